What follows belongs to an exercise in optimizing a design on an open flow for small area, a short achievable clock period and few clock cycles per item; a production flow would make more cautious choices.
Function was checked by simulation only, so behaviour that the tests miss may differ from the original.
Order is by start time. A run may have started before the one above it ended, and the first run may already hold edits.
Not every run is shown, and edits may drop behaviour that the tests do not exercise.
Power figures rest on the tool's default switching activity, not on a simulated workload.

===== flow/design.v =====
`timescale 1ns/1ps
module fft8_f32_stream (
    input  wire        clk,
    input  wire        rst_n,
    input  wire        s_valid,
    output wire        s_ready,
    input  wire [31:0] s_real,
    input  wire [31:0] s_imag,
    output reg         m_valid,
    input  wire        m_ready,
    output reg  [31:0] m_real,
    output reg  [31:0] m_imag
);
    localparam [31:0] FP_P0    = 32'h00000000;  
    localparam [31:0] FP_P1    = 32'h3F800000;  
    localparam [31:0] FP_M1    = 32'hBF800000;  
    localparam [31:0] FP_P0707 = 32'h3F3504F3;  
    localparam [31:0] FP_M0707 = 32'hBF3504F3;  
    localparam [31:0] TW_R0 = 32'h3F800000;  
    localparam [31:0] TW_I0 = 32'h00000000;
    localparam [31:0] TW_R1 = 32'h3F3504F3;  
    localparam [31:0] TW_I1 = 32'hBF3504F3;
    localparam [31:0] TW_R2 = 32'h00000000;  
    localparam [31:0] TW_I2 = 32'hBF800000;
    localparam [31:0] TW_R3 = 32'hBF3504F3;  
    localparam [31:0] TW_I3 = 32'hBF3504F3;
    function [31:0] fneg32;
        input [31:0] x;
        begin fneg32 = {~x[31], x[30:0]}; end
    endfunction
    function [31:0] fadd32;
        input [31:0] a, b;
        reg sa,sb,sr;
        reg [7:0] ea,eb,er;
        reg [23:0] ma,mb;
        reg [24:0] s,d;
        reg [23:0] shv;
        integer sh, i;
        reg [24:0] d_reg;
        reg [7:0] er_reg;
        begin
            sa = a[31]; ea = a[30:23]; ma = (ea==8'd0) ? 24'd0 : {1'b1, a[22:0]};
            sb = b[31]; eb = b[30:23]; mb = (eb==8'd0) ? 24'd0 : {1'b1, b[22:0]};
            if (eb > ea) begin
                sr = sb; er = eb;
                sh = eb - ea;
                if (sh >= 24) shv = 24'd0; else shv = ma >> sh;
                ma = mb; mb = shv;
            end else begin
                sr = sa; er = ea;
                sh = ea - eb;
                if (sh >= 24) shv = 24'd0; else shv = mb >> sh;
                mb = shv;
            end
            if (sa == sb) begin
                s = {1'b0, ma} + {1'b0, mb};
                if (s[24]) begin er = er + 8'd1; s = s >> 1; end
                fadd32 = {sr, er, s[22:0]};
            end else begin
                if (ma >= mb) d = {1'b0, ma} - {1'b0, mb};
                else begin d = {1'b0, mb} - {1'b0, ma}; sr = ~sr; end
                if (d == 25'd0) fadd32 = 32'h00000000;
                else begin
                    d_reg = d;
                    er_reg = er;
                    for (i = 0; i < 24; i = i + 1) begin
                        if (d_reg[23] == 1'b0 && er_reg != 8'd0) begin
                            d_reg = d_reg << 1;
                            er_reg = er_reg - 8'd1;
                        end
                    end
                    fadd32 = {sr, er_reg, d_reg[22:0]};
                end
            end
        end
    endfunction
    function [31:0] fsub32;
        input [31:0] a, b;
        begin fsub32 = fadd32(a, fneg32(b)); end
    endfunction
    function [31:0] fmul32;
        input [31:0] a, b;
        reg sa, sb, sr;
        reg [7:0] ea, eb, er;
        reg [23:0] ma, mb;
        reg [47:0] prod;
        begin
            sa = a[31]; ea = a[30:23]; ma = (ea==8'd0) ? 24'd0 : {1'b1, a[22:0]};
            sb = b[31]; eb = b[30:23]; mb = (eb==8'd0) ? 24'd0 : {1'b1, b[22:0]};
            sr = sa ^ sb;
            if (ma == 24'd0 || mb == 24'd0) fmul32 = 32'h00000000;
            else begin
                er = ea + eb - 8'd127;
                prod = ma * mb;  
                if (prod[47]) fmul32 = {sr, er+8'd1, prod[46:24]};
                else          fmul32 = {sr, er,     prod[45:23]};
            end
        end
    endfunction
    function [31:0] ffma32;
        input [31:0] a,b,c;
        begin ffma32 = fadd32(fmul32(a,b), c); end
    endfunction
    function [31:0] cadd_r; input [31:0] ax, bx; begin cadd_r = fadd32(ax, bx); end endfunction
    function [31:0] cadd_i; input [31:0] ay, by; begin cadd_i = fadd32(ay, by); end endfunction
    function [31:0] csub_r; input [31:0] ax, bx; begin csub_r = fsub32(ax, bx); end endfunction
    function [31:0] csub_i; input [31:0] ay, by; begin csub_i = fsub32(ay, by); end endfunction
    reg fill_sel;                     
    reg [2:0] wr_idx;
    reg full_A, full_B;
    reg [31:0] xrA [0:7];
    reg [31:0] xiA [0:7];
    reg [31:0] xrB [0:7];
    reg [31:0] xiB [0:7];
    wire load_A, load_B;
    always @(posedge clk or negedge rst_n) begin
        if (!rst_n) begin
            fill_sel <= 1'b0;
            wr_idx   <= 3'd0;
            full_A   <= 1'b0;
            full_B   <= 1'b0;
        end else begin
            if (s_valid && s_ready) begin
                if (fill_sel == 1'b0) begin
                    xrA[wr_idx] <= s_real;
                    xiA[wr_idx] <= s_imag;
                end else begin
                    xrB[wr_idx] <= s_real;
                    xiB[wr_idx] <= s_imag;
                end
                if (wr_idx == 3'd7) begin
                    if (fill_sel == 1'b0) full_A <= 1'b1; else full_B <= 1'b1;
                    wr_idx  <= 3'd0;
                    fill_sel<= ~fill_sel;
                end else begin
                    wr_idx <= wr_idx + 3'd1;
                end
            end
            if (load_A) full_A <= 1'b0;
            if (load_B) full_B <= 1'b0;
        end
    end
    assign s_ready = (fill_sel == 1'b0) ? !full_A : !full_B;
    localparam [1:0] ST_IDLE = 2'd0, ST_COMP = 2'd1, ST_OUT = 2'd2;
    reg [1:0]  state;
    reg        rd_sel;           
    reg [3:0]  bf_cnt;           
    reg [2:0]  out_idx;
    reg [31:0] wr [0:7];
    reg [31:0] wi [0:7];
    wire load_go = (state == ST_IDLE) && (rd_sel ? full_B : full_A);
    assign load_A = load_go && !rd_sel;
    assign load_B = load_go &&  rd_sel;
    reg [2:0] bp, bq;
    reg [1:0] tw;
    always @(*) begin
        case (bf_cnt)
            4'd0:  begin bp = 3'd0; bq = 3'd1; tw = 2'd0; end
            4'd1:  begin bp = 3'd2; bq = 3'd3; tw = 2'd0; end
            4'd2:  begin bp = 3'd4; bq = 3'd5; tw = 2'd0; end
            4'd3:  begin bp = 3'd6; bq = 3'd7; tw = 2'd0; end
            4'd4:  begin bp = 3'd0; bq = 3'd2; tw = 2'd0; end
            4'd5:  begin bp = 3'd1; bq = 3'd3; tw = 2'd2; end
            4'd6:  begin bp = 3'd4; bq = 3'd6; tw = 2'd0; end
            4'd7:  begin bp = 3'd5; bq = 3'd7; tw = 2'd2; end
            4'd8:  begin bp = 3'd0; bq = 3'd4; tw = 2'd0; end
            4'd9:  begin bp = 3'd1; bq = 3'd5; tw = 2'd1; end
            4'd10: begin bp = 3'd2; bq = 3'd6; tw = 2'd2; end
            default: begin bp = 3'd3; bq = 3'd7; tw = 2'd3; end
        endcase
    end
    reg [31:0] twr, twi;
    always @(*) begin
        case (tw)
            2'd0: begin twr = TW_R0; twi = TW_I0; end
            2'd1: begin twr = TW_R1; twi = TW_I1; end
            2'd2: begin twr = TW_R2; twi = TW_I2; end
            default: begin twr = TW_R3; twi = TW_I3; end
        endcase
    end
    wire [31:0] ar = wr[bp];
    wire [31:0] ai = wi[bp];
    wire [31:0] br = wr[bq];
    wire [31:0] bi = wi[bq];
    wire [31:0] tr = fsub32(fmul32(twr, br), fmul32(twi, bi));
    wire [31:0] ti = fadd32(fmul32(twr, bi), fmul32(twi, br));
    wire [31:0] yr_p = cadd_r(ar, tr);
    wire [31:0] yi_p = cadd_i(ai, ti);
    wire [31:0] yr_q = csub_r(ar, tr);
    wire [31:0] yi_q = csub_i(ai, ti);
    integer n;
    always @(posedge clk or negedge rst_n) begin
        if (!rst_n) begin
            state   <= ST_IDLE;
            rd_sel  <= 1'b0;
            bf_cnt  <= 4'd0;
            out_idx <= 3'd0;
            m_valid <= 1'b0;
            m_real  <= 32'h0;
            m_imag  <= 32'h0;
        end else begin
            case (state)
                ST_IDLE: begin
                    if (load_go) begin
                        for (n = 0; n < 8; n = n + 1) begin
                            wr[{n[0], n[1], n[2]}] <= rd_sel ? xrB[n] : xrA[n];
                            wi[{n[0], n[1], n[2]}] <= rd_sel ? xiB[n] : xiA[n];
                        end
                        rd_sel <= ~rd_sel;
                        bf_cnt <= 4'd0;
                        state  <= ST_COMP;
                    end
                end
                ST_COMP: begin
                    wr[bp] <= yr_p; wi[bp] <= yi_p;
                    wr[bq] <= yr_q; wi[bq] <= yi_q;
                    if (bf_cnt == 4'd11) begin
                        state   <= ST_OUT;
                        out_idx <= 3'd0;
                    end else begin
                        bf_cnt <= bf_cnt + 4'd1;
                    end
                end
                default: begin  
                    if (!m_valid || m_ready) begin
                        if (m_valid && out_idx == 3'd0) begin
                            m_valid <= 1'b0;
                            state   <= ST_IDLE;
                        end else begin
                            m_valid <= 1'b1;
                            m_real  <= wr[out_idx];
                            m_imag  <= wi[out_idx];
                            out_idx <= out_idx + 3'd1;
                        end
                    end
                end
            endcase
        end
    end
endmodule

===== flow/run.sh =====
#!/bin/bash
# synth_recipe.tcl (not shown) runs the flow's synth.tcl, then flattens the netlist and writes it again
# the make line also repeats each setting of config.mk as NAME=value (left out here)
make -C /OpenROAD-flow-scripts/flow DESIGN_CONFIG=/design/flow/config.mk WORK_HOME=/design/flow/orfs CLKGATE_MAP_FILE= SYNTH_SCRIPT=/design/flow/synth_recipe.tcl finish

===== flow/config.mk =====
export PLATFORM = sky130hd
export DESIGN_NAME = fft8_f32_stream
export DESIGN_NICKNAME = fft8_f32_stream
export VERILOG_FILES = /design/flow/design.v
export SDC_FILE = /design/flow/constraint.sdc
export NUM_CORES = 4
export LEC_CHECK = 0
export CAP_MARGIN = 20
export CORE_MARGIN = 2
export CORE_UTILIZATION = 30
export PLACE_DENSITY = 0.4
export SLEW_MARGIN = 20

===== flow/constraint.sdc =====
create_clock -name core_clock -period 90.0 [get_ports {clk}]
set_input_delay 18.0000 -clock core_clock [delete_from_list [all_inputs] [get_ports {clk}]]
set_output_delay 18.0000 -clock core_clock [all_outputs]
set_load 0.01 [all_outputs]

==> flow_summary.ini, run 1 <==
[place]
numPortBuffers = 133
dpl.hpwl_mm = 671
placed_area_sq_um = 213000
place_congestion = 0.931

[critical_path]
cpMostUsedCell = ha_1
path_class = flop to flop
critPathCaptureType = flop
cp_slowest_cell = buf_4
rr_endpoint = wr[1][23]$_DFFE_PP_
max_stage_delay_ns = 0.69
worstPathMaxFanout = 32
r2r-start = bf_cnt[0]$_DFFE_PN0P_
rr_worst_depth = 313
worstPathArrival_ns = 84.31
start_kind = flop
ff2ff_setup_slack_ns = 6.35
required_ns = 90.66

[logic_synthesis]
syn_inst = 22500
netlist.area_leader.share_pct = 23.0
synth.distinct_cells = 228
ys_seq_area_share_pct = 24.0
synth_fp_nets = 24600
synth_edf_count = 1536
synth_most_common_cell = nand2_1
synth-async-reset-ratio_pct = 5.01
synth_area_per_cell_sq_um = 8.91
synth_ff_type = edfxtp_1
synth_area_leader_cell = edfxtp_1
synth_area_leaders = edfxtp_1 23%, ha_1 8.8%, mux2i_1 7.1%, fa_1 6.7%, a21oi_1 4.2%
synth_common_cells = 1921 x nand2_1, 1839 x nor2_1, 1666 x a21oi_1
ys_ff_latch = 1617
yosys_warnings = 7
syn_area_sq_um = 200000

[clocking]
cts_buffer_depth = 4
worstSkewPairLatency_ns = 0.87
root_buffer = clkbuf_16
cts.clk_slew.worst_paths_ns = 0.06
tritoncts = built
cts_buffers = 168
h-tree-depth = 4
cts.sinks = 1617

[finish]
fin_nets = 24600
final_util_pct = 32.8
design_area_sq_um = 219000
area_growth_pct = 9.25
final_layout_size_suffix_gt1_share_pct = 14.7

[floorplan]
initial_utilization_pct = 30.1
rows = 300
pin_count = 134
die_area_sq_um = 675000
die_height_um = 821
coreArea_sq_um = 667000
die_w_um = 821

[grt]
grt_max_degree = 107
antenna_found_initial = 53
grt_pass1_wl_mm = 1260
grt_usage_pct = 24.9
grt_pass1_vias = 173000
grt_overflow = 0

[min_path]
hp-start = m_real[27]$_DFFE_PN0P_
hold_depth = 2
hold_end = m_real[27]$_DFFE_PN0P_
hp-class = flop to flop

[sta]
final.period_utilization_pct = 92.9
clock_skew_ns = 0.0628
period_needed_ns = 83.65
holdWs_ns = 0.482
tightest_slew_ns = 1.30
hold_viol_final = 0
drv_slew = 0
max_slew_margin_pct = 12.4
setup_violations = 0
max_freq_mhz = 12.0

[detailed_routing]
wirelength_mm = 884
drt-initial-drc-count = 19900
dr.pass1.iters = 10
vias = 181000
drt.antenna.violating_nets = 0
remaining_drc_errors = 0
post_drt_wl_per_cell_um = 28.1
avgViaCountPerCell = 5.75

[flow_run]
drv_cap = 0

[run_status]
status = timing/DRC/antenna clean
metrics by stage:
step / setup slack [ns] / instances / setup TNS, ns
after detailed placement: 3.59 / 31200 / 0
final: 6.35 / 31500 / 0
after global placement: 4.64 / 31200 / 0
after floorplan: 16.52 / 22500 / 0
after global routing: -0.00349 / 31500 / -0.00349
after CTS: 3.17 / 31500 / 0
registers in the layout, summed over array words and instances (netlist names), 2 cells and up:
name / count
wi: 256
xiA: 256
bf_cnt: 4
xrA: 256
state: 2
m_imag: 32
wr_idx: 3
wr: 256
xiB: 256
out_idx: 3
m_real: 32
xrB: 256
critical path: cells and delay by family, from the launching register on:
kind / cells / cell delay, ns
compound gates: 107 / 32.77
simple gates: 104 / 23.99
fa+ha+maj: 35 / 11.75
xor+xnor: 25 / 6.21
buf+inv: 36 / 5.96
mux: 6 / 1.85
flops: 1 / 0.62
timing repair:
| action | 4_1_cts | 5_1_grt |
|---|---|---|
| endpoints found under the setup margin | 0 | 496 |
| setup buffers | 0 | 10 |
| hold buffers | 0 | 0 |
| gates resized for setup | 0 | 63 |
| hold endpoints to repair | 0 | 0 |
routing by layer:
layer  share of wire (%)  track usage [%]  up-vias
met5               0.021                0        -
met3                 7.0             3.78     1108
met1                  47             36.2    90000
met4                 2.9             6.22       26
li1                    -                -    83500
met2                  43             38.4     6555
cell families (layout without fill, tap and decap cells):
| logic type | after synthesis | in the layout | share of synthesized area [%] |
|---|---|---|---|
| AND/OR/NAND/NOR | 6455 | 6455 | 16.0 |
| flip-flops | 1617 | 1617 | 24.0 |
| multiplexers | 1999 | 1999 | 10.5 |
| AO/OA/AOI/OAI | 6768 | 6770 | 23.7 |
| buffers and inverters | 2912 | 2986 | 7.16 |
| other | 0 | 20 | 0 |
| adder cells (fa/ha/maj) | 2079 | 2079 | 15.5 |
| XOR/XNOR | 661 | 661 | 3.07 |
how the worst max path moves through the flow:
stage                     startpoint                  end  cells past startpoint
6_report       bf_cnt[0]$_DFFE_PN0P_  wr[1][23]$_DFFE_PP_                    313
5_1_grt        bf_cnt[1]$_DFFE_PN0P_  wi[1][16]$_DFFE_PP_                    342
4_1_cts        bf_cnt[1]$_DFFE_PN0P_  wi[7][23]$_DFFE_PP_                    341
3_5_place_dp   bf_cnt[1]$_DFFE_PN0P_  wi[7][23]$_DFFE_PP_                    341
3_3_place_gp   bf_cnt[1]$_DFFE_PN0P_  wi[7][23]$_DFFE_PP_                    340
2_1_floorplan  bf_cnt[2]$_DFFE_PN0P_  wi[1][16]$_DFFE_PP_                    350
final cells by class:
cell class | instances | area (sq um)
fill | 70100 | 448000
multi-input combinational | 18000 | 140000
sequential | 1617 | 48200
tap | 8909 | 11100
timing repair buffer | 1019 | 8500
inverter | 1675 | 6300
clock buffer | 214 | 4470
clock inverter | 78 | 759
antenna | 20 | 50.0
placed cells by master (no fill, tap or decap), types with 207 or more instances in the layout:
cell type / synthesis / layout
mux2_2: 499 / 499
mux2i_1: 1428 / 1419
nand2_1: 1921 / 1917
o22ai_1: 280 / 277
o21ai_0: 1235 / 1228
a211oi_1: 237 / 236
nor3_1: 389 / 377
nand3_1: 461 / 461
a21oi_1: 1666 / 1620
inv_1: 1641 / 1640
buf_4: 32 / 841
o21ai_1: 207 / 207
nand4_1: 217 / 217
a22oi_1: 261 / 261
ha_1: 1406 / 1399
fa_1: 670 / 670
nor2_1: 1839 / 1822
xnor2_1: 475 / 441
edfxtp_1: 1536 / 1536
Testbench counts, summed over its fixed seeds: cycles 8,512, frames 384.
Power of run 1 is left out: the tool's default activity adds up to more than one toggle a clock period on the data nets, which glitch-free logic cannot reach.
==> run 2, diff against run 1 <==
==> flow/design.v (replaced) <==
`timescale 1ns/1ps
module fft8_f32_stream (
    input  wire        clk,
    input  wire        rst_n,
    input  wire        s_valid,
    output wire        s_ready,
    input  wire [31:0] s_real,
    input  wire [31:0] s_imag,
    output reg         m_valid,
    input  wire        m_ready,
    output reg  [31:0] m_real,
    output reg  [31:0] m_imag
);
    function [31:0] fz;
        input [31:0] x;
        begin fz = {x[31] & (x[30:23] != 8'd0), x[30:0]}; end
    endfunction
    function [31:0] fnz;
        input [31:0] x;
        begin fnz = {~x[31] & (x[30:23] != 8'd0), x[30:0]}; end
    endfunction
    function [31:0] ftriv;
        input [31:0] x, y;
        begin
            if (x[30:23] == 8'd0 && y[30:23] == 8'd0) ftriv = {x[31] & y[31], 31'd0};
            else if (x[30:23] == 8'd0)                ftriv = y;
            else                                      ftriv = x;
        end
    endfunction
    function [31:0] fflip;
        input [31:0] x;
        begin fflip = {~x[31], x[30:0]}; end
    endfunction
    function [63:0] tw2;
        input [63:0] b;
        begin tw2 = {fz(b[31:0]), fnz(b[63:32])}; end
    endfunction
    function [63:0] tw0;
        input [63:0] b;
        begin tw0 = {fz(b[63:32]), fz(b[31:0])}; end
    endfunction
    reg        hv, tv;
    reg [63:0] h, t;             
    reg [2:0]  ph;               
    reg        dm;               
    reg        fvc, fv1, fv2;    
    reg        skv;              
    reg [63:0] sk;
    wire in_ok  = (ph == 3'd0) ? (hv | fv1 | fv2) : (dm | hv);
    wire adv    = ~skv & in_ok;
    wire dmy    = (ph == 3'd0) ? ~hv : dm;
    wire pop    = adv & ~dmy;
    assign s_ready = ~tv;
    wire h_en = pop | ~hv;
    wire t_en = hv & ~pop & ~tv;
    always @(posedge clk) begin
        if (h_en) h <= tv ? t : {s_real, s_imag};
        if (t_en) t <= {s_real, s_imag};
    end
    always @(posedge clk or negedge rst_n) begin
        if (!rst_n) begin
            hv <= 1'b0;
            tv <= 1'b0;
        end else begin
            if (h_en) hv <= tv | s_valid;
            if (t_en) tv <= s_valid;
            else if (pop) tv <= 1'b0;
        end
    end
    always @(posedge clk or negedge rst_n) begin
        if (!rst_n) begin
            ph  <= 3'd0;
            dm  <= 1'b0;
            fvc <= 1'b0;
            fv1 <= 1'b0;
            fv2 <= 1'b0;
        end else if (adv) begin
            ph <= ph + 3'd1;
            if (ph == 3'd0) begin
                fvc <= hv;
                dm  <= ~hv;
            end
            if (ph == 3'd7) begin
                fv1 <= fvc;
                fv2 <= fv1;
            end
        end
    end
    reg [63:0] d1, d2, d3, d4;       
    reg [63:0] e1;
    reg [63:0] ss1, ss2, ss3, ss4;   
    reg [63:0] c5;                   
    reg [63:0] mm;                   
    reg        mzr, mzi;             
    reg [63:0] tt1, tt3;             
    reg [63:0] g1, g2;               
    reg [63:0] u1, u3;
    reg [63:0] f1, f2, f3, f4;       
    wire [63:0] xp, xq, yp, yq;      
    wire [63:0] tw;                  
    always @(posedge clk) begin
        if (adv) begin
            d1 <= ph[2] ? xq : h;
            d2 <= d1;
            d3 <= d2;
            d4 <= d3;
            e1 <= d4;
            g1 <= yp;
            g2 <= g1;
            f1 <= yq;
            f2 <= f1;
            f3 <= f2;
            f4 <= f3;
            if (ph[2] || ph == 3'd2) begin
                ss1 <= xp;
                ss2 <= ss1;
                ss3 <= ss2;
                ss4 <= ss3;
            end
            if (ph == 3'd0) c5 <= yp;
            if (ph == 3'd1) begin
                u1 <= yp;
                u3 <= yq;
            end
            if (ph == 3'd2) tt1 <= tw;
            if (ph == 3'd3) tt3 <= tw;
        end
    end
    wire [63:0] cin = (ph == 3'd1) ? c5 : f2;
    wire [31:0] cm_r, cm_i;
    fft8_cmul cmr (.x(cin[63:32]), .y(cm_r));
    fft8_cmul cmi (.x(cin[31:0]),  .y(cm_i));
    always @(posedge clk) begin
        if (adv) begin
            mm  <= {cm_r, cm_i};
            mzr <= (cin[62:55] == 8'd0);
            mzi <= (cin[30:23] == 8'd0);
        end
    end
    wire        w3  = (ph == 3'd3);
    wire [31:0] pr  = mm[63:32];
    wire [31:0] pi  = mm[31:0];
    wire [31:0] nr  = mzr ? 32'd0 : fflip(pr);     
    wire [31:0] ni  = mzi ? 32'd0 : fflip(pi);     
    wire        triv = (pr[30:23] == 8'd0) | (pi[30:23] == 8'd0);
    wire [31:0] tra = w3 ? ftriv(nr, fflip(ni)) : ftriv(pr, fflip(ni));
    wire [31:0] tia = w3 ? ftriv(ni, nr)        : ftriv(pi, nr);
    wire        x_tw = ~ph[2];
    wire [63:0] xa   = d4;
    wire [63:0] xb   = tw0(h);
    wire [31:0] xra  = x_tw ? (w3 ? fflip(pr) : pi) : xa[63:32];
    wire [31:0] xrb  = x_tw ? (w3 ? pi : pr)        : xb[63:32];
    fft8_as xr (.a(xra),       .b(xrb),      .p(xp[63:32]), .q(xq[63:32]));
    fft8_as xi (.a(xa[31:0]),  .b(xb[31:0]), .p(xp[31:0]),  .q(xq[31:0]));
    assign tw = triv ? {tra, tia} : {xp[63:32], xq[63:32]};
    reg [63:0] ya, yb;
    always @(*) begin
        case (ph)
            3'd0:    begin ya = d3;  yb = tw2(d1);  end    
            3'd1:    begin ya = e1;  yb = tw2(d3);  end    
            3'd2:    begin ya = ss4; yb = tw0(ss2); end    
            3'd3:    begin ya = ss4; yb = tw0(ss2); end    
            3'd4:    begin ya = g2;  yb = tw0(g1);  end    
            3'd5:    begin ya = u1;  yb = tt1;      end    
            3'd6:    begin ya = f4;  yb = tw2(f3);  end    
            default: begin ya = u3;  yb = tt3;      end    
        endcase
    end
    fft8_as yr (.a(ya[63:32]), .b(yb[63:32]), .p(yp[63:32]), .q(yq[63:32]));
    fft8_as yi (.a(ya[31:0]),  .b(yb[31:0]),  .p(yp[31:0]),  .q(yq[31:0]));
    wire [63:0] po_d = ph[2] ? yp : f4;
    wire        po_v = ph[2] ? fv1 : fv2;
    wire        o_free = ~m_valid | m_ready;
    always @(posedge clk) begin
        if (o_free & (adv | skv)) {m_real, m_imag} <= adv ? po_d : sk;
        if (adv & ~o_free) sk <= po_d;
    end
    always @(posedge clk or negedge rst_n) begin
        if (!rst_n) begin
            m_valid <= 1'b0;
            skv     <= 1'b0;
        end else if (adv) begin
            if (o_free) m_valid <= po_v;
            else if (po_v) skv <= 1'b1;
        end else if (skv & o_free) begin
            m_valid <= 1'b1;
            skv     <= 1'b0;
        end else if (m_ready) begin
            m_valid <= 1'b0;
        end
    end
endmodule
module fft8_as (
    input  wire [31:0] a,
    input  wire [31:0] b,
    output wire [31:0] p,
    output wire [31:0] q
);
    wire        sa = a[31];
    wire        sb = b[31];
    wire [7:0]  ea = a[30:23];
    wire [7:0]  eb = b[30:23];
    wire [23:0] ma = (ea == 8'd0) ? 24'd0 : {1'b1, a[22:0]};
    wire [23:0] mb = (eb == 8'd0) ? 24'd0 : {1'b1, b[22:0]};
    wire [8:0]  dab  = {1'b0, ea} - {1'b0, eb};
    wire        swap = dab[8];
    wire [7:0]  sh   = swap ? (eb - ea) : dab[7:0];
    wire [7:0]  er   = swap ? eb : ea;
    wire [23:0] mbig = swap ? mb : ma;
    wire [23:0] msm0 = swap ? ma : mb;
    wire        far  = (sh[7:5] != 3'd0) || (sh[4] & sh[3]);
    wire [23:0] msm  = far ? 24'd0 : (msm0 >> sh[4:0]);
    wire [24:0] s    = {1'b0, mbig} + {1'b0, msm};
    wire [31:0] ra   = {sa, er + {7'd0, s[24]}, s[24] ? s[23:1] : s[22:0]};
    wire [24:0] d1   = {1'b0, mbig} - {1'b0, msm};
    wire        neg  = d1[24];
    wire [23:0] d2   = msm - mbig;
    wire [23:0] d    = neg ? d2 : d1[23:0];
    reg  [4:0]  lz;
    integer k;
    always @(*) begin
        lz = 5'd23;
        for (k = 0; k < 24; k = k + 1)
            if (d[k]) lz = 5'd23 - k[4:0];
    end
    wire [7:0]  shn  = (er < {3'd0, lz}) ? er : {3'd0, lz};
    wire [23:0] dn   = d << shn[4:0];
    wire [31:0] rs   = (d == 24'd0) ? 32'd0 : {sa ^ swap ^ neg, er - shn, dn[22:0]};
    wire same = (sa == sb);
    assign p = same ? ra : rs;
    assign q = same ? rs : ra;
endmodule
module fft8_cmul (
    input  wire [31:0] x,
    output wire [31:0] y
);
    wire [7:0]  e  = x[30:23];
    wire [23:0] m  = {1'b1, x[22:0]};
    wire [26:0] t5   = {3'd0, m} + {1'b0, m, 2'b00};
    wire [31:0] t180 = {t5, 5'd0} + {3'd0, t5, 2'd0};
    wire [31:0] y181 = t180 + {8'd0, m};
    wire [34:0] y7   = {y181, 3'd0} - {3'd0, y181};
    wire [47:0] pr   = {y181, 16'd0} + {13'd0, y7};
    wire        p47  = pr[47];
    wire [7:0]  er   = p47 ? e : e - 8'd1;
    wire [22:0] mr   = p47 ? pr[46:24] : pr[45:23];
    assign y = (e == 8'd0) ? 32'd0 : {x[31], er, mr};
endmodule
==> run 2 against run 1 <==
  * The layout now fails its checks (capacitance limit, slew limit)
  * Die area shrank 45%
  * Synthesized area shrank 46%
  * Clock skew grew 0.061 ns
  * Flip-flop and latch count shrank 4
  * Synthesized cell count shrank 52%
  * Worst hold slack lost 0.14 ns
  * Non-clock buffer count shrank 638
  * Core utilization grew 1.0 points
  * Count of clock-buffer cells in the layout grew 14
  * Cell count shrank 50%
  * Largest cell class unchanged
  * Highest routed layer unchanged
==> flow_summary.ini, run 2 <==
[floorplan]
die_area_sq_um = 368000
rows = 221
die_w_um = 607
coreArea_sq_um = 362000
pin_count = 134
initial_utilization_pct = 30.1
die_height_um = 607

[clocking]
hold_buffers = 0
worstSkewPairLatency_ns = 0.97
cts_buffers = 194
postCtsSetupBuffers = 0
cts_buffer_depth = 4
tritoncts = built
h-tree-depth = 4
cts.clk_slew.worst_paths_ns = 0.06
cts.sinks = 1613
root_buffer = clkbuf_16
cts_resized = 0

[logic_synthesis]
yosys.area_share.xor_xnor_pct = 2.94
synth_top_family_by_area = compound AO/OA/AOI/OAI gates
synth-async-reset-ratio_pct = 0.682
netlist.area_leader.share_pct = 44.2
syn_inst = 10900
synthMuxAreaShare_pct = 8.19
synth.distinct_cells = 137
synth_fp_nets = 11600
synth_edf_count = 1602
syn_area_sq_um = 109000
synth_compound_area_share_pct = 18.5
synth_common_cells = 1602 x edfxtp_1, 1099 x nand2_1, 879 x nor2_1
yosys.area_share.simple_pct = 13.7
ys_seq_area_share_pct = 44.4
synth_area_per_cell_sq_um = 10.0
yosys_warnings = 2
synth_ff_type = edfxtp_1
synth_area_leaders = edfxtp_1 44%, ha_1 6.9%, mux2i_1 5.3%, nand2_1 3.8%, a21oi_1 3.6%
synth_area_leader_cell = edfxtp_1
synth_most_common_cell = edfxtp_1
ys_ff_latch = 1613
synth_adder_area_share_pct = 8.11

[critical_path]
ff2ff_setup_slack_ns = 70.86
worstPathMaxFanout = 19
critPathCaptureType = output port
start_kind = flop
required_ns = 72.00
worstPathArrival_ns = 2.23
path_class = flop to output port

[place]
dpl.hpwl_mm = 406
place_congestion = 0.928
place_inst = 15400
numPortBuffers = 133

[finish]
final_layout_size_suffix_gt1_share_pct = 9.38
final_cells = 15800
final_common_cell = edfxtp_1
fin_nets = 11600
fillers = 36500
area_growth_pct = 12.6
final_cell_mix = 1602 x edfxtp_1, 1098 x nand2_1, 869 x nor2_1

[sta]
hold_viol_final = 0
period_needed_ns = 20.23
max_slew_margin_pct = -0.365
tns_ns = 0
rsz0062_at_grt = false
clock_skew_ns = 0.124
drv_slew = 1
final.period_utilization_pct = 22.5
max_freq_mhz = 49.4
setup_violations = 0
tightest_slew_ns = 1.49

[flow_run]
drv_cap = 1

[detailed_routing]
remaining_drc_errors = 0
wirelength_mm = 513
vias = 91000
dr.pass1.iters = 11
post_drt_wl_per_cell_um = 32.5
drt-initial-drc-count = 11100
drt.antenna.violating_nets = 0
avgViaCountPerCell = 5.76

[grt]
grt_max_degree = 148
grt_pass1_wl_mm = 702
antenna_found_initial = 51
grt_usage_pct = 27.0
grt_pass1_vias = 85100
grt_overflow = 0

[min_path]
hp-class = flop to flop

[run_status]
checkFailReasons = capacitance limit, slew limit
status = finished with violations
[run 2: cell types whose count changed in the layout (fill, tap and decap cells not counted), sizes merged, moves of 606 or more]
| cell | delta |
|---|---|
| a21oi | -961 |
| buf | -641 |
| fa | -606 |
| ha | -802 |
| inv | -1099 |
| mux2i | -893 |
| nand2 | -850 |
| nor2 | -997 |
| o21ai | -911 |
[run 2: area by class of cell]
type	instances	area (sq um)	share of cell area, %
Antenna cell	21	52.6	0.0428
Clock buffer	228	5000	4.08
Clock inverter	121	1270	1.04
Inverter	565	2140	1.75
Multi-Input combinational cell	8072	56500	46.1
Sequential cell	1613	48400	39.5
Tap cell	4794	6000	4.89
Timing Repair Buffer	381	3270	2.66
[run 2: cell families after synthesis]
| kind of cell | Yosys count |
|---|---|
| buf+inv | 1171 |
| mux | 840 |
| xor+xnor | 362 |
| compound gates | 2973 |
| fa+ha+maj | 668 |
| flops | 1613 |
| simple gates | 3229 |
[run 2: worst max-delay path, stage by stage (launching register included)]
cell,delay [ns]
dfrtp_4,0.63
inv_1,0.10
clkdlybuf4s50_1,0.53
[run 2: per-stage QoR]
step	utilization (%)	worst slack, ns	hold slack (ns)	area (sq um)
2_1_floorplan	-	64.27	0.400	109000
3_3_place_gp	32.1	69.41	0.400	116000
3_5_place_dp	32.1	69.41	0.405	116000
4_1_cts	33.9	69.71	0.317	123000
5_1_grt	33.9	69.71	0.345	123000
6_report	33.9	69.77	0.338	123000
[run 2: final timing paths]
path / start / end / cells after the start
worst min-delay path: f1[11]$_DFFE_PP_ / f2[11]$_DFFE_PP_ / 0
max in group asynchronous: rst_n / tv$_DFFE_PN0P_ / 1
worst max register to register: ph[2]$_DFFE_PN0P_ / m_real[14]$_DFFE_PP_ / 52
worst max-delay path: tv$_DFFE_PN0P_ / s_ready / 2
min in group asynchronous: rst_n / ph[1]$_DFFE_PN0P_ / 1
worst min register to register: f1[11]$_DFFE_PP_ / f2[11]$_DFFE_PP_ / 0
[run 2: per-layer routing]
layer  global-route usage (%)  wire [um]
met1                     38.7     234000
met3                     3.14      32400
met5                        0         58
met4                     9.36      20200
met2                     41.9     227000
Testbench counts for the RTL of run 2, summed over its fixed seeds: cycles 3,184, frames 384.
Power of run 2 is left out for the same reason.
==> run 3, diff against run 2 <==
==> flow/design.v (replaced) <==
`timescale 1ns/1ps
module fft8_f32_stream (
    input  wire        clk,
    input  wire        rst_n,
    input  wire        s_valid,
    output wire        s_ready,
    input  wire [31:0] s_real,
    input  wire [31:0] s_imag,
    output reg         m_valid,
    input  wire        m_ready,
    output reg  [31:0] m_real,
    output reg  [31:0] m_imag
);
    function [31:0] fz;
        input [31:0] x;
        begin fz = {x[31] & (x[30:23] != 8'd0), x[30:0]}; end
    endfunction
    function [31:0] fnz;
        input [31:0] x;
        begin fnz = {~x[31] & (x[30:23] != 8'd0), x[30:0]}; end
    endfunction
    function [31:0] ftriv;
        input [31:0] x, y;
        begin
            if (x[30:23] == 8'd0 && y[30:23] == 8'd0) ftriv = {x[31] & y[31], 31'd0};
            else if (x[30:23] == 8'd0)                ftriv = y;
            else                                      ftriv = x;
        end
    endfunction
    function [31:0] fflip;
        input [31:0] x;
        begin fflip = {~x[31], x[30:0]}; end
    endfunction
    function [63:0] tw2;
        input [63:0] b;
        begin tw2 = {fz(b[31:0]), fnz(b[63:32])}; end
    endfunction
    function [63:0] tw0;
        input [63:0] b;
        begin tw0 = {fz(b[63:32]), fz(b[31:0])}; end
    endfunction
    reg        hv, tv;
    reg [63:0] h, t;             
    reg [2:0]  ph;               
    reg [7:0]  po;               
    reg        srdy;             
    reg        mvn;              
    reg        dm;               
    reg        fvc, fv1, fv2;    
    reg        skv;              
    reg [63:0] sk;
    wire in_ok  = po[0] ? (hv | fv1 | fv2) : (dm | hv);
    wire adv    = ~skv & in_ok;
    wire dmy    = po[0] ? ~hv : dm;
    wire pop    = adv & ~dmy;
    assign s_ready = srdy;
    wire h_en = pop | ~hv;
    wire t_en = hv & ~pop & ~tv;
    always @(posedge clk) begin
        if (h_en) h <= tv ? t : {s_real, s_imag};
        if (t_en) t <= {s_real, s_imag};
    end
    always @(posedge clk or negedge rst_n) begin
        if (!rst_n) begin
            hv   <= 1'b0;
            tv   <= 1'b0;
            srdy <= 1'b1;
        end else begin
            if (h_en) hv <= tv | s_valid;
            if (t_en) begin
                tv   <= s_valid;
                srdy <= ~s_valid;
            end else if (pop) begin
                tv   <= 1'b0;
                srdy <= 1'b1;
            end
        end
    end
    always @(posedge clk or negedge rst_n) begin
        if (!rst_n) begin
            ph  <= 3'd0;
            po  <= 8'd1;
            dm  <= 1'b0;
            fvc <= 1'b0;
            fv1 <= 1'b0;
            fv2 <= 1'b0;
        end else if (adv) begin
            ph <= ph + 3'd1;
            po <= {po[6:0], po[7]};
            if (po[0]) begin
                fvc <= hv;
                dm  <= ~hv;
            end
            if (po[7]) begin
                fv1 <= fvc;
                fv2 <= fv1;
            end
        end
    end
    reg [63:0] d1, d2, d3, d4;       
    reg [63:0] e1;
    reg [63:0] ss1, ss2, ss3, ss4;   
    reg [63:0] mm;                   
    reg        mzr, mzi;             
    reg [63:0] tt1, tt3;             
    reg [63:0] g1, g2;               
    reg [63:0] u1, u3;
    reg [63:0] f1, f2, f3, f4;       
    wire [63:0] xp, xq, yp, yq;      
    wire [63:0] tw;                  
    always @(posedge clk) begin
        if (adv) begin
            d1 <= ph[2] ? xq : h;
            d2 <= d1;
            d3 <= d2;
            d4 <= d3;
            e1 <= d4;
            g1 <= yp;
            g2 <= g1;
            f1 <= yq;
            f2 <= f1;
            f3 <= f2;
            f4 <= f3;
            if (ph[2] || po[2]) begin
                ss1 <= xp;
                ss2 <= ss1;
                ss3 <= ss2;
                ss4 <= ss3;
            end
            if (po[1]) begin
                u1 <= yp;
                u3 <= yq;
            end
            if (po[2]) tt1 <= tw;
            if (po[3]) tt3 <= tw;
        end
    end
    wire [63:0] cin = po[1] ? g1 : f2;
    wire [31:0] cm_r, cm_i;
    fft8_cmul cmr (.x(cin[63:32]), .y(cm_r));
    fft8_cmul cmi (.x(cin[31:0]),  .y(cm_i));
    always @(posedge clk) begin
        if (adv) begin
            mm  <= {cm_r, cm_i};
            mzr <= (cin[62:55] == 8'd0);
            mzi <= (cin[30:23] == 8'd0);
        end
    end
    wire        w3  = po[3];
    wire [31:0] pr  = mm[63:32];
    wire [31:0] pi  = mm[31:0];
    wire [31:0] nr  = mzr ? 32'd0 : fflip(pr);     
    wire [31:0] ni  = mzi ? 32'd0 : fflip(pi);     
    wire        triv = (pr[30:23] == 8'd0) | (pi[30:23] == 8'd0);
    wire [31:0] tra = w3 ? ftriv(nr, fflip(ni)) : ftriv(pr, fflip(ni));
    wire [31:0] tia = w3 ? ftriv(ni, nr)        : ftriv(pi, nr);
    wire        x_tw = ~ph[2];
    wire [63:0] xa   = d4;
    wire [63:0] xb   = tw0(h);
    wire [31:0] xra  = x_tw ? (w3 ? fflip(pr) : pi) : xa[63:32];
    wire [31:0] xrb  = x_tw ? (w3 ? pi : pr)        : xb[63:32];
    fft8_as xr (.a(xra),       .b(xrb),      .p(xp[63:32]), .q(xq[63:32]));
    fft8_as xi (.a(xa[31:0]),  .b(xb[31:0]), .p(xp[31:0]),  .q(xq[31:0]));
    assign tw = triv ? {tra, tia} : {xp[63:32], xq[63:32]};
    wire [63:0] ya = ({64{po[0]}} & d3) | ({64{po[1]}} & e1) |
                     ({64{po[2] | po[3]}} & ss4) | ({64{po[4]}} & g2) |
                     ({64{po[5]}} & u1) | ({64{po[6]}} & f4) | ({64{po[7]}} & u3);
    wire [63:0] yb = ({64{po[0]}} & tw2(d1)) | ({64{po[1]}} & tw2(d3)) |
                     ({64{po[2] | po[3]}} & tw0(ss2)) | ({64{po[4]}} & tw0(g1)) |
                     ({64{po[5]}} & tt1) | ({64{po[6]}} & tw2(f3)) | ({64{po[7]}} & tt3);
    fft8_as yr (.a(ya[63:32]), .b(yb[63:32]), .p(yp[63:32]), .q(yq[63:32]));
    fft8_as yi (.a(ya[31:0]),  .b(yb[31:0]),  .p(yp[31:0]),  .q(yq[31:0]));
    wire [63:0] po_d = ph[2] ? yp : f4;
    wire        po_v = ph[2] ? fv1 : fv2;
    wire        o_free = mvn | m_ready;
    always @(posedge clk) begin
        if (o_free & (adv | skv)) {m_real, m_imag} <= adv ? po_d : sk;
        if (adv & ~o_free) sk <= po_d;
    end
    always @(posedge clk or negedge rst_n) begin
        if (!rst_n) begin
            m_valid <= 1'b0;
            mvn     <= 1'b1;
            skv     <= 1'b0;
        end else if (adv) begin
            if (o_free) begin
                m_valid <= po_v;
                mvn     <= ~po_v;
            end else if (po_v) skv <= 1'b1;
        end else if (skv & o_free) begin
            m_valid <= 1'b1;
            mvn     <= 1'b0;
            skv     <= 1'b0;
        end else if (m_ready) begin
            m_valid <= 1'b0;
            mvn     <= 1'b1;
        end
    end
endmodule
module fft8_as (
    input  wire [31:0] a,
    input  wire [31:0] b,
    output wire [31:0] p,
    output wire [31:0] q
);
    wire        sa = a[31];
    wire        sb = b[31];
    wire [7:0]  ea = a[30:23];
    wire [7:0]  eb = b[30:23];
    wire        za = (ea == 8'd0);
    wire        zb = (eb == 8'd0);
    wire [22:0] fa = za ? 23'd0 : a[22:0];
    wire [22:0] fb = zb ? 23'd0 : b[22:0];
    wire        swap = {ea, fa} < {eb, fb};
    wire [7:0]  er   = swap ? eb : ea;
    wire [7:0]  es   = swap ? ea : eb;
    wire [7:0]  sh   = er - es;
    wire [23:0] mbig = swap ? {~zb, fb} : {~za, fa};
    wire [23:0] msm0 = swap ? {~za, fa} : {~zb, fb};
    wire        far  = (sh[7:5] != 3'd0) || (sh[4] & sh[3]);
    wire [23:0] msm  = far ? 24'd0 : (msm0 >> sh[4:0]);
    wire [24:0] s    = {1'b0, mbig} + {1'b0, msm};
    wire [31:0] ra   = {sa, er + {7'd0, s[24]}, s[24] ? s[23:1] : s[22:0]};
    wire [23:0] d    = mbig - msm;
    reg  [4:0]  lz;
    integer k;
    always @(*) begin
        lz = 5'd23;
        for (k = 0; k < 24; k = k + 1)
            if (d[k]) lz = 5'd23 - k[4:0];
    end
    wire [7:0]  shn  = (er < {3'd0, lz}) ? er : {3'd0, lz};
    wire [23:0] dn   = d << shn[4:0];
    wire [31:0] rs   = (d == 24'd0) ? 32'd0 : {sa ^ swap, er - shn, dn[22:0]};
    wire same = (sa == sb);
    assign p = same ? ra : rs;
    assign q = same ? rs : ra;
endmodule
module fft8_cmul (
    input  wire [31:0] x,
    output wire [31:0] y
);
    function [47:0] radd;    
        input [47:0] a, b;
        input ci;
        reg c;
        integer i;
        begin
            c = ci;
            for (i = 0; i < 48; i = i + 1) begin
                radd[i] = a[i] ^ b[i] ^ c;
                c = (a[i] & b[i]) | (c & (a[i] ^ b[i]));
            end
        end
    endfunction
    wire [7:0]  e  = x[30:23];
    wire [47:0] m  = {24'd0, 1'b1, x[22:0]};
    wire [47:0] t5   = radd(m, m << 2, 1'b0);                  
    wire [47:0] t180 = radd(t5 << 5, t5 << 2, 1'b0);           
    wire [47:0] y181 = radd(t180, m, 1'b0);                    
    wire [34:0] y7   = {y181[31:0], 3'd0} - {3'd0, y181[31:0]};
    wire [47:0] pr   = {y181[31:0], 16'd0} + {13'd0, y7};
    wire        p47 = pr[47];
    wire [7:0]  er  = p47 ? e : e - 8'd1;
    wire [22:0] mr  = p47 ? pr[46:24] : pr[45:23];
    assign y = (e == 8'd0) ? 32'd0 : {x[31], er, mr};
endmodule
--- a/flow/config.mk
+++ b/flow/config.mk
@@ -5,8 +5,8 @@
 export SDC_FILE = /design/flow/constraint.sdc
 export NUM_CORES = 4
 export LEC_CHECK = 0
-export CAP_MARGIN = 20
+export CAP_MARGIN = 35
 export CORE_MARGIN = 2
 export CORE_UTILIZATION = 30
 export PLACE_DENSITY = 0.4
-export SLEW_MARGIN = 20
+export SLEW_MARGIN = 35
==> run 3 against run 2 <==
  * The run now finishes clean
  * Synthesized area fell by 6.2%
  * Maximum frequency up 1.6%
  * Flip-flop and latch count down 54
  * Wire length down 8.3%
  * Die area shrank 6.2%
  * Worst setup slack improved by 0.32 ns
  * Clock skew down 0.069 ns
==> flow_summary.ini, run 3 <==
[critical_path]
critPathCaptureType = output port
cp_cell_sequence = clkdlybuf4s50_1
start_kind = flop
worstPathArrival_ns = 1.91
cp_slowest_cell = dfstp_2
required_ns = 72.00
critical_path.n_buffers_inverters = 1
crit_family = flip-flops
path_class = flop to output port
max_stage_delay_ns = 0.53
worstPathMaxFanout = 2

[logic_synthesis]
syn_area_sq_um = 102000
synth_adder_area_share_pct = 8.60
synth_top_family_by_area = compound AO/OA/AOI/OAI gates
synth_area_leader_cell = edfxtp_1
synth_fp_nets = 10500
synth_most_common_cell = edfxtp_1
ys_seq_area_share_pct = 45.7
yosys.area_share.xor_xnor_pct = 2.50
yosys_warnings = 3
synth_common_cells = 1538 x edfxtp_1, 932 x nand2_1, 729 x nor2_1
synth-async-reset-ratio_pct = 1.35
yosys.area_share.simple_pct = 13.3
synth_area_per_cell_sq_um = 10.4
synth_area_leaders = edfxtp_1 45%, ha_1 5.9%, mux2i_1 5.5%, nand2_1 3.4%, a21oi_1 3.0%
syn_inst = 9811
synth.distinct_cells = 122
netlist.area_leader.share_pct = 45.2
synth_ff_type = edfxtp_1
ys_ff_latch = 1559
synth_compound_area_share_pct = 16.7
synth_edf_count = 1538
synthMuxAreaShare_pct = 9.04

[detailed_routing]
post_drt_wl_per_cell_um = 32.5
wirelength_mm = 471
vias = 83000
remaining_drc_errors = 0
drt.antenna.violating_nets = 0
dr.pass1.iters = 9
drt-initial-drc-count = 11000
avgViaCountPerCell = 5.73

[finish]
multiInputGateArea_sq_um = 51800
fillers = 34300
final_cell_mix = 1538 x edfxtp_1, 926 x nand2_1, 723 x nor2_1
fin_nets = 10500
register_area_sq_um = 46700
final_common_cell = edfxtp_1
final_layout_size_suffix_gt1_share_pct = 10.1
area_growth_pct = 12.6

[place]
dp_slack_ns = 69.71
place_congestion = 0.958
dpl.hpwl_mm = 375
numPortBuffers = 133

[min_path]
hp-class = flop to flop

[grt]
grt_pass1_wl_mm = 644
grt_pass1_vias = 77800
grt_usage_pct = 26.3
antenna_found_initial = 42
use_met1_pct = 38.6
grt.busiest_layer = met2
gr-usage-met2_pct = 39.5
grt_overflow = 0
gr-usage-met3_pct = 3.78
grt_max_degree = 131

[sta]
hold_viol_final = 0
max_slew_margin_pct = 26.4
drv_slew = 0
max_freq_mhz = 50.2
layout_setup_ws_ns = 70.09
period_needed_ns = 19.91
clock_skew_ns = 0.0543
final.period_utilization_pct = 22.1
tightest_slew_ns = 1.10
setup_violations = 0
rsz0062_at_grt = false
tns_ns = 0

[clocking]
tritoncts = built
h-tree-depth = 4
root_buffer = clkbuf_16
cts.clk_slew.worst_paths_ns = 0.06
cts_resized = 0
cts_buffers = 185
postCtsSetupBuffers = 0
cts.sinks = 1559
cts_buffer_depth = 4
hold_buffers = 0
worstSkewPairLatency_ns = 0.90

[flow_run]
drv_cap = 0

[run_status]
status = timing/DRC/antenna clean

[floorplan]
die_w_um = 587
coreArea_sq_um = 339000
die_height_um = 587
pin_count = 134
initial_utilization_pct = 30.1
die_area_sq_um = 345000
rows = 214
-- run 3: cell types whose count changed in the layout (fill, tap and decap cells not counted), sizes merged, moves of 80 or more --
cell and delta:
a21oi -166, o211ai -80, ha -123, nand2 -169, nor2 -160, o21ai -110, a22oi +199
-- run 3: cells by family (layout without fill, tap and decap cells) --
group,count (synthesis),count (layout)
XOR/XNOR,292,292
multiplexers,860,860
other,0,14
adder cells (fa/ha/maj),619,619
flip-flops,1559,1559
buffers and inverters,1074,1185
AO/OA/AOI/OAI,2504,2504
AND/OR/NAND/NOR,2903,2903
-- run 3: layout make-up --
type,count,share of cell area [%]
Sequential cell,1559,40.6
Clock buffer,227,4.21
Timing Repair Buffer,343,2.64
Tap cell,4536,4.93
Clock inverter,106,0.831
Multi-Input combinational cell,7178,45.1
Inverter,509,1.67
Antenna cell,14,0.0305
-- run 3: metrics by stage --
step                hold slack, ns  std cells  area [sq um]  utilization (%)
finish                       0.401      14500        115000             33.9
global route                 0.407      14500        115000             33.9
CTS                          0.408      14500        115000             33.9
detailed placement           0.405      14100        109000             32.2
global placement             0.400      14100        109000             32.1
floorplan                    0.400       9811        102000                -
-- run 3: worst paths after layout --
kind / startpoint / to / slack [ns] / cells past startpoint
worst min-delay path: ss3[4]$_DFFE_PP_ / ss4[4]$_DFFE_PP_ / 0.40 / 0
max in group asynchronous: rst_n / po[1]$_DFFE_PN0P_ / 72.20 / 2
worst min register to register: ss3[4]$_DFFE_PP_ / ss4[4]$_DFFE_PP_ / 0.40 / 0
min in group asynchronous: rst_n / ph[0]$_DFFE_PN0P_ / 17.25 / 2
worst max-delay path: srdy$_DFFE_PN1P_ / s_ready / 70.09 / 1
worst max register to register: po[1]$_DFFE_PN0P_ / mm[29]$_SDFFCE_PP0P_ / 70.38 / 56
-- run 3: layer usage --
metal	part of all wire (%)	wire length (um)	vias to the layer above
li1	-	-	36900
met1	46	217000	42000
met2	43	202000	3491
met3	7.1	33500	505
met4	3.8	17900	20
met5	0.029	138	-
Testbench counts for the RTL of run 3, summed over its fixed seeds: cycles 3,184, frames 384.
Power of run 3 is left out for the same reason.
==> run 4, diff against run 3 <==
--- a/flow/config.mk
+++ b/flow/config.mk
@@ -7,6 +7,6 @@
 export LEC_CHECK = 0
 export CAP_MARGIN = 35
 export CORE_MARGIN = 2
-export CORE_UTILIZATION = 30
-export PLACE_DENSITY = 0.4
+export CORE_UTILIZATION = 45
+export PLACE_DENSITY = 0.55
 export SLEW_MARGIN = 35
==> run 4 against run 3 <==
  * Critical path type unchanged
  * Cell count down 11%
  * Clock skew down 0.014 ns
  * Critical endpoint unchanged
  * Synthesized cell count unchanged
  * Non-clock buffer count down 43
  * Synthesized area unchanged
  * Core utilization up 16 points
  * Worst setup slack better by 0.053 ns
  * Count of clock-buffer cells in the layout down 33
  * Flip-flop and latch count unchanged
  * Critical path depth unchanged
  * Via count up 1.0%
==> flow_summary.ini, run 4 <==
[run_status]
status = timing/DRC/antenna clean

[critical_path]
cp_slowest_cell = dfstp_2
ff2ff_setup_slack_ns = 70.40
critical_path.n_buffers_inverters = 1
crit_family = flip-flops
path_class = flop to output port
required_ns = 72.00
worstPathArrival_ns = 1.86
cp_cell_sequence = clkdlybuf4s50_1
rr_endpoint = mm[21]$_SDFFCE_PP0P_
rr_worst_depth = 57
r2r-start = po[1]$_DFFE_PN0P_
worstPathMaxFanout = 2
max_stage_delay_ns = 0.53
start_kind = flop
critPathCaptureType = output port
crit_cells = 1

[floorplan]
die_height_um = 480
coreArea_sq_um = 225000
rows = 174
die_w_um = 480
pin_count = 134
die_area_sq_um = 231000
initial_utilization_pct = 45.3

[grt]
grt_usage_pct = 35.3
grt_overflow = 0
grt_pass1_vias = 76300
grt_pass1_wl_mm = 582
grt_max_degree = 144
antenna_found_initial = 33

[logic_synthesis]
netlist.area_leader.share_pct = 45.2
synth_fp_nets = 10500
yosys_warnings = 3
synth_common_cells = 1538 x edfxtp_1, 932 x nand2_1, 729 x nor2_1
syn_inst = 9811
ys_seq_area_share_pct = 45.7
synth_edf_count = 1538
synth_area_per_cell_sq_um = 10.4
synth_area_leaders = edfxtp_1 45%, ha_1 5.9%, mux2i_1 5.5%, nand2_1 3.4%, a21oi_1 3.0%
synth_area_leader_cell = edfxtp_1
syn_area_sq_um = 102000
synth.distinct_cells = 122
synth-async-reset-ratio_pct = 1.35
synth_most_common_cell = edfxtp_1
ys_ff_latch = 1559
synth_ff_type = edfxtp_1

[detailed_routing]
remaining_drc_errors = 0
post_drt_wl_per_cell_um = 32.6
drt-initial-drc-count = 12400
vias = 83800
dr.pass1.iters = 10
drt.antenna.violating_nets = 0
wirelength_mm = 418
avgViaCountPerCell = 6.53

[sta]
rsz0062_at_grt = false
hold_viol_final = 0
setup_violations = 0
tightest_slew_ns = 1.11
drv_slew = 0
tns_ns = 0
clock_skew_ns = 0.0407
max_slew_margin_pct = 25.4
holdWs_ns = 0.401
period_needed_ns = 19.86
max_freq_mhz = 50.4
final.period_utilization_pct = 22.1

[finish]
final_common_cell = edfxtp_1
fin_nets = 10400
final_cell_mix = 1538 x edfxtp_1, 927 x nand2_1, 723 x nor2_1
fillers = 20600
final_layout_size_suffix_gt1_share_pct = 9.32
design_area_sq_um = 112000
area_growth_pct = 9.92

[clocking]
worstSkewPairLatency_ns = 0.83
cts.clk_slew.worst_paths_ns = 0.06
tritoncts = built
cts_buffer_depth = 3
h-tree-depth = 4
root_buffer = clkbuf_16
cts_resized = 0
hold_buffers = 0
cts_buffers = 164
cts.sinks = 1559
postCtsSetupBuffers = 0

[min_path]
hp-class = flop to flop
hold_end = ss2[61]$_DFFE_PP_
hp-start = ss1[61]$_DFFE_PP_
hold_depth = 0

[flow_run]
drv_cap = 0

[place]
place_congestion = 1.01
dpl.hpwl_mm = 328
numPortBuffers = 133
placed_area_sq_um = 107000
run 4: changes by cell type in the layout (fill, tap and decap cells not counted), sizes merged:
| cell | change |
|---|---|
| clkdlybuf4s18 | +1 |
| clkinvlp | +3 |
| diode | -5 |
| buf | -44 |
| clkinv | -11 |
| inv | -4 |
| clkbuf | -33 |
run 4: layout make-up:
type / instances / area [sq um] / share of cell area (%)
multi-input combinational: 7178 / 51800 / 46.1
sequential: 1559 / 46700 / 41.6
clock buffer: 194 / 4280 / 3.81
tap: 2992 / 3740 / 3.33
timing repair buffer: 300 / 2820 / 2.51
inverter: 509 / 1920 / 1.71
clock inverter: 94 / 963 / 0.858
antenna: 9 / 22.5 / 0.0201
run 4: logic make-up after synthesis:
| group | synth area share (%) |
|---|---|
| and+or+nand+nor | 13.3 |
| AOI/OAI and AO/OA | 16.7 |
| DFF | 45.7 |
| buffers and inverters | 4.08 |
| muxes | 9.04 |
| adders and majority gates | 8.60 |
| xor gates and xnor gates | 2.50 |
run 4: how the worst max path moves through the flow:
stage / startpoint / slack, ns / end
2_1_floorplan: po[0]$_DFFE_PN1P_ / 64.75 / d1[0]$_DFFE_PP_
3_3_place_gp: m_ready / 69.20 / m_imag[18]$_DFFE_PP_
3_5_place_dp: m_ready / 70.06 / m_imag[13]$_DFFE_PP_
4_1_cts: srdy$_DFFE_PN1P_ / 70.10 / s_ready
5_1_grt: po[1]$_DFFE_PN0P_ / 69.37 / mm[21]$_SDFFCE_PP0P_
6_report: srdy$_DFFE_PN1P_ / 70.14 / s_ready
run 4: layer usage:
layer / vias up / GRT usage, % / routed length [um]
li1: 36800 / - / -
met1: 41700 / 52.2 / 179000
met2: 4751 / 50.7 / 175000
met3: 598 / 6.90 / 45300
met4: 20 / 13.3 / 18200
met5: - / 0 / 127
run 4: metrics by stage:
stage	setup WS (ns)	instances	utilization, %
2_1_floorplan	64.75	9811	-
3_3_place_gp	69.20	12500	47.3
3_5_place_dp	70.06	12500	47.4
4_1_cts	70.10	12800	49.7
5_1_grt	69.37	12800	49.8
6_report	70.14	12800	49.8
run 4: worst register-to-register path: cells and delay by family, from the launching register on:
kind | cells | cell delay, ns
multiplexers | 1 | 0.57
AO/OA/AOI/OAI | 3 | 0.75
XOR/XNOR | 3 | 0.43
AND/OR/NAND/NOR | 7 | 1.91
adder cells (fa/ha/maj) | 31 | 12.35
flip-flops | 1 | 0.73
buffers and inverters | 12 | 2.67
Power of run 4 is left out for the same reason.
==> run 5, diff against run 4 <==
--- a/flow/design.v
+++ b/flow/design.v
@@ -39,8 +39,8 @@
         input [63:0] b;
         begin tw0 = {fz(b[63:32]), fz(b[31:0])}; end
     endfunction
-    reg        hv, tv;
-    reg [63:0] h, t;             
+    reg        hv;
+    reg [63:0] h;                
     reg [2:0]  ph;               
     reg [7:0]  po;               
     reg        srdy;             
@@ -53,60 +53,53 @@
     wire adv    = ~skv & in_ok;
     wire dmy    = po[0] ? ~hv : dm;
     wire pop    = adv & ~dmy;
+    wire [63:0] po_d;                
+    wire        po_v;
+    wire        o_free = mvn | m_ready;
+    wire       hv_n  = srdy ? s_valid : hv;
+    wire [7:0] po_n  = adv ? {po[6:0], po[7]} : po;
+    wire       dm_n  = (adv & po[0]) ? ~hv : dm;
+    wire       fvc_n = (adv & po[0]) ? hv : fvc;
+    wire       fv1_n = (adv & po[7]) ? fvc : fv1;
+    wire       fv2_n = (adv & po[7]) ? fv1 : fv2;
+    wire       skv_n = adv ? (~o_free & po_v) : (skv & ~o_free);
+    wire       adv_n = ~skv_n & (po_n[0] ? (hv_n | fv1_n | fv2_n) : (dm_n | hv_n));
+    wire       pop_n = adv_n & ~(po_n[0] ? ~hv_n : dm_n);
     assign s_ready = srdy;
-    wire h_en = pop | ~hv;
-    wire t_en = hv & ~pop & ~tv;
-    always @(posedge clk) begin
-        if (h_en) h <= tv ? t : {s_real, s_imag};
-        if (t_en) t <= {s_real, s_imag};
+    always @(posedge clk) begin
+        if (srdy) h <= {s_real, s_imag};
     end
     always @(posedge clk or negedge rst_n) begin
         if (!rst_n) begin
             hv   <= 1'b0;
-            tv   <= 1'b0;
             srdy <= 1'b1;
+            ph   <= 3'd0;
+            po   <= 8'd1;
+            dm   <= 1'b0;
+            fvc  <= 1'b0;
+            fv1  <= 1'b0;
+            fv2  <= 1'b0;
         end else begin
-            if (h_en) hv <= tv | s_valid;
-            if (t_en) begin
-                tv   <= s_valid;
-                srdy <= ~s_valid;
-            end else if (pop) begin
-                tv   <= 1'b0;
-                srdy <= 1'b1;
-            end
-        end
-    end
-    always @(posedge clk or negedge rst_n) begin
-        if (!rst_n) begin
-            ph  <= 3'd0;
-            po  <= 8'd1;
-            dm  <= 1'b0;
-            fvc <= 1'b0;
-            fv1 <= 1'b0;
-            fv2 <= 1'b0;
-        end else if (adv) begin
-            ph <= ph + 3'd1;
-            po <= {po[6:0], po[7]};
-            if (po[0]) begin
-                fvc <= hv;
-                dm  <= ~hv;
-            end
-            if (po[7]) begin
-                fv1 <= fvc;
-                fv2 <= fv1;
-            end
+            hv   <= hv_n;
+            srdy <= ~hv_n | pop_n;
+            if (adv) ph <= ph + 3'd1;
+            po   <= po_n;
+            dm   <= dm_n;
+            fvc  <= fvc_n;
+            fv1  <= fv1_n;
+            fv2  <= fv2_n;
         end
     end
     reg [63:0] d1, d2, d3, d4;       
-    reg [63:0] e1;
     reg [63:0] ss1, ss2, ss3, ss4;   
-    reg [63:0] mm;                   
+    reg [63:0] rr;                   
     reg        mzr, mzi;             
-    reg [63:0] tt1, tt3;             
-    reg [63:0] g1, g2;               
-    reg [63:0] u1, u3;
+    reg [63:0] tt1;                  
+    reg [63:0] u1;
+    reg [63:0] u3;
     reg [63:0] f1, f2, f3, f4;       
     wire [63:0] xp, xq, yp, yq;      
+    wire [31:0] cm_r, cm_i;          
     wire [63:0] tw;                  
     always @(posedge clk) begin
         if (adv) begin
@@ -114,41 +107,40 @@
             d2 <= d1;
             d3 <= d2;
             d4 <= d3;
-            e1 <= d4;
-            g1 <= yp;
-            g2 <= g1;
             f1 <= yq;
             f2 <= f1;
             f3 <= f2;
             f4 <= f3;
             if (ph[2] || po[2]) begin
-                ss1 <= xp;
-                ss2 <= ss1;
+                ss1 <= po[2] ? yp : xp;
                 ss3 <= ss2;
                 ss4 <= ss3;
             end
+            if (ph[2] || po[2] || po[3]) ss2 <= po[3] ? yp : ss1;
+            if (po[0]) tt1 <= yp;
+            if (po[1]) tt1 <= f1;
             if (po[1]) begin
                 u1 <= yp;
                 u3 <= yq;
             end
             if (po[2]) tt1 <= tw;
-            if (po[3]) tt3 <= tw;
-        end
-    end
-    wire [63:0] cin = po[1] ? g1 : f2;
-    wire [31:0] cm_r, cm_i;
+            if (po[0]) rr <= d4;
+            if (po[1] || po[2]) rr <= {cm_r, cm_i};
+            if (po[3]) rr <= tw;
+        end
+    end
+    wire [63:0] cin = tt1;
     fft8_cmul cmr (.x(cin[63:32]), .y(cm_r));
     fft8_cmul cmi (.x(cin[31:0]),  .y(cm_i));
     always @(posedge clk) begin
         if (adv) begin
-            mm  <= {cm_r, cm_i};
             mzr <= (cin[62:55] == 8'd0);
             mzi <= (cin[30:23] == 8'd0);
         end
     end
     wire        w3  = po[3];
-    wire [31:0] pr  = mm[63:32];
-    wire [31:0] pi  = mm[31:0];
+    wire [31:0] pr  = rr[63:32];
+    wire [31:0] pi  = rr[31:0];
     wire [31:0] nr  = mzr ? 32'd0 : fflip(pr);     
     wire [31:0] ni  = mzi ? 32'd0 : fflip(pi);     
     wire        triv = (pr[30:23] == 8'd0) | (pi[30:23] == 8'd0);
@@ -162,17 +154,16 @@
     fft8_as xr (.a(xra),       .b(xrb),      .p(xp[63:32]), .q(xq[63:32]));
     fft8_as xi (.a(xa[31:0]),  .b(xb[31:0]), .p(xp[31:0]),  .q(xq[31:0]));
     assign tw = triv ? {tra, tia} : {xp[63:32], xq[63:32]};
-    wire [63:0] ya = ({64{po[0]}} & d3) | ({64{po[1]}} & e1) |
-                     ({64{po[2] | po[3]}} & ss4) | ({64{po[4]}} & g2) |
+    wire [63:0] ya = ({64{po[0]}} & d3) | ({64{po[1]}} & rr) |
+                     ({64{po[2] | po[3]}} & ss4) | ({64{po[4]}} & ss1) |
                      ({64{po[5]}} & u1) | ({64{po[6]}} & f4) | ({64{po[7]}} & u3);
     wire [63:0] yb = ({64{po[0]}} & tw2(d1)) | ({64{po[1]}} & tw2(d3)) |
-                     ({64{po[2] | po[3]}} & tw0(ss2)) | ({64{po[4]}} & tw0(g1)) |
-                     ({64{po[5]}} & tt1) | ({64{po[6]}} & tw2(f3)) | ({64{po[7]}} & tt3);
+                     ({64{po[2] | po[3] | po[4]}} & tw0(ss2)) |
+                     ({64{po[5]}} & tt1) | ({64{po[6]}} & tw2(f3)) | ({64{po[7]}} & rr);
     fft8_as yr (.a(ya[63:32]), .b(yb[63:32]), .p(yp[63:32]), .q(yq[63:32]));
     fft8_as yi (.a(ya[31:0]),  .b(yb[31:0]),  .p(yp[31:0]),  .q(yq[31:0]));
-    wire [63:0] po_d = ph[2] ? yp : f4;
-    wire        po_v = ph[2] ? fv1 : fv2;
-    wire        o_free = mvn | m_ready;
+    assign po_d = ph[2] ? yp : f4;
+    assign po_v = ph[2] ? fv1 : fv2;
     always @(posedge clk) begin
         if (o_free & (adv | skv)) {m_real, m_imag} <= adv ? po_d : sk;
         if (adv & ~o_free) sk <= po_d;
@@ -182,18 +173,15 @@
             m_valid <= 1'b0;
             mvn     <= 1'b1;
             skv     <= 1'b0;
-        end else if (adv) begin
-            if (o_free) begin
-                m_valid <= po_v;
-                mvn     <= ~po_v;
-            end else if (po_v) skv <= 1'b1;
-        end else if (skv & o_free) begin
-            m_valid <= 1'b1;
-            mvn     <= 1'b0;
-            skv     <= 1'b0;
-        end else if (m_ready) begin
-            m_valid <= 1'b0;
-            mvn     <= 1'b1;
+        end else begin
+            skv <= skv_n;
+            if (o_free & (adv | skv)) begin
+                m_valid <= adv ? po_v : 1'b1;
+                mvn     <= adv ? ~po_v : 1'b0;
+            end else if (m_ready) begin
+                m_valid <= 1'b0;
+                mvn     <= 1'b1;
+            end
         end
     end
 endmodule
--- a/flow/config.mk
+++ b/flow/config.mk
@@ -7,6 +7,6 @@
 export LEC_CHECK = 0
 export CAP_MARGIN = 35
 export CORE_MARGIN = 2
-export CORE_UTILIZATION = 45
-export PLACE_DENSITY = 0.55
+export CORE_UTILIZATION = 30
+export PLACE_DENSITY = 0.4
 export SLEW_MARGIN = 35
==> run 5 against run 4 <==
  * Maximum frequency decreased by 2.1%
  * Sequential share of layout area decreased by 6.0 points
  * First-iteration DRC count decreased by 11%
  * Die area increased by 36%
  * Worst setup slack got worse by 0.42 ns
  * Design area decreased by 7.1%
  * Synthesized area decreased by 9.3%
  * Highest routed layer unchanged
==> flow_summary.ini, run 5 <==
[grt]
use_met1_pct = 40.8
grt_usage_pct = 28.8
gr-usage-met3_pct = 3.42
antenna_found_initial = 24
grt_overflow = 0
grt_max_degree = 130
grt.busiest_layer = met2
gr-usage-met2_pct = 43.9
grt_pass1_wl_mm = 640
grt_pass1_vias = 77100

[sta]
tightest_slew_ns = 1.14
final.period_utilization_pct = 22.5
period_needed_ns = 20.28
setup_violations = 0
rsz0062_at_grt = false
tns_ns = 0
hold_viol_final = 0
drv_slew = 0
max_slew_margin_pct = 24.1
layout_setup_ws_ns = 69.72
max_freq_mhz = 49.3
holdWs_ns = 0.379
clock_skew_ns = 0.101

[power_and_ir_drop]
p_leak_nw = 40.7
p_per_area_nw_per_um2 = 34.5
fin_total_pwr_mw = 3.60
peakVddDrop_uv = 38.8

[logic_synthesis]
yosys_warnings = 3
syn_area_sq_um = 92700
ys_ff_latch = 1238
synth_ff_type = edfxtp_1
netlist.area_leader.share_pct = 39.5
synth_area_leader_cell = edfxtp_1
synth_common_cells = 1218 x edfxtp_1, 928 x nand2_1, 854 x nor2_1
synth.distinct_cells = 114
synth_most_common_cell = edfxtp_1
synth_area_leaders = edfxtp_1 39%, ha_1 6.5%, mux2i_1 6.1%, a21oi_1 4.1%, nand2_1 3.8%
synth_area_per_cell_sq_um = 9.50
synth-async-reset-ratio_pct = 1.62
syn_inst = 9752
synth_edf_count = 1218
ys_seq_area_share_pct = 40.0
synth_fp_nets = 10400

[detailed_routing]
avgViaCountPerCell = 5.90
wirelength_mm = 469
post_drt_wl_per_cell_um = 33.7
remaining_drc_errors = 0
vias = 82000
drt.antenna.violating_nets = 0
drt-initial-drc-count = 11100
dr.pass1.iters = 7

[place]
place_inst = 13600
numPortBuffers = 133
dpl.hpwl_mm = 369
dp_slack_ns = 69.69
placed_area_sq_um = 99100
place_congestion = 0.980

[run_status]
status = timing/DRC/antenna clean

[finish]
area_growth_pct = 12.5
final_common_cell = edfxtp_1
design_area_sq_um = 104000
final_layout_size_suffix_gt1_share_pct = 9.26
final_util_pct = 33.9
final_cells = 13900
final_cell_mix = 1218 x edfxtp_1, 928 x nand2_1, 843 x nor2_1
fin_nets = 10300

[floorplan]
pin_count = 134
die_height_um = 560
coreArea_sq_um = 308000
initial_utilization_pct = 30.1
rows = 204
die_w_um = 560
die_area_sq_um = 313000

[clocking]
tritoncts = built
postCtsSetupBuffers = 0
hold_buffers = 0
cts.clk_slew.worst_paths_ns = 0.06
cts_buffers = 157
root_buffer = clkbuf_16
cts.sinks = 1238
cts_resized = 0
h-tree-depth = 4
cts_buffer_depth = 4
worstSkewPairLatency_ns = 0.90

[critical_path]
worstPathMaxFanout = 4
cp_slowest_cell = dfstp_4
max_stage_delay_ns = 0.79
worstPathArrival_ns = 2.28
required_ns = 72.00
ff2ff_setup_slack_ns = 71.28
crit_family = flip-flops
cp_cell_sequence = clkdlybuf4s50_1
path_class = flop to output port
critPathCaptureType = output port
start_kind = flop
critical_path.n_buffers_inverters = 1

[flow_run]
drv_cap = 0

[min_path]
hp-class = flop to flop
==> run 5: cell count changes after synthesis, moves of 39 or more <==
| cell | delta |
|---|---|
| nor2_1 | +125 |
| edfxtp_1 | -320 |
| a22oi_1 | -42 |
| inv_1 | +51 |
| and3_1 | -47 |
| xnor2_1 | -39 |
| mux2_2 | -52 |
| o21ai_0 | +74 |
| a21oi_1 | +155 |
| clkbuf_1 | +64 |
==> run 5: worst paths after layout <==
check                                       start                   end  depth (start not counted)
worst min register to register  ss3[52]$_DFFE_PP_     ss4[52]$_DFFE_PP_                          0
min in group asynchronous                   rst_n   m_valid$_DFFE_PN0P_                          1
max in group asynchronous                   rst_n     po[4]$_DFFE_PN0P_                          1
worst max register to register    po[0]$_DFF_PN1_  m_imag[30]$_DFFE_PP_                         55
worst min-delay path            ss3[52]$_DFFE_PP_     ss4[52]$_DFFE_PP_                          0
worst max-delay path               srdy$_DFF_PN1_               s_ready                          1
==> run 5: kinds of logic after synthesis <==
kind of cell	after synthesis	synth area share [%]
compound gates	2678	19.2
xor+xnor	278	2.63
fa+ha+maj	617	9.45
buf+inv	1168	4.86
flops	1238	40.0
mux	802	9.15
simple gates	2971	14.7
==> run 5: cell type report <==
| type | instances | area (sq um) |
|---|---|---|
| Fill cell | 31700 | 204000 |
| Multi-Input combinational cell | 7346 | 51700 |
| Sequential cell | 1238 | 37100 |
| Tap cell | 4120 | 5150 |
| Clock buffer | 186 | 4060 |
| Timing Repair Buffer | 356 | 3100 |
| Inverter | 563 | 2130 |
| Clock inverter | 92 | 1020 |
| Antenna cell | 13 | 32.5 |
==> run 5: worst reg2reg max path, delay by kind of cell, from the launching register on <==
kind,cells,cell delay [ns]
adders and majority gates,6,2.38
AOI/OAI and AO/OA,22,6.48
buffers and inverters,8,3.97
xor gates and xnor gates,1,0.17
and+or+nand+nor,11,2.48
muxes,7,2.15
DFF,1,0.96
==> run 5: routing by layer <==
layer  vias up  part of all wire [%]
met5         -                 0.057
met4        10                   5.3
met3       582                   7.3
met2      3791                    43
met1     41500                    44
li1      36100                     -
==> run 5: power breakdown <==
group          internal (mW)  total (mW)  switching (mW)
clock network          0.378       0.657           0.278
logic                  0.639        2.13            1.49
registers              0.752       0.816          0.0644
total                   1.77        3.60            1.83
Testbench counts for the RTL of run 5, summed over its fixed seeds: cycles 3,184, frames 384.
==> run 6, diff against run 5 <==
--- a/flow/design.v
+++ b/flow/design.v
@@ -35,6 +35,10 @@
         input [63:0] b;
         begin tw2 = {fz(b[31:0]), fnz(b[63:32])}; end
     endfunction
+    function [63:0] tw2n;
+        input [63:0] b;
+        begin tw2n = {fflip(fz(b[31:0])), fflip(fnz(b[63:32]))}; end
+    endfunction
     function [63:0] tw0;
         input [63:0] b;
         begin tw0 = {fz(b[63:32]), fz(b[31:0])}; end
@@ -44,6 +48,7 @@
     reg [2:0]  ph;               
     reg [7:0]  po;               
     reg        srdy;             
+    reg        hbz;              
     reg        mvn;              
     reg        dm;               
     reg        fvc, fv1, fv2;    
@@ -56,7 +61,7 @@
     wire [63:0] po_d;                
     wire        po_v;
     wire        o_free = mvn | m_ready;
-    wire       hv_n  = srdy ? s_valid : hv;
+    wire       hv_n  = hbz ? hv : s_valid;
     wire [7:0] po_n  = adv ? {po[6:0], po[7]} : po;
     wire       dm_n  = (adv & po[0]) ? ~hv : dm;
     wire       fvc_n = (adv & po[0]) ? hv : fvc;
@@ -67,12 +72,13 @@
     wire       pop_n = adv_n & ~(po_n[0] ? ~hv_n : dm_n);
     assign s_ready = srdy;
     always @(posedge clk) begin
-        if (srdy) h <= {s_real, s_imag};
+        if (!hbz) h <= {s_real, s_imag};
     end
     always @(posedge clk or negedge rst_n) begin
         if (!rst_n) begin
             hv   <= 1'b0;
             srdy <= 1'b1;
+            hbz  <= 1'b0;
             ph   <= 3'd0;
             po   <= 8'd1;
             dm   <= 1'b0;
@@ -82,6 +88,7 @@
         end else begin
             hv   <= hv_n;
             srdy <= ~hv_n | pop_n;
+            hbz  <= hv_n & ~pop_n;
             if (adv) ph <= ph + 3'd1;
             po   <= po_n;
             dm   <= dm_n;
@@ -95,7 +102,6 @@
     reg [63:0] rr;                   
     reg        mzr, mzi;             
     reg [63:0] tt1;                  
-    reg [63:0] u1;
     reg [63:0] u3;
     reg [63:0] f1, f2, f3, f4;       
     wire [63:0] xp, xq, yp, yq;      
@@ -119,10 +125,7 @@
             if (ph[2] || po[2] || po[3]) ss2 <= po[3] ? yp : ss1;
             if (po[0]) tt1 <= yp;
             if (po[1]) tt1 <= f1;
-            if (po[1]) begin
-                u1 <= yp;
-                u3 <= yq;
-            end
+            if (po[1]) u3 <= yp;
             if (po[2]) tt1 <= tw;
             if (po[0]) rr <= d4;
             if (po[1] || po[2]) rr <= {cm_r, cm_i};
@@ -156,8 +159,8 @@
     assign tw = triv ? {tra, tia} : {xp[63:32], xq[63:32]};
     wire [63:0] ya = ({64{po[0]}} & d3) | ({64{po[1]}} & rr) |
                      ({64{po[2] | po[3]}} & ss4) | ({64{po[4]}} & ss1) |
-                     ({64{po[5]}} & u1) | ({64{po[6]}} & f4) | ({64{po[7]}} & u3);
-    wire [63:0] yb = ({64{po[0]}} & tw2(d1)) | ({64{po[1]}} & tw2(d3)) |
+                     ({64{po[5] | po[6]}} & f4) | ({64{po[7]}} & u3);
+    wire [63:0] yb = ({64{po[0]}} & tw2(d1)) | ({64{po[1]}} & tw2n(d3)) |
                      ({64{po[2] | po[3] | po[4]}} & tw0(ss2)) |
                      ({64{po[5]}} & tt1) | ({64{po[6]}} & tw2(f3)) | ({64{po[7]}} & rr);
     fft8_as yr (.a(ya[63:32]), .b(yb[63:32]), .p(yp[63:32]), .q(yq[63:32]));
==> run 6 against run 5 <==
  * Synthesized area fell by 0.37%
  * Sequential power rose by 1%
  * Synthesized cell count rose by 0.96%
  * Largest power group unchanged
  * Core utilization fell by 0.14 points
  * Critical endpoint unchanged
==> flow_summary.ini, run 6 <==
[run_status]
status = timing/DRC/antenna clean

[sta]
max_freq_mhz = 50.3
setup_violations = 0
final.period_utilization_pct = 22.1
drv_slew = 0
layout_setup_ws_ns = 70.13
tns_ns = 0
max_slew_margin_pct = 25.6
clock_skew_ns = 0.0989
rsz0062_at_grt = false
period_needed_ns = 19.87
tightest_slew_ns = 1.12
holdWs_ns = 0.363
hold_viol_final = 0

[critical_path]
critical_path.n_buffers_inverters = 1
ff2ff_setup_slack_ns = 71.35
r2r-start = po[1]$_DFFE_PN0P_
worstPathMaxFanout = 1
path_class = flop to output port
critPathCaptureType = output port
crit_family = buffers and inverters
crit_cells = 1
rr_worst_depth = 53
cp_slowest_cell = clkdlybuf4s50_1
max_stage_delay_ns = 0.54
crit_start = srdy$_DFF_PN1_
required_ns = 72.00
crit_path_end = s_ready
cp_cell_sequence = clkdlybuf4s50_1
worstPathArrival_ns = 1.87
rr_endpoint = tt1[30]$_DFFE_PP_
start_kind = flop

[finish]
fillers = 31500
final_util_pct = 33.7
area_growth_pct = 11.7
final_layout_size_suffix_gt1_share_pct = 10.0
final_cell_mix = 1154 x edfxtp_1, 922 x nand2_1, 826 x nor2_1
register_area_sq_um = 35200
final_common_cell = edfxtp_1
design_area_sq_um = 103000
multiInputGateArea_sq_um = 53200
fin_nets = 10400

[clocking]
h-tree-depth = 4
tritoncts = built
worstSkewPairLatency_ns = 0.90
cts.clk_slew.worst_paths_ns = 0.07
cts_buffer_depth = 4
hold_buffers = 0
cts_resized = 0
root_buffer = clkbuf_16
cts_buffers = 148
cts.sinks = 1175
postCtsSetupBuffers = 0

[logic_synthesis]
syn_area_sq_um = 92300
netlist.area_leader.share_pct = 37.5
ys_seq_area_share_pct = 38.1
synth_fp_nets = 10500
synth_ff_type = edfxtp_1
synth_edf_count = 1154
yosys_warnings = 3
synth_common_cells = 1154 x edfxtp_1, 924 x nand2_1, 836 x nor2_1
synth-async-reset-ratio_pct = 1.79
synth_area_per_cell_sq_um = 9.38
synth_area_leader_cell = edfxtp_1
synth_area_leaders = edfxtp_1 38%, ha_1 6.5%, mux2i_1 4.6%, a21oi_1 4.2%, nand2_1 3.8%
syn_inst = 9846
synth_most_common_cell = edfxtp_1
synth.distinct_cells = 146
ys_ff_latch = 1175

[power_and_ir_drop]
p_int_mw = 1.67
power_frac_seq_pct = 23.1
combPwrFrac_pct = 60.5
peakVddDrop_uv = 44.5
p_sw_mw = 1.92
p_sw_share_pct = 53.5
p_leak_nw = 38.7
clkPwrFrac_pct = 16.5
p_per_area_nw_per_um2 = 34.8

[floorplan]
die_area_sq_um = 312000
coreArea_sq_um = 306000
rows = 203
die_height_um = 559
initial_utilization_pct = 30.2
pin_count = 134
die_w_um = 559

[place]
numPortBuffers = 133
dpl.hpwl_mm = 382
dp_slack_ns = 70.16
place_congestion = 1.00
placed_area_sq_um = 98500

[grt]
grt_overflow = 0
grt_pass1_wl_mm = 655
grt_max_degree = 130
antenna_found_initial = 47
grt_usage_pct = 30.0
grt_pass1_vias = 78500

[detailed_routing]
wirelength_mm = 486
dr.pass1.iters = 10
drt-initial-drc-count = 11300
remaining_drc_errors = 0
avgViaCountPerCell = 6.02
drt.antenna.violating_nets = 0
vias = 84100
post_drt_wl_per_cell_um = 34.8

[flow_run]
drv_cap = 0

[min_path]
hp-class = flop to flop
[run 6: worst min-delay path by stage]
| stage | startpoint | to | slack [ns] | depth (start not counted) |
|---|---|---|---|---|
| 2_1_floorplan | d2[0]$_DFFE_PP_ | d3[0]$_DFFE_PP_ | 0.40 | 0 |
| 3_3_place_gp | d2[33]$_DFFE_PP_ | d3[33]$_DFFE_PP_ | 0.40 | 0 |
| 3_5_place_dp | d2[16]$_DFFE_PP_ | d3[16]$_DFFE_PP_ | 0.40 | 0 |
| 4_1_cts | ss3[35]$_DFFE_PP_ | ss4[35]$_DFFE_PP_ | 0.37 | 0 |
| 5_1_grt | f2[19]$_DFFE_PP_ | f3[19]$_DFFE_PP_ | 0.38 | 0 |
| 6_report | ss3[35]$_DFFE_PP_ | ss4[35]$_DFFE_PP_ | 0.36 | 0 |
[run 6: final cells by class]
cell class | count | share of cell area [%]
Antenna cell | 21 | 0.0509
Sequential cell | 1175 | 34.1
Multi-Input combinational cell | 7559 | 51.6
Clock inverter | 67 | 0.485
Tap cell | 4100 | 4.97
Inverter | 495 | 1.83
Timing Repair Buffer | 362 | 3.03
Clock buffer | 191 | 3.90
[run 6: per-layer routing]
layer / vias up / part of all wire, % / GRT usage [%]
met2: 3970 / 45 / 47.3
li1: 36700 / - / -
met3: 789 / 8.0 / 5.66
met5: - / 0.033 / 0
met4: 22 / 5.7 / 14.9
met1: 42600 / 41 / 39.3
[run 6: cell families after synthesis]
logic type | synth area share, %
simple gates | 14.9
xor+xnor | 2.90
flops | 38.1
buf+inv | 4.88
compound gates | 22.1
fa+ha+maj | 9.48
mux | 7.57
[run 6: metrics by stage]
stage	power, mW	cells
finish	3.59	14000
global route	3.69	14000
CTS	3.53	13900
detailed placement	2.93	13700
global placement	2.92	13700
floorplan	1.98	9846
[run 6: worst register-to-register path, delay by kind of cell (launching register included)]
kind                     cells  cell delay (ns)
AND/OR/NAND/NOR             17             6.00
multiplexers                 3             1.57
adder cells (fa/ha/maj)      4             1.79
flip-flops                   1             0.67
buffers and inverters        4             1.85
AO/OA/AOI/OAI               23             6.08
XOR/XNOR                     2             0.59
[run 6: power groups by stage]
stage	Clock [mW]	Sequential, mW	Combinational, mW
after floorplan	0	0.775	1.20
after global placement	0	0.832	2.08
after detailed placement	0	0.832	2.10
after CTS	0.597	0.822	2.11
after global routing	0.614	0.827	2.25
final	0.590	0.828	2.17
Testbench counts for the RTL of run 6, summed over its fixed seeds: cycles 3,184, frames 384.
==> run 7, diff against run 6 <==
==> flow/flow/run.sh (new file) <==
#!/bin/bash
# The standard layout (standard synthesis included), except that the port
# buffers are plain buffers rather than the delay cells the placer picks by
# default. Every input and output port still gets its own buffer.
set -euo pipefail
export BUFFER_PORTS_ARGS="-buffer_cell sky130_fd_sc_hd__buf_2"
bash standard.sh > standard.log 2>&1
==> flow/standard.sh (new file) <==
#!/bin/bash
# synth_recipe.tcl (not shown) runs the flow's synth.tcl, then flattens the netlist and writes it again
# the make line also repeats each setting of config.mk as NAME=value (left out here)
make -C /OpenROAD-flow-scripts/flow DESIGN_CONFIG=/design/flow/config.mk WORK_HOME=/design/flow/orfs CLKGATE_MAP_FILE= SYNTH_SCRIPT=/design/flow/synth_recipe.tcl "${@:-finish}"
removed: flow/run.sh
==> run 7 against run 6 <==
  * Maximum frequency increased by 2.2%
  * Design area decreased by 0.36%
  * Synthesized cell count unchanged
  * Combinational power about the same
  * Cell count about the same
  * Global-route usage increased by 0.49 points
  * Largest cell class unchanged
==> flow_summary.ini, run 7 <==
[run_status]
status = timing/DRC/antenna clean

[min_path]
hp-class = flop to flop
hold_depth = 0

[grt]
grt_usage_pct = 30.5
grt_max_degree = 152
grt_pass1_wl_mm = 664
grt_pass1_vias = 78500
grt_overflow = 0
antenna_found_initial = 55

[detailed_routing]
avgViaCountPerCell = 6.05
drt.antenna.violating_nets = 0
dr.pass1.iters = 10
vias = 84500
post_drt_wl_per_cell_um = 35.2
remaining_drc_errors = 0
wirelength_mm = 492
drt-initial-drc-count = 12000

[clocking]
postCtsSetupBuffers = 0
cts_resized = 0
cts.clk_slew.worst_paths_ns = 0.06
cts_buffer_depth = 4
hold_buffers = 0
h-tree-depth = 4
tritoncts = built
root_buffer = clkbuf_16
worstSkewPairLatency_ns = 0.91
cts.sinks = 1175
cts_buffers = 150

[critical_path]
worstPathArrival_ns = 1.44
ff2ff_setup_slack_ns = 71.28
crit_family = flip-flops
crit_cells = 1
cp_slowest_cell = dfstp_2
cp_cell_sequence = buf_2
worstPathMaxFanout = 1
max_stage_delay_ns = 0.51
path_class = flop to output port
rr_worst_depth = 53
start_kind = flop
critPathCaptureType = output port
required_ns = 72.00
critical_path.n_buffers_inverters = 1

[finish]
final_layout_size_suffix_gt1_share_pct = 11.4
final_common_cell = edfxtp_1
final_util_pct = 33.6
fin_nets = 10400
final_cells = 14000
area_growth_pct = 11.3
final_cell_mix = 1154 x edfxtp_1, 923 x nand2_1, 827 x nor2_1
design_area_sq_um = 103000

[logic_synthesis]
ys_seq_area_share_pct = 38.1
ys_ff_latch = 1175
synth_area_leader_cell = edfxtp_1
synth_area_leaders = edfxtp_1 38%, ha_1 6.5%, mux2i_1 4.6%, a21oi_1 4.2%, nand2_1 3.8%
synth_ff_type = edfxtp_1
synth_edf_count = 1154
synth_common_cells = 1154 x edfxtp_1, 924 x nand2_1, 836 x nor2_1
synth_area_per_cell_sq_um = 9.38
yosys_warnings = 3
syn_inst = 9846
synth-async-reset-ratio_pct = 1.79
netlist.area_leader.share_pct = 37.5
synth_fp_nets = 10500
syn_area_sq_um = 92300
synth.distinct_cells = 146
synth_most_common_cell = edfxtp_1

[sta]
hold_viol_final = 0
tightest_slew_ns = 1.12
holdWs_ns = 0.399
drv_slew = 0
max_slew_margin_pct = 24.8
rsz0062_at_grt = false
period_needed_ns = 19.44
clock_skew_ns = 0.110
final.period_utilization_pct = 21.6
tns_ns = 0
max_freq_mhz = 51.4
layout_setup_ws_ns = 70.56
setup_violations = 0

[floorplan]
die_area_sq_um = 312000
die_height_um = 559
pin_count = 134
die_w_um = 559
coreArea_sq_um = 306000
initial_utilization_pct = 30.2
rows = 203

[power_and_ir_drop]
peakVddDrop_uv = 47.6
p_per_area_nw_per_um2 = 35.2
fin_total_pwr_mw = 3.62
p_leak_nw = 39.0

[place]
numPortBuffers = 133
place_congestion = 1.02
placed_area_sq_um = 97900
dpl.hpwl_mm = 388
dp_slack_ns = 70.57
place_inst = 13700

[flow_run]
drv_cap = 0
[run 7: kinds of logic (layout without fill, tap and decap cells)]
group           Yosys count  in the layout  share of synthesized area (%)
flops                  1175           1175                           38.1
fa+ha+maj               617            617                           9.48
compound gates         3044           3044                           22.1
other cells               0             19                              0
mux                     646            646                           7.57
simple gates           2946           2946                           14.9
xor+xnor                306            306                           2.90
buf+inv                1112           1122                           4.88
[run 7: cell type report]
cell class	instances	area, sq um
diodes	19	47.5
inverters	495	1890
flip-flops and latches	1175	35200
clock buffers	197	4080
well taps	4100	5130
clock inverters	58	573
repair buffers	372	2620
fillers	31500	203000
multi-input cells	7559	53200
[run 7: per-layer routing]
metal	share of wire, %	routed length, um	GRT usage, %
met4	6.2	30400	15.8
met2	45	220000	48.1
met3	7.9	38900	5.03
met1	41	203000	40.1
met5	0.031	153	0
[run 7: final timing paths]
check	endpoint	start
worst max register to register	tt1[30]$_DFFE_PP_	po[3]$_DFFE_PN0P_
worst min-delay path	f3[13]$_DFFE_PP_	f2[13]$_DFFE_PP_
min in group asynchronous	ph[2]$_DFFE_PN0P_	rst_n
worst max-delay path	s_ready	srdy$_DFF_PN1_
max in group asynchronous	po[2]$_DFFE_PN0P_	rst_n
worst min register to register	f3[13]$_DFFE_PP_	f2[13]$_DFFE_PP_
[run 7: report_power, final]
part	leakage [nW]	internal (mW)	switching, mW	total, mW
Clock	2.27	0.342	0.258	0.600
Sequential	11.1	0.728	0.0979	0.826
Combinational	25.6	0.610	1.58	2.19
Total	39.0	1.68	1.94	3.62
[run 7: worst reg2reg max path, delay by kind of cell (launching register included)]
| kind | cells | cell delay (ns) |
|---|---|---|
| mux | 3 | 1.52 |
| compound gates | 23 | 6.39 |
| xor+xnor | 2 | 0.60 |
| simple gates | 15 | 4.89 |
| flops | 1 | 0.75 |
| fa+ha+maj | 4 | 1.77 |
| buf+inv | 6 | 2.66 |
==> run 8, diff against run 7 <==
--- a/flow/design.v
+++ b/flow/design.v
@@ -98,11 +98,10 @@
         end
     end
     reg [63:0] d1, d2, d3, d4;       
-    reg [63:0] ss1, ss2, ss3, ss4;   
+    reg [63:0] sa, sb, sc, sd;
     reg [63:0] rr;                   
     reg        mzr, mzi;             
-    reg [63:0] tt1;                  
-    reg [63:0] u3;
+    reg [63:0] u3;                   
     reg [63:0] f1, f2, f3, f4;       
     wire [63:0] xp, xq, yp, yq;      
     wire [31:0] cm_r, cm_i;          
@@ -117,22 +116,15 @@
             f2 <= f1;
             f3 <= f2;
             f4 <= f3;
-            if (ph[2] || po[2]) begin
-                ss1 <= po[2] ? yp : xp;
-                ss3 <= ss2;
-                ss4 <= ss3;
-            end
-            if (ph[2] || po[2] || po[3]) ss2 <= po[3] ? yp : ss1;
-            if (po[0]) tt1 <= yp;
-            if (po[1]) tt1 <= f1;
-            if (po[1]) u3 <= yp;
-            if (po[2]) tt1 <= tw;
-            if (po[0]) rr <= d4;
-            if (po[1] || po[2]) rr <= {cm_r, cm_i};
-            if (po[3]) rr <= tw;
-        end
-    end
-    wire [63:0] cin = tt1;
+            if (po[4] || po[2]) sa <= po[4] ? xp : yp;
+            if (po[5] || po[3]) sb <= po[5] ? xp : yp;
+            if (po[6] || po[2]) sc <= po[6] ? xp : tw;
+            if (po[7] || po[3]) sd <= po[7] ? xp : tw;
+            if (po[0] || po[1]) u3 <= yp;
+            rr <= po[0] ? d4 : {cm_r, cm_i};
+        end
+    end
+    wire [63:0] cin = po[1] ? u3 : f2;
     fft8_cmul cmr (.x(cin[63:32]), .y(cm_r));
     fft8_cmul cmi (.x(cin[31:0]),  .y(cm_i));
     always @(posedge clk) begin
@@ -158,11 +150,12 @@
     fft8_as xi (.a(xa[31:0]),  .b(xb[31:0]), .p(xp[31:0]),  .q(xq[31:0]));
     assign tw = triv ? {tra, tia} : {xp[63:32], xq[63:32]};
     wire [63:0] ya = ({64{po[0]}} & d3) | ({64{po[1]}} & rr) |
-                     ({64{po[2] | po[3]}} & ss4) | ({64{po[4]}} & ss1) |
+                     ({64{po[2] | po[4]}} & sa) | ({64{po[3]}} & sb) |
                      ({64{po[5] | po[6]}} & f4) | ({64{po[7]}} & u3);
     wire [63:0] yb = ({64{po[0]}} & tw2(d1)) | ({64{po[1]}} & tw2n(d3)) |
-                     ({64{po[2] | po[3] | po[4]}} & tw0(ss2)) |
-                     ({64{po[5]}} & tt1) | ({64{po[6]}} & tw2(f3)) | ({64{po[7]}} & rr);
+                     ({64{po[2]}} & tw0(sc)) | ({64{po[3]}} & tw0(sd)) |
+                     ({64{po[4]}} & tw0(sb)) | ({64{po[5]}} & sc) |
+                     ({64{po[6]}} & tw2(f3)) | ({64{po[7]}} & sd);
     fft8_as yr (.a(ya[63:32]), .b(yb[63:32]), .p(yp[63:32]), .q(yq[63:32]));
     fft8_as yi (.a(ya[31:0]),  .b(yb[31:0]),  .p(yp[31:0]),  .q(yq[31:0]));
     assign po_d = ph[2] ? yp : f4;
==> run 8 against run 7 <==
  * Worst setup slack better by 0.013 ns
  * Cell count down 3.5%
  * Design area down 3.3%
  * Register-to-register slack better by 0.28 ns
  * Worst hold slack better by 0.017 ns
  * Core utilization about the same
  * Clock skew down 0.036 ns
  * Critical path type unchanged
  * Highest routed layer unchanged
==> flow_summary.ini, run 8 <==
[run_status]
status = timing/DRC/antenna clean

[critical_path]
required_ns = 72.00
max_stage_delay_ns = 0.51
crit_family = flip-flops
cp_slowest_cell = dfstp_2
cp_cell_sequence = buf_2
start_kind = flop
path_class = flop to output port
critPathCaptureType = output port
worstPathMaxFanout = 1
critical_path.n_buffers_inverters = 1
worstPathArrival_ns = 1.43

[clocking]
cts_buffer_depth = 4
cts_resized = 0
postCtsSetupBuffers = 0
tritoncts = built
cts.clk_slew.worst_paths_ns = 0.06
cts.sinks = 1111
h-tree-depth = 4
hold_buffers = 0
worstSkewPairLatency_ns = 0.85
cts_buffers = 141
root_buffer = clkbuf_16

[logic_synthesis]
ys_ff_latch = 1111
synth-async-reset-ratio_pct = 1.89
synth_common_cells = 1090 x edfxtp_1, 851 x nand2_1, 839 x nor2_1
synth_area_leaders = edfxtp_1 37%, mux2i_1 6.9%, ha_1 6.7%, a21oi_1 3.8%, nand2_1 3.6%
netlist.area_leader.share_pct = 36.7
synth_area_per_cell_sq_um = 9.39
synth_most_common_cell = edfxtp_1
synth_area_leader_cell = edfxtp_1
synth_edf_count = 1090
synth_ff_type = edfxtp_1
syn_inst = 9492
synth_fp_nets = 10200
synth.distinct_cells = 123
syn_area_sq_um = 89100
yosys_warnings = 3
ys_seq_area_share_pct = 37.3

[floorplan]
die_w_um = 549
coreArea_sq_um = 296000
die_area_sq_um = 301000
die_height_um = 549
pin_count = 134
rows = 200
initial_utilization_pct = 30.1

[finish]
area_growth_pct = 11.6
final_layout_size_suffix_gt1_share_pct = 11.3
final_cell_mix = 1090 x edfxtp_1, 851 x nand2_1, 831 x nor2_1
fin_nets = 10100
final_common_cell = edfxtp_1

[sta]
clock_skew_ns = 0.0731
tns_ns = 0
max_freq_mhz = 51.5
tightest_slew_ns = 1.02
drv_slew = 0
setup_violations = 0
period_needed_ns = 19.43
final.period_utilization_pct = 21.6
max_slew_margin_pct = 30.4
rsz0062_at_grt = false
hold_viol_final = 0

[grt]
grt_max_degree = 106
grt_usage_pct = 28.0
grt_pass1_vias = 74600
grt_overflow = 0
grt_pass1_wl_mm = 598
antenna_found_initial = 41

[detailed_routing]
remaining_drc_errors = 0
wirelength_mm = 437
drt-initial-drc-count = 9555
dr.pass1.iters = 6
vias = 78600
post_drt_wl_per_cell_um = 32.4
drt.antenna.violating_nets = 0
avgViaCountPerCell = 5.83

[place]
place_congestion = 0.976
numPortBuffers = 133
dpl.hpwl_mm = 349

[min_path]
hp-class = flop to flop

[flow_run]
drv_cap = 0
[run 8: changes by cell type after synthesis, sizes merged, moves of 31 or more]
cell    change
a21oi     -113
a22oi     +124
mux2       +55
nand3      +31
mux2i     +196
clkbuf     -32
o211ai     -39
nand2      -75
a222oi     -64
a21o       -31
edfxtp     -64
a211oi     -60
[run 8: worst paths after layout]
kind | endpoint | from | cells after the start | slack [ns]
worst max-delay path | s_ready | srdy$_DFF_PN1_ | 1 | 70.57
worst min-delay path | f2[31]$_DFFE_PP_ | f1[31]$_DFFE_PP_ | 0 | 0.42
worst max register to register | m_imag[29]$_DFFE_PP_ | po[0]$_DFF_PN1_ | 63 | 71.56
worst min register to register | f2[31]$_DFFE_PP_ | f1[31]$_DFFE_PP_ | 0 | 0.42
max in group asynchronous | po[6]$_DFFE_PN0P_ | rst_n | 1 | 72.42
min in group asynchronous | ph[1]$_DFFE_PN0P_ | rst_n | 1 | 17.16
[run 8: kinds of logic (layout without fill, tap and decap cells)]
group	after synthesis	after routing	synth area share, %
flops	1111	1111	37.3
compound gates	2682	2682	19.6
xor+xnor	298	298	2.93
buf+inv	1079	1120	4.75
simple gates	2795	2795	14.5
mux	910	910	11.0
other cells	0	13	0
fa+ha+maj	617	617	9.83
[run 8: area by class of cell]
class	instances	area [sq um]
fill	30600	197000
multi-input combinational	7302	52100
sequential	1111	33300
tap	3939	4930
clock buffer	162	3630
timing repair buffer	360	2540
inverter	513	1940
clock inverter	85	963
antenna	13	32.5
[run 8: metal layers]
metal	global-route usage (%)	share of wire [%]	routed length [um]
met5	0	0.022	95
met4	13.2	5.3	23300
met3	4.47	7.0	30600
met2	43.8	45	195000
met1	37.8	43	188000
[run 8: metrics by stage]
stage / hold WS, ns / worst slack, ns / utilization (%) / area [sq um] / instances
global route: 0.418 / 70.49 / 33.5 / 99400 / 13500
detailed placement: 0.405 / 70.41 / 32.0 / 94700 / 13200
CTS: 0.413 / 70.51 / 33.5 / 99300 / 13500
finish: 0.416 / 70.57 / 33.6 / 99400 / 13500
floorplan: 0.400 / 67.04 / - / 89100 / 9492
global placement: 0.401 / 70.01 / 31.8 / 94300 / 13200
Testbench counts for the RTL of run 8, summed over its fixed seeds: cycles 3,184, frames 384.
Power of run 8 is not shown: the default activity estimate is doubtful for this run.
==> run 9, diff against run 8 <==
--- a/flow/design.v
+++ b/flow/design.v
@@ -77,8 +77,8 @@
     always @(posedge clk or negedge rst_n) begin
         if (!rst_n) begin
             hv   <= 1'b0;
-            srdy <= 1'b1;
-            hbz  <= 1'b0;
+            srdy <= 1'b0;
+            hbz  <= 1'b1;
             ph   <= 3'd0;
             po   <= 8'd1;
             dm   <= 1'b0;
==> run 9 against run 8 <==
  * Critical path type unchanged
  * Still clean on timing, DRC and antenna
  * Design area shrank 0.13%
  * Sequential share of layout area hardly changed
  * Global-route usage about the same
  * Wire length increased by 0.13%
  * Critical endpoint is now m_imag[18]
  * Count of clock-buffer cells in the layout grew 16
  * Clock skew increased by 0.0063 ns
  * Worst hold slack worse by 0.023 ns
  * Worst setup slack better by 0.079 ns
  * Non-clock buffer count decreased by 12
==> flow_summary.ini, run 9 <==
[sta]
hold_viol_final = 0
clock_skew_ns = 0.0793
drv_slew = 0
layout_setup_ws_ns = 70.65
tns_ns = 0
final.period_utilization_pct = 21.5
rsz0062_at_grt = false
holdWs_ns = 0.393
setup_violations = 0
max_slew_margin_pct = 25.8
period_needed_ns = 19.35
max_freq_mhz = 51.7
tightest_slew_ns = 1.10

[logic_synthesis]
synth_common_cells = 1090 x edfxtp_1, 851 x nand2_1, 839 x nor2_1
synth_compound_area_share_pct = 19.6
synth_ff_type = edfxtp_1
ys_ff_latch = 1111
yosys_warnings = 3
synth_most_common_cell = edfxtp_1
synth_area_leader_cell = edfxtp_1
synth_adder_area_share_pct = 9.83
syn_area_sq_um = 89100
ys_seq_area_share_pct = 37.3
syn_inst = 9492
synth_area_per_cell_sq_um = 9.39
synth-async-reset-ratio_pct = 1.89
netlist.area_leader.share_pct = 36.7
yosys.area_share.simple_pct = 14.5
synth_area_leaders = edfxtp_1 37%, mux2i_1 6.9%, ha_1 6.7%, a21oi_1 3.8%, nand2_1 3.6%
synth_top_family_by_area = compound AO/OA/AOI/OAI gates
synth_edf_count = 1090
synth.distinct_cells = 123
yosys.area_share.xor_xnor_pct = 2.93
synthMuxAreaShare_pct = 11.0
synth_fp_nets = 10200

[floorplan]
initial_utilization_pct = 30.1
rows = 200
coreArea_sq_um = 296000
pin_count = 134
die_w_um = 549
die_height_um = 549
die_area_sq_um = 301000

[critical_path]
worstPathMaxFanout = 1
critPathCaptureType = output port
worstPathArrival_ns = 1.35
max_stage_delay_ns = 0.37
crit_family = flip-flops
cp_cell_sequence = buf_2
cp_slowest_cell = edfxtp_1
path_class = flop to output port
required_ns = 72.00
start_kind = flop
critical_path.n_buffers_inverters = 1

[grt]
grt_overflow = 0
grt_pass1_wl_mm = 598
antenna_found_initial = 37
grt_max_degree = 122
grt_pass1_vias = 74200
grt_usage_pct = 28.1

[detailed_routing]
wirelength_mm = 438
post_drt_wl_per_cell_um = 32.5
avgViaCountPerCell = 5.82
dr.pass1.iters = 6
vias = 78500
drt-initial-drc-count = 9271
drt.antenna.violating_nets = 0
remaining_drc_errors = 0

[clocking]
h-tree-depth = 4
cts_buffers = 144
root_buffer = clkbuf_16
cts.clk_slew.worst_paths_ns = 0.06
hold_buffers = 0
worstSkewPairLatency_ns = 0.87
cts_buffer_depth = 4
postCtsSetupBuffers = 0
cts_resized = 0
cts.sinks = 1111
tritoncts = built

[finish]
area_growth_pct = 11.4
final_cells = 13500
fin_nets = 10100
final_cell_mix = 1090 x edfxtp_1, 851 x nand2_1, 831 x nor2_1
final_layout_size_suffix_gt1_share_pct = 11.2
final_common_cell = edfxtp_1

[place]
dpl.hpwl_mm = 349
numPortBuffers = 133
place_inst = 13200
dp_slack_ns = 70.50
place_congestion = 0.968

[flow_run]
drv_cap = 0

[min_path]
hp-class = flop to flop

[run_status]
status = timing/DRC/antenna clean
[run 9: cell type report]
cell class	count	area [sq um]
clock buffers	178	3840
clock inverters	74	602
repair buffers	348	2510
inverters	513	1950
flip-flops and latches	1111	33300
diodes	16	40.0
multi-input cells	7302	52100
fillers	30700	197000
well taps	3939	4930
[run 9: stage by stage]
stage                     util [%]  area [sq um]
after floorplan                  -         89100
after global placement        31.8         94200
after detailed placement      31.9         94600
after CTS                     33.4         99000
after global routing          33.5         99300
final                         33.5         99300
[run 9: path summary, 6_finish.rpt]
path	cells past startpoint	startpoint	slack [ns]	to
min in group asynchronous	1	rst_n	17.16	po[1]$_DFFE_PN0P_
hold reg to reg	0	f1[16]$_DFFE_PP_	0.39	f2[16]$_DFFE_PP_
setup / recovery	1	m_imag[18]$_DFFE_PP_	70.65	m_imag[18]
max in group asynchronous	1	rst_n	72.43	ph[2]$_DFFE_PN0P_
hold / removal	0	f1[16]$_DFFE_PP_	0.39	f2[16]$_DFFE_PP_
setup reg to reg	54	po[1]$_DFFE_PN0P_	71.76	rr[60]$_DFFE_PP_
[run 9: logic make-up (layout without fill, tap and decap cells)]
| kind of cell | Yosys count | count (layout) |
|---|---|---|
| and+or+nand+nor | 2795 | 2795 |
| AOI/OAI and AO/OA | 2682 | 2682 |
| DFF | 1111 | 1111 |
| buffers and inverters | 1079 | 1113 |
| muxes | 910 | 910 |
| adders and majority gates | 617 | 617 |
| xor gates and xnor gates | 298 | 298 |
| other | 0 | 16 |
[run 9: per-layer routing]
layer	routed length (um)	vias up	share of wire [%]	track usage [%]
met4	21900	10	5.0	12.5
met2	197000	3067	45	44.2
met1	188000	39600	43	37.5
li1	-	35300	-	-
met5	66	-	0.015	0
met3	31000	577	7.1	4.93
Testbench counts for the RTL of run 9, summed over its fixed seeds: cycles 3,184, frames 384.
Power of run 9 is not shown: the default activity estimate is doubtful for this run.
==> run 10, diff against run 9 <==
--- a/flow/config.mk
+++ b/flow/config.mk
@@ -8,5 +8,7 @@
 export CAP_MARGIN = 35
 export CORE_MARGIN = 2
 export CORE_UTILIZATION = 30
+export CTS_CLUSTER_DIAMETER = 100
+export CTS_CLUSTER_SIZE = 18
 export PLACE_DENSITY = 0.4
 export SLEW_MARGIN = 35
==> run 10 against run 9 <==
  * Core utilization fell by 0.63 points
  * Maximum frequency fell by 0.11%
  * Critical path type unchanged
  * Clock skew fell by 0.0084 ns
  * Largest cell class unchanged
  * Flip-flop and latch count did not move
  * Via count fell by 0.56%
  * Non-clock buffer count did not move
  * Worst hold slack improved by 0.012 ns
  * Worst setup slack got worse by 0.021 ns
==> flow_summary.ini, run 10 <==
[sta]
setup_violations = 0
tightest_slew_ns = 1.14
rsz0062_at_grt = false
drv_slew = 0
max_freq_mhz = 51.6
period_needed_ns = 19.37
clock_skew_ns = 0.0709
max_slew_margin_pct = 24.3
hold_viol_final = 0
tns_ns = 0
final.period_utilization_pct = 21.5

[logic_synthesis]
synth_ff_type = edfxtp_1
syn_area_sq_um = 89100
synth_edf_count = 1090
synth_fp_nets = 10200
ys_ff_latch = 1111
synth_area_leader_cell = edfxtp_1
synth_common_cells = 1090 x edfxtp_1, 851 x nand2_1, 839 x nor2_1
syn_inst = 9492
ys_seq_area_share_pct = 37.3
synth_area_leaders = edfxtp_1 37%, mux2i_1 6.9%, ha_1 6.7%, a21oi_1 3.8%, nand2_1 3.6%
yosys_warnings = 3
netlist.area_leader.share_pct = 36.7
synth-async-reset-ratio_pct = 1.89
synth_area_per_cell_sq_um = 9.39
synth.distinct_cells = 123
synth_most_common_cell = edfxtp_1

[clocking]
cts_buffer_depth = 4
postCtsSetupBuffers = 0
cts_resized = 0
worstSkewPairLatency_ns = 0.85
hold_buffers = 0
h-tree-depth = 3
cts.clk_slew.worst_paths_ns = 0.08
root_buffer = clkbuf_16
cts_buffers = 86
tritoncts = built
cts.sinks = 1111

[critical_path]
cp_slowest_cell = edfxtp_1
critPathCaptureType = output port
required_ns = 72.00
worstPathMaxFanout = 1
cp_cell_sequence = buf_2
start_kind = flop
worstPathArrival_ns = 1.37
critical_path.n_buffers_inverters = 1
max_stage_delay_ns = 0.39
crit_family = flip-flops
path_class = flop to output port

[place]
dpl.hpwl_mm = 349
place_congestion = 0.968
numPortBuffers = 133

[finish]
final_cell_mix = 1090 x edfxtp_1, 851 x nand2_1, 831 x nor2_1
final_layout_size_suffix_gt1_share_pct = 10.4
multiInputGateArea_sq_um = 52100
final_common_cell = edfxtp_1
fin_nets = 10000
area_growth_pct = 9.35
final_util_pct = 32.9
fillers = 30900
register_area_sq_um = 33300

[detailed_routing]
wirelength_mm = 436
vias = 78100
remaining_drc_errors = 0
avgViaCountPerCell = 5.84
drt.antenna.violating_nets = 0
drt-initial-drc-count = 9488
dr.pass1.iters = 6
post_drt_wl_per_cell_um = 32.6

[min_path]
hp-class = flop to flop

[floorplan]
die_w_um = 549
die_height_um = 549
rows = 200
initial_utilization_pct = 30.1
pin_count = 134
coreArea_sq_um = 296000
die_area_sq_um = 301000

[flow_run]
drv_cap = 0

[grt]
antenna_found_initial = 35
grt_overflow = 0
grt_usage_pct = 27.9
grt_pass1_vias = 73600
grt_max_degree = 122
grt_pass1_wl_mm = 595

[run_status]
status = timing/DRC/antenna clean
run 10: cell counts after synthesis:
Identical to the previous run, type by type.
run 10: worst paths after layout:
path | start | endpoint | slack, ns | depth (start not counted)
setup / recovery | m_real[1]$_DFFE_PP_ | m_real[1] | 70.63 | 1
hold / removal | f1[55]$_DFFE_PP_ | f2[55]$_DFFE_PP_ | 0.40 | 0
setup reg to reg | po[1]$_DFFE_PN0P_ | rr[60]$_DFFE_PP_ | 71.67 | 54
hold reg to reg | f1[55]$_DFFE_PP_ | f2[55]$_DFFE_PP_ | 0.40 | 0
max in group asynchronous | rst_n | ph[2]$_DFFE_PN0P_ | 72.48 | 1
min in group asynchronous | rst_n | m_valid$_DFFE_PN0P_ | 17.13 | 1
run 10: stage by stage:
step / instance area, sq um / hold slack [ns] / setup WS, ns / instances
after floorplan: 89100 / 0.400 / 67.04 / 9492
after global placement: 94200 / 0.401 / 70.50 / 13200
after detailed placement: 94600 / 0.405 / 70.50 / 13200
after CTS: 97200 / 0.400 / 70.56 / 13300
after global routing: 97400 / 0.405 / 70.55 / 13300
final: 97400 / 0.404 / 70.63 / 13400
run 10: final cells by class:
cell class                 count  share of cell area (%)
inverter                     513                    2.00
clock buffer                  98                    2.28
clock inverter                25                   0.387
timing repair buffer         348                    2.57
sequential                  1111                    34.2
multi-input combinational   7302                    53.5
tap                         3939                    5.06
antenna                       20                  0.0514
run 10: kinds of logic (layout without fill, tap and decap cells):
logic type                 Yosys count  count (layout)  share of synthesized area, %
xor gates and xnor gates           298             298                          2.93
DFF                               1111            1111                          37.3
AOI/OAI and AO/OA                 2682            2682                          19.6
muxes                              910             910                          11.0
adders and majority gates          617             617                          9.83
other                                0              20                             0
and+or+nand+nor                   2795            2795                          14.5
buffers and inverters             1079             984                          4.75
run 10: metal layers:
layer	share of wire (%)	vias to the layer above	GRT usage, %
met5	0.017	-	0
met4	5.3	10	12.6
met3	6.9	525	4.42
met2	45	3068	44.1
met1	43	39400	37.5
li1	-	35000	-
Power of run 10 is not shown: the default activity estimate is doubtful for this run.
==> run 11, diff against run 10 <==
--- a/flow/config.mk
+++ b/flow/config.mk
@@ -7,8 +7,6 @@
 export LEC_CHECK = 0
 export CAP_MARGIN = 35
 export CORE_MARGIN = 2
-export CORE_UTILIZATION = 30
-export CTS_CLUSTER_DIAMETER = 100
-export CTS_CLUSTER_SIZE = 18
-export PLACE_DENSITY = 0.4
+export CORE_UTILIZATION = 40
+export PLACE_DENSITY = 0.5
 export SLEW_MARGIN = 35
==> run 11 against run 10 <==
  * Sequential share of layout area hardly changed
  * Count of clock-buffer cells in the layout increased by 75
  * Worst setup slack improved by 0.039 ns
  * Highest routed layer unchanged
  * Maximum frequency up 0.20%
  * Critical path type unchanged
  * Register-to-register slack got worse by 0.25 ns
  * Largest cell class unchanged
  * Design area is 0.14% higher
  * Non-clock buffer count shrank 34
  * Critical endpoint is now m_imag[11]
  * Core utilization increased by 11 points
  * Via count rose by 1.5%
  * First-iteration DRC count rose by 5.4%
  * Flip-flop and latch count did not move
==> flow_summary.ini, run 11 <==
[logic_synthesis]
synth_area_leaders = edfxtp_1 37%, mux2i_1 6.9%, ha_1 6.7%, a21oi_1 3.8%, nand2_1 3.6%
synth_most_common_cell = edfxtp_1
synth_top_family_by_area = compound AO/OA/AOI/OAI gates
synth_ff_type = edfxtp_1
yosys.area_share.simple_pct = 14.5
synthMuxAreaShare_pct = 11.0
synth_edf_count = 1090
synth_area_per_cell_sq_um = 9.39
synth_fp_nets = 10200
synth_compound_area_share_pct = 19.6
synth_common_cells = 1090 x edfxtp_1, 851 x nand2_1, 839 x nor2_1
netlist.area_leader.share_pct = 36.7
synth-async-reset-ratio_pct = 1.89
synth.distinct_cells = 123
yosys_warnings = 3
ys_seq_area_share_pct = 37.3
yosys.area_share.xor_xnor_pct = 2.93
syn_area_sq_um = 89100
syn_inst = 9492
synth_adder_area_share_pct = 9.83
synth_area_leader_cell = edfxtp_1
ys_ff_latch = 1111

[clocking]
cts.sinks = 1111
postCtsSetupBuffers = 0
cts_resized = 0
worstSkewPairLatency_ns = 0.84
hold_buffers = 0
cts_buffer_depth = 3
cts.clk_slew.worst_paths_ns = 0.06
cts_buffers = 133
tritoncts = built
root_buffer = clkbuf_16
h-tree-depth = 4

[critical_path]
required_ns = 72.00
path_class = flop to output port
cp_slowest_cell = edfxtp_1
cp_cell_sequence = buf_2
crit_family = flip-flops
crit_start = m_imag[11]$_DFFE_PP_
r2r-start = po[1]$_DFFE_PN0P_
start_kind = flop
critical_path.n_buffers_inverters = 1
critPathCaptureType = output port
worstPathArrival_ns = 1.33
max_stage_delay_ns = 0.38
worstPathMaxFanout = 1

[grt]
grt_pass1_vias = 73000
grt_usage_pct = 35.2
antenna_found_initial = 35
grt_overflow = 0
grt_pass1_wl_mm = 565
grt_max_degree = 171

[finish]
final_layout_size_suffix_gt1_share_pct = 10.7
area_growth_pct = 9.50
fin_nets = 10100
fillers = 21500
final_cells = 12500
final_common_cell = edfxtp_1
final_cell_mix = 1090 x edfxtp_1, 850 x nand2_1, 831 x nor2_1

[floorplan]
initial_utilization_pct = 40.2
rows = 173
die_height_um = 476
coreArea_sq_um = 222000
pin_count = 134
die_w_um = 476
die_area_sq_um = 227000

[detailed_routing]
drt.antenna.violating_nets = 0
avgViaCountPerCell = 6.35
remaining_drc_errors = 0
post_drt_wl_per_cell_um = 32.9
wirelength_mm = 410
dr.pass1.iters = 11
vias = 79200
drt-initial-drc-count = 9999

[sta]
clock_skew_ns = 0.0645
hold_viol_final = 0
holdWs_ns = 0.404
rsz0062_at_grt = false
max_slew_margin_pct = 24.9
tightest_slew_ns = 1.12
drv_slew = 0
setup_violations = 0
tns_ns = 0
max_freq_mhz = 51.7
period_needed_ns = 19.33
final.period_utilization_pct = 21.5

[flow_run]
drv_cap = 0

[place]
dpl.hpwl_mm = 322
place_inst = 12200
place_congestion = 1.03
numPortBuffers = 133

[min_path]
hp-start = d2[24]$_DFFE_PP_
hp-class = flop to flop

[run_status]
status = timing/DRC/antenna clean
run 11: cell counts after synthesis:
No cell type changed its count.
run 11: layout make-up:
class / count / area [sq um] / share of cell area (%)
sequential: 1111 / 33300 / 34.1
clock inverter: 64 / 728 / 0.746
clock buffer: 173 / 3510 / 3.60
inverter: 513 / 1940 / 1.99
multi-input combinational: 7302 / 52200 / 53.5
tap: 2975 / 3720 / 3.81
timing repair buffer: 314 / 2180 / 2.23
antenna: 18 / 45.0 / 0.0462
run 11: final timing paths:
path | end | slack, ns | cells after the start
min in group asynchronous | srdy$_DFF_PN0_ | 17.16 | 1
max | m_imag[11] | 70.67 | 1
max reg2reg | rr[30]$_DFFE_PP_ | 71.42 | 54
min | d3[24]$_DFFE_PP_ | 0.40 | 0
max in group asynchronous | ph[2]$_DFFE_PN0P_ | 72.46 | 1
min reg2reg | d3[24]$_DFFE_PP_ | 0.40 | 0
run 11: per-stage QoR:
step	util, %	setup WS (ns)	area, sq um
global placement	41.9	70.53	92900
floorplan	-	67.04	89100
global route	44.0	70.52	97500
finish	44.0	70.67	97600
CTS	43.9	70.60	97300
detailed placement	42.0	70.53	93100
run 11: cells by family after synthesis:
| group | count (synthesis) |
|---|---|
| xor+xnor | 298 |
| flops | 1111 |
| compound gates | 2682 |
| buf+inv | 1079 |
| simple gates | 2795 |
| fa+ha+maj | 617 |
| mux | 910 |
run 11: metal layers:
metal  GRT usage, %  share of wire, %  wire length, um
met5              0             0.021               86
met1           46.5                41           167000
met4           20.3               6.8            27800
met2           54.0                44           180000
met3           6.54               8.7            35800
Power of run 11 is not shown: the default activity estimate is doubtful for this run.
==> run 12, diff against run 11 <==
--- a/flow/config.mk
+++ b/flow/config.mk
@@ -8,5 +8,7 @@
 export CAP_MARGIN = 35
 export CORE_MARGIN = 2
 export CORE_UTILIZATION = 40
+export CTS_CLUSTER_DIAMETER = 100
+export CTS_CLUSTER_SIZE = 18
 export PLACE_DENSITY = 0.5
 export SLEW_MARGIN = 35
==> run 12 against run 11 <==
  * Core utilization down 0.85 points
  * Maximum frequency up 0.17%
  * Global-route usage down 0.14 points
  * Clock skew down 0.0097 ns
  * Worst hold slack better by 0.014 ns
  * Synthesized cell count unchanged
  * Wire length down 0.39%
  * Critical endpoint is now m_imag[18]
  * Highest routed layer unchanged
==> flow_summary.ini, run 12 <==
[min_path]
hp-class = flop to flop
hold_end = f2[37]$_DFFE_PP_
hold_depth = 0
hp-start = f1[37]$_DFFE_PP_

[detailed_routing]
vias = 78800
avgViaCountPerCell = 6.38
wirelength_mm = 409
drt.antenna.violating_nets = 0
post_drt_wl_per_cell_um = 33.1
dr.pass1.iters = 6
remaining_drc_errors = 0
drt-initial-drc-count = 10400

[critical_path]
worstPathMaxFanout = 1
worstPathArrival_ns = 1.30
crit_family = flip-flops
start_kind = flop
rr_worst_depth = 52
cp_slowest_cell = edfxtp_1
ff2ff_setup_slack_ns = 71.43
path_class = flop to output port
cp_cell_sequence = buf_2
r2r-start = po[1]$_DFFE_PN0P_
critical_path.n_buffers_inverters = 1
rr_endpoint = rr[3]$_DFFE_PP_
required_ns = 72.00
critPathCaptureType = output port
max_stage_delay_ns = 0.37

[logic_synthesis]
synth_area_leader_cell = edfxtp_1
ys_ff_latch = 1111
syn_area_sq_um = 89100
synth_edf_count = 1090
synth_most_common_cell = edfxtp_1
yosys_warnings = 3
synth_ff_type = edfxtp_1
synth_area_per_cell_sq_um = 9.39
netlist.area_leader.share_pct = 36.7
synth.distinct_cells = 123
synth_fp_nets = 10200
synth-async-reset-ratio_pct = 1.89
synth_area_leaders = edfxtp_1 37%, mux2i_1 6.9%, ha_1 6.7%, a21oi_1 3.8%, nand2_1 3.6%
ys_seq_area_share_pct = 37.3
syn_inst = 9492
synth_common_cells = 1090 x edfxtp_1, 851 x nand2_1, 839 x nor2_1

[finish]
final_util_pct = 43.1
area_growth_pct = 7.39
fin_nets = 10000
fillers = 21600
final_common_cell = edfxtp_1
final_cell_mix = 1090 x edfxtp_1, 850 x nand2_1, 831 x nor2_1
design_area_sq_um = 95700
final_layout_size_suffix_gt1_share_pct = 10.1

[sta]
period_needed_ns = 19.30
clock_skew_ns = 0.0547
final.period_utilization_pct = 21.4
hold_viol_final = 0
max_slew_margin_pct = 28.2
tightest_slew_ns = 1.07
holdWs_ns = 0.419
drv_slew = 0
max_freq_mhz = 51.8
tns_ns = 0
rsz0062_at_grt = false
setup_violations = 0

[clocking]
worstSkewPairLatency_ns = 0.80
root_buffer = clkbuf_16
postCtsSetupBuffers = 0
cts_buffer_depth = 3
cts_buffers = 79
cts.sinks = 1111
cts_resized = 0
hold_buffers = 0
cts.clk_slew.worst_paths_ns = 0.08
h-tree-depth = 3
tritoncts = built

[grt]
grt_pass1_vias = 72500
grt_pass1_wl_mm = 563
grt_overflow = 0
grt_max_degree = 171
antenna_found_initial = 32
grt_usage_pct = 35.1

[run_status]
status = timing/DRC/antenna clean

[place]
numPortBuffers = 133
dpl.hpwl_mm = 322
place_congestion = 1.03
placed_area_sq_um = 93100

[flow_run]
drv_cap = 0

[floorplan]
initial_utilization_pct = 40.2
coreArea_sq_um = 222000
die_w_um = 476
pin_count = 134
die_area_sq_um = 227000
rows = 173
die_height_um = 476
## run 12: final cells by class
cell class | instances | area, sq um | area share (%)
antenna | 14 | 35.0 | 0.0366
timing repair buffer | 316 | 2190 | 2.29
inverter | 513 | 1940 | 2.03
clock inverter | 27 | 354 | 0.370
sequential | 1111 | 33300 | 34.8
clock buffer | 88 | 2010 | 2.10
multi-input combinational | 7302 | 52100 | 54.5
tap | 2975 | 3720 | 3.89
## run 12: through the flow
stage,worst slack (ns),std cells
after detailed placement,70.53,12200
final,70.70,12300
after CTS,70.65,12300
after global routing,70.54,12300
after global placement,70.53,12200
after floorplan,67.04,9492
## run 12: worst max-delay path by stage
stage | from | endpoint | cells past startpoint
global route | po[1]$_DFFE_PN0P_ | rr[58]$_DFFE_PP_ | 55
global placement | m_ready | sk[41]$_DFFE_PP_ | 3
CTS | m_imag[18]$_DFFE_PP_ | m_imag[18] | 1
floorplan | m_ready | sk[0]$_DFFE_PP_ | 1
finish | m_imag[18]$_DFFE_PP_ | m_imag[18] | 1
detailed placement | m_ready | m_real[12]$_DFFE_PP_ | 4
## run 12: routing by layer
layer / wire length, um / global-route usage (%) / vias to the layer above
li1: - / - / 35000
met1: 166000 / 46.2 / 39100
met2: 180000 / 54.1 / 3891
met3: 34600 / 6.36 / 777
met4: 27700 / 20.1 / 18
met5: 146 / 0 / -
## run 12: logic make-up (layout without fill, tap and decap cells)
family	count (synthesis)	after routing	synth area share [%]
mux	910	910	11.0
xor+xnor	298	298	2.93
buf+inv	1079	944	4.75
compound gates	2682	2682	19.6
flops	1111	1111	37.3
simple gates	2795	2795	14.5
fa+ha+maj	617	617	9.83
other cells	0	14	0
Power of run 12 is not shown: the default activity estimate is doubtful for this run.

## static timing again, ports no longer ideal
No port has a modelled driver above. Below, the same layouts with a new extraction and two added sets of constraints.
Step 1 (the two cells are an assumption about what drives the block):
set clk [get_ports {clk}]
set_driving_cell -lib_cell sky130_fd_sc_hd__clkbuf_16 $clk
set_driving_cell -lib_cell sky130_fd_sc_hd__buf_2 [delete_from_list [all_inputs] $clk]
Step 2 times the ports against the registers' clock, not the clock port: input delays grow and output delays shrink by t, the midpoint of the rising clock arrivals with the driver on.
Slacks: ideal ports / drivers / drivers and shift; pairs: ideal ports / drivers.
run | t (ns) | slack for setup (ns) | hold slack, ns | latest minus earliest clock arrival (ns) | worst data-port slew with drivers (ns)
run 1 | 0.925 | 6.347 / 6.347 / 6.347 | 0.482 / 0.482 / 0.482 | 0.077 / 0.077 | 0.32
run 2 | 1.016 | 69.774 / 69.668 / 69.420 | 0.338 / 0.338 / 0.338 | 0.124 / 0.124 | 0.05
run 3 | 0.970 | 70.089 / 69.989 / 69.692 | 0.401 / 0.401 / 0.401 | 0.054 / 0.055 | 0.09
run 4 | 0.915 | 70.142 / 70.041 / 69.995 | 0.401 / 0.401 / 0.401 | 0.041 / 0.041 | 0.05
run 5 | 0.960 | 69.720 / 69.615 / 69.744 | 0.379 / 0.379 / 0.379 | 0.101 / 0.101 | 0.06
run 6 | 0.966 | 70.134 / 70.016 / 70.108 | 0.363 / 0.363 / 0.363 | 0.099 / 0.099 | 0.06
run 7 | 0.958 | 70.558 / 70.451 / 70.567 | 0.399 / 0.399 / 0.399 | 0.110 / 0.110 | 0.06
run 8 | 0.911 | 70.570 / 70.476 / 70.449 | 0.416 / 0.416 / 0.416 | 0.073 / 0.074 | 0.06
run 9 | 0.926 | 70.649 / 70.552 / 70.645 | 0.393 / 0.393 / 0.393 | 0.080 / 0.080 | 0.05
run 10 | 0.919 | 70.629 / 70.528 / 70.652 | 0.404 / 0.404 / 0.404 | 0.071 / 0.071 | 0.06
run 11 | 0.906 | 70.667 / 70.569 / 70.665 | 0.404 / 0.404 / 0.404 | 0.065 / 0.065 | 0.05
run 12 | 0.859 | 70.700 / 70.610 / 70.683 | 0.419 / 0.419 / 0.419 | 0.059 / 0.059 | 0.05
The setup slack of run 3, which loses most, moves by -0.100 ns with the drivers and by -0.397 ns with both steps.
